Background: an optimization exercise with open tools, aiming at small area. Do not read the settings as production practice. In this exercise RTL edits were held to simulation tests only and were not proved equivalent to the original. Runs are listed by start time; runs that overlapped did not see each other's results, and the first one shown may already differ from the original design. Some runs may be left out. An edit can pass the tests and still lose a function that they never use. Power and IR drop assume default switching activity.

`flow/run.sh`:
```
#!/bin/bash
# synth_recipe.tcl (not shown) runs the flow's synth.tcl, then flattens the netlist and writes it again
# the make line also repeats each setting of config.mk as NAME=value (left out here)
make -C /OpenROAD-flow-scripts/flow DESIGN_CONFIG=/design/flow/config.mk WORK_HOME=/design/flow/orfs CLKGATE_MAP_FILE= SYNTH_SCRIPT=/design/flow/synth_recipe.tcl finish
```
`flow/config.mk`:
```
export PLATFORM = sky130hd
export DESIGN_NAME = DE1_SoC
export DESIGN_NICKNAME = DE1_SoC
export VERILOG_FILES = /design/flow/design.v
export SDC_FILE = /design/flow/constraint.sdc
export NUM_CORES = 4
export LEC_CHECK = 0
export CAP_MARGIN = 20
export CORE_MARGIN = 2
export CORE_UTILIZATION = 40
export SLEW_MARGIN = 20
```
`flow/constraint.sdc`:
```
create_clock -name core_clock -period 6.0 [get_ports {CLOCK_50}]
set_input_delay 1.2000 -clock core_clock [delete_from_list [all_inputs] [get_ports {CLOCK_50}]]
set_output_delay 1.2000 -clock core_clock [all_outputs]
set_load 0.01 [all_outputs]
```
`flow/design.v`:
```
module bitCounter (
  input logic [7:0] data,
  output  logic [3:0] count
);
  always @(data) begin
    count <= count_ones(data);
  end
  function logic [3:0] count_ones (input logic [7:0] data);
    logic [3:0] county;
    county = 0;
    for (integer i = 0; i < 8; i++) begin
      if (data[i] == 1) begin
        county++;
      end
    end
    count_ones = county;
  endfunction
endmodule
module cCell(
  input logic clk, gameState,
  input logic [7:0]  neighbros,
  input logic userInput,
  input logic freeze,
  output logic status
);
logic nextStatus;
logic [3:0] count;
bitCounter counter_inst (.data(neighbros), .count(count));
always_comb begin
  case(status)
   1'b0: begin
    if( count == 4'b0011 ) nextStatus = 1'b1;
    else nextStatus = 1'b0;
   end
   1'b1: begin
     if( (count == 4'b0011) | (count == 4'b0010)) nextStatus = 1'b1;
    else nextStatus = 1'b0;
   end
   default: begin
    nextStatus = 1'bx;
   end
  endcase
end
always_ff @(posedge clk) begin
		 if (freeze) status <= status | userInput;
     else if (!gameState) status <= userInput;
     else status <= nextStatus;
	  end
endmodule
module gameOfLife(
  input logic clk,
  input logic gameState,
  input logic freeze,
  input logic  [15:0] [15:0] userInput,
  output logic [15:0] [15:0] cellStatus
  );
parameter gridSize = 16;
cCell cell_inst0 (.clk(clk),
      .gameState(gameState),
      .freeze(freeze),
      .neighbros({
      cellStatus[gridSize-1][gridSize-1],
      cellStatus[gridSize-1][0],
      cellStatus[gridSize-1][1],
      cellStatus[0][gridSize-1],
      cellStatus[0][1],
      cellStatus[1][gridSize -1],
      cellStatus[1][0],
      cellStatus[1][1]}),
      .userInput(userInput[0][0]),
      .status(cellStatus[0][0]));
generate
  genvar k;
    for ( k = 1; k < gridSize; k++) begin : gen_block_in
    cCell cell_inst (
      .clk(clk),
      .gameState(gameState),
      .freeze(freeze),
      .neighbros({
      cellStatus[(gridSize-1)][((k-1)%gridSize)],
      cellStatus[(gridSize-1)][(k)%gridSize],
      cellStatus[(gridSize-1)][(k+1)%gridSize],
      cellStatus[0][(k-1)%gridSize],
      cellStatus[0][(k+1)%gridSize],
      cellStatus[1][(k-1)%gridSize],
      cellStatus[1][(k)%gridSize],
      cellStatus[1][(k+1)%gridSize] }),
      .userInput(userInput[0][k]),
      .status(cellStatus[0][k])
    );
    end
  endgenerate
  generate
  genvar i;
  for ( i = 1; i < gridSize; i++) begin  : gen_block_out
    cCell cell_inst (
      .clk(clk),
      .gameState(gameState),
      .freeze(freeze),
      .neighbros({
      cellStatus[((i-1)%gridSize)][(gridSize)-1],
      cellStatus[(i-1)%gridSize][0],
      cellStatus[(i-1)%gridSize][1],
      cellStatus[(i)%gridSize][gridSize-1],
      cellStatus[(i)%gridSize][1],
      cellStatus[(i+1)%gridSize][(gridSize)-1],
      cellStatus[(i+1)%gridSize][0],
      cellStatus[(i+1)%gridSize][1] }),
      .userInput(userInput[i][0]),
      .status(cellStatus[i][0])
    );
  end
  endgenerate
 generate
  genvar x;
  genvar y;
  for ( x = 1; x < gridSize; x++) begin  : gen_block_out_2
    for ( y = 1; y < gridSize; y++) begin : gen_block_in_2
    cCell cell_inst (
      .clk(clk),
      .gameState(gameState),
      .freeze(freeze),
      .neighbros({
      cellStatus[((x-1)%gridSize)][((y-1)%gridSize)],
      cellStatus[(x-1)%gridSize][(y)%gridSize],
      cellStatus[(x-1)%gridSize][(y+1)%gridSize],
      cellStatus[(x)%gridSize][(y-1)%gridSize],
      cellStatus[(x)%gridSize][(y+1)%gridSize],
      cellStatus[(x+1)%gridSize][(y-1)%gridSize],
      cellStatus[(x+1)%gridSize][(y)%gridSize],
      cellStatus[(x+1)%gridSize][(y+1)%gridSize] }),
      .userInput(userInput[x][y]),
      .status(cellStatus[x][y])
    );
    end
  end
  endgenerate
endmodule
module cellSelector(
  input clk,
  input logic [3:0] counterValue1,
  input logic [3:0] counterValue2,
  input logic reset,
  input logic KEY,
  input logic [15:0][15:0] prevGame,
  output logic [15:0][15:0] userInput
);
integer decimalValue1;
integer decimalValue2;
logic debug;
always_comb begin
  decimalValue1 = $unsigned(counterValue1);
  decimalValue2 = $unsigned(counterValue2);
  if (KEY) debug= ~(userInput[decimalValue1][decimalValue2]);
  else debug = userInput[decimalValue1][decimalValue2];
end
always_ff @(posedge clk) begin
    if (reset) begin
      userInput <= prevGame;
		end
    else if (!reset)
      userInput[decimalValue1][decimalValue2] <= debug;
  end
endmodule
module bigSync(
  input logic clk,
  input logic [15:0][15:0] KEY,
  output logic [15:0][15:0] sync_KEY_out
);
	logic [15:0][15:0] sync_KEY;
  always_ff @(posedge clk) begin
   sync_KEY <= KEY;
	sync_KEY_out <= sync_KEY;
  end
endmodule  
module four_bit_counter (
  input logic clk,
  input logic count,
  input logic deCount,
  input logic reset,
  output logic [3:0] out
);
 logic [3:0] fOut;
  always_comb begin
    if (count) begin
	   if (out == 4'b1111) fOut = 4'b0000;
	   else fOut = out + 1'b1;
	  end
	 else if(deCount) begin
     if (out == 4'b0000) fOut = 4'b1111;
	   else fOut = out - 1'b1;
   end
   else
    fOut = out;
  end
  always_ff @(posedge clk) begin
    if (reset)
      out <= 1'b0;
    else if (count | deCount)
      out <= fOut;
  end
endmodule
module doubleCounterDisplay(
  input logic clk,
  input logic reset,
  input logic count,
  input logic deCount,
  output logic [6:0] out1,
  output logic [6:0] out2,
  output logic [3:0] counterValue
);
 four_bit_counter counter(.clk(clk), .reset(reset), .count(count), .deCount(deCount), .out(counterValue));
 logic [6:0] fOut1;
 logic [6:0] fOut2;
always_comb begin
  case(counterValue)
   4'b0000: begin
    fOut1 =  ~7'b0111111;
    fOut2 =  ~7'b0111111;
   end
   4'b0001: begin
    fOut1 = ~7'b0111111;
    fOut2 =  ~7'b0000110;
   end
   4'b0010: begin
    fOut1 =  ~7'b0111111;
    fOut2 =  ~7'b1011011;
   end
   4'b0011: begin
    fOut1 = ~7'b0111111;
    fOut2 =  ~7'b1001111;
   end
   4'b0100: begin
    fOut1 =  ~7'b0111111;
    fOut2 =  ~7'b1100110;
   end
   4'b0101: begin
    fOut1 = ~7'b0111111;
    fOut2 =  ~7'b1101101;
   end
   4'b0110: begin
    fOut1 =  ~7'b0111111;
    fOut2 =  ~7'b1111101;
   end
   4'b0111: begin
    fOut1 = ~7'b0111111;
    fOut2 =  ~7'b0000111;
   end
   4'b1000: begin
    fOut1 = ~7'b0111111;
    fOut2 =  ~7'b1111111;
   end
   4'b1001: begin
    fOut1 = ~7'b0111111;
    fOut2 =  ~7'b1101111;
   end
   4'b1010: begin
    fOut1 = ~7'b0000110;
    fOut2 =  ~7'b0111111;
   end
   4'b1011: begin
    fOut1 = ~7'b0000110;
    fOut2 =  ~7'b0000110;
   end
   4'b1100: begin
    fOut1 = ~7'b0000110;
    fOut2 =  ~7'b1011011;
   end
   4'b1101: begin
    fOut1 = ~7'b0000110;
    fOut2 =  ~7'b1001111;
   end
   4'b1110: begin
    fOut1 = ~7'b0000110;
    fOut2 =  ~7'b1100110;
   end
   4'b1111: begin
    fOut1 = ~7'b0000110;
    fOut2 =  ~7'b1101101;
   end
  endcase
end
always_ff @(posedge clk) begin
		 if(reset) begin
      out1 <= ~7'b0111111;
      out2 <= ~7'b0111111;
     end
     else begin
      out1 <= fOut1;
      out2 <= fOut2;
     end
	  end
endmodule  
module Mux8to1 (
  input logic [15:0][15:0] data0,
  input logic [15:0][15:0] data1,
  input logic [15:0][15:0] data2,
  input logic [15:0][15:0] data3,
  input logic [15:0][15:0] data4,
  input logic [15:0][15:0] data5,
  input logic [15:0][15:0] data6,
  input logic [15:0][15:0] data7,
  input logic [2:0] select,
  input logic reset,
  output logic [15:0][15:0] outputU
);
  always @* begin
    if (reset)
      outputU <= 0;
    else begin
    case (select)
      3'b000: outputU <= data0;
      3'b001: outputU <= data1;
      3'b010: outputU <= data2;
      3'b011: outputU <= data3;
      3'b100: outputU <= data4;
      3'b101: outputU <= data5;
      3'b110: outputU <= data6;
      3'b111: outputU <= data7;
    endcase
    end
  end
endmodule
module LEDDriver #(parameter FREQDIV = 0) (GPIO_1, RedPixels, GrnPixels, EnableCount, CLK, RST);
    output logic [35:0] GPIO_1;
    input logic [15:0][15:0] RedPixels ;
    input logic [15:0][15:0] GrnPixels ;
    input logic EnableCount, CLK, RST;
    reg [(FREQDIV + 3):0] Counter;
    logic [3:0] RowSelect;
    assign RowSelect = Counter[(FREQDIV + 3):FREQDIV];
    always_ff @(posedge CLK)
    begin
        if(RST) Counter <= 'b0;
        else if(EnableCount) Counter <= Counter + 1'b1;
    end
    assign GPIO_1[35:32] = RowSelect;
    assign GPIO_1[31:16] = { GrnPixels[RowSelect][0], GrnPixels[RowSelect][1], GrnPixels[RowSelect][2], GrnPixels[RowSelect][3], GrnPixels[RowSelect][4], GrnPixels[RowSelect][5], GrnPixels[RowSelect][6], GrnPixels[RowSelect][7], GrnPixels[RowSelect][8], GrnPixels[RowSelect][9], GrnPixels[RowSelect][10], GrnPixels[RowSelect][11], GrnPixels[RowSelect][12], GrnPixels[RowSelect][13], GrnPixels[RowSelect][14], GrnPixels[RowSelect][15] };
    assign GPIO_1[15:0] = { RedPixels[RowSelect][0], RedPixels[RowSelect][1], RedPixels[RowSelect][2], RedPixels[RowSelect][3], RedPixels[RowSelect][4], RedPixels[RowSelect][5], RedPixels[RowSelect][6], RedPixels[RowSelect][7], RedPixels[RowSelect][8], RedPixels[RowSelect][9], RedPixels[RowSelect][10], RedPixels[RowSelect][11], RedPixels[RowSelect][12], RedPixels[RowSelect][13], RedPixels[RowSelect][14], RedPixels[RowSelect][15] };
endmodule
module synchronizer(
  input logic clk,
  input logic KEY,
  output logic sync_KEY_out
);
  logic sync_KEY;
  always_ff @(posedge clk) begin
    sync_KEY <= KEY;
    sync_KEY_out <= sync_KEY;
  end
endmodule
module edgeDetector(
  input logic clk,
  input logic reset,
  input logic KEY,
  output logic KEY_O
);
  logic prev;
  always_ff @(posedge clk) begin
    if (reset) prev <= 1'b0;
    else prev <= KEY;
  end
  assign KEY_O = KEY & ~prev;
endmodule
module DE1_SoC
   ( output logic [6:0]  HEX0, HEX1, HEX2, HEX3, HEX4, HEX5,
	 output logic [9:0]  LEDR,
    input  logic [3:0]  KEY,
    input  logic [9:0]  SW,
    output logic [35:0] GPIO_1,
    input logic CLOCK_50);
   logic [15:0] [15:0] preset0;
   always_comb begin
   preset0 = 256'b0;
   preset0[0][0] = 1;
preset0[0][1] = 1;
preset0[0][2] = 1;
preset0[1][2] = 1;
preset0[2][1] = 1;
   end
   logic [15:0] [15:0] preset1;
   always_comb begin
   preset1 = 256'b0;
preset1[8][1] = 1;
preset1[8][2] = 1;
preset1[9][3] = 1;
preset1[10][3] = 1;
preset1[11][3] = 1;
preset1[12][3] = 1;
preset1[13][2] = 1;
preset1[13][1] = 1;
preset1[14][0] = 1;
preset1[1][0] = 1;
preset1[2][0] = 1;
preset1[3][0] = 1;
preset1[5][0] = 1;
preset1[6][0] = 1;
preset1[7][1] = 1;
preset1[7][3] = 1;
preset1[6][4] = 1;
preset1[7][5] = 1;
preset1[8][5] = 1;
preset1[9][5] = 1;
preset1[10][4] = 1;
preset1[12][2] = 1;
preset1[12][1] = 1;
preset1[13][0] = 1;
preset1[0][0] = 1;
   end
   logic [15:0] [15:0] preset2;
   always_comb begin
   preset2 = 256'b0;
preset2[3][2] = 1;
preset2[4][2] = 1;
preset2[6][2] = 1;
preset2[2][3] = 1;
preset2[4][3] = 1;
preset2[6][3] = 1;
preset2[7][3] = 1;
preset2[8][3] = 1;
preset2[9][3] = 1;
preset2[10][3] = 1;
preset2[11][3] = 1;
preset2[12][3] = 1;
preset2[1][4] = 1;
preset2[6][4] = 1;
preset2[11][4] = 1;
preset2[0][5] = 1;
preset2[5][5] = 1;
preset2[10][5] = 1;
preset2[12][5] = 1;
   end
   logic [15:0] [15:0] preset3;
   always_comb begin
   preset3 = 256'b0;
   preset3[3][2] = 1;
preset3[4][2] = 1;
preset3[5][2] = 1;
preset3[6][2] = 1;
preset3[3][3] = 1;
preset3[4][3] = 1;
preset3[5][3] = 1;
preset3[6][3] = 1;
preset3[7][3] = 1;
preset3[8][3] = 1;
preset3[9][3] = 1;
preset3[2][4] = 1;
preset3[3][4] = 1;
preset3[4][4] = 1;
preset3[5][4] = 1;
preset3[6][4] = 1;
preset3[7][4] = 1;
preset3[8][4] = 1;
preset3[9][4] = 1;
preset3[10][4] = 1;
preset3[3][5] = 1;
preset3[4][5] = 1;
preset3[5][5] = 1;
preset3[6][5] = 1;
preset3[7][5] = 1;
preset3[8][5] = 1;
preset3[9][5] = 1;
preset3[3][6] = 1;
preset3[4][6] = 1;
preset3[5][6] = 1;
preset3[6][6] = 1;
   end
   logic [15:0] [15:0] preset4;
   always_comb begin
   preset4 = 256'b0;
   preset4[5][2] = 1;
preset4[6][3] = 1;
preset4[7][4] = 1;
preset4[4][5] = 1;
preset4[5][5] = 1;
preset4[6][5] = 1;
preset4[7][5] = 1;
preset4[4][6] = 1;
preset4[5][7] = 1;
   end
   logic [15:0] [15:0] preset5;
   always_comb begin
   preset5 = 256'b0;
   preset5[0][0] = 0;
preset5[1][0] = 0;
preset5[2][0] = 0;
preset5[0][1] = 0;
preset5[1][1] = 0;
preset5[2][1] = 0;
preset5[0][2] = 1;
preset5[1][2] = 1;
preset5[2][2] = 1;
preset5[0][3] = 1;
preset5[1][3] = 0;
preset5[2][3] = 1;
preset5[0][4] = 1;
preset5[1][4] = 0;
preset5[2][4] = 1;
   end
   logic [15:0] [15:0] preset6;
   always_comb begin
   preset6 = 256'b0;
   end
	 logic SYSTEM_CLOCK;
	 logic GAME_CLOCK;
	 assign SYSTEM_CLOCK = CLOCK_50;
	 assign GAME_CLOCK = CLOCK_50;
	 assign HEX2 = 7'b0;
	 assign HEX5 = 7'b0;
	 assign LEDR = 10'b0;
	 logic [15:0][15:0]RedPixels;  
    logic [15:0][15:0]GrnPixels;  
	 logic RST;                    
	 assign RST = SW[9];
	 LEDDriver Driver (.CLK(SYSTEM_CLOCK), .RST, .EnableCount(1'b1), .RedPixels, .GrnPixels, .GPIO_1);
   logic [3:0] counterValue1;
   logic [3:0] counterValue2;
   logic [15:0][15:0] userInput;
      logic [15:0][15:0] userInput2;
	logic syncKEY0;
   synchronizer synchronizerKEY0 (.clk(GAME_CLOCK), .KEY(~KEY[0]), .sync_KEY_out(syncKEY0));
   logic syncKEY2;
   synchronizer synchronizerKEY2 (.clk(GAME_CLOCK), .KEY(~KEY[2]), .sync_KEY_out(syncKEY2));
   logic syncKEY3;
   synchronizer synchronizerKEY3 (.clk(GAME_CLOCK), .KEY(~KEY[3]), .sync_KEY_out(syncKEY3));
   logic syncKEY1;
   synchronizer synchronizerKEY1 (.clk(GAME_CLOCK), .KEY(~KEY[1]), .sync_KEY_out(syncKEY1));
   logic clockedKEY1;
   edgeDetector edgeDetectorKEY1(.clk(GAME_CLOCK), .reset(SW[8]& ~(SW[4])), .KEY(syncKEY1), .KEY_O(clockedKEY1));
   logic clockedKEY0;
   edgeDetector edgeDetectorKEY0(.clk(GAME_CLOCK), .reset(SW[8] & ~(SW[4])), .KEY(syncKEY0), .KEY_O(clockedKEY0));
   logic clockedKEY2;
   edgeDetector edgeDetectorKEY2(.clk(GAME_CLOCK), .reset(SW[8]& ~(SW[4])), .KEY(syncKEY2), .KEY_O(clockedKEY2));
   logic clockedKEY3;
   edgeDetector edgeDetectorKEY3(.clk(GAME_CLOCK), .reset(SW[8]& ~(SW[4])), .KEY(syncKEY3), .KEY_O(clockedKEY3));
   doubleCounterDisplay counter1(.clk(GAME_CLOCK), .reset(SW[8]& ~(SW[4])), .count(clockedKEY3), .deCount(clockedKEY1) ,.out1(HEX4), .out2(HEX3), .counterValue(counterValue1));
   doubleCounterDisplay counter2(.clk(GAME_CLOCK), .reset(SW[8]& ~(SW[4])), .count(clockedKEY2), .deCount(clockedKEY1) ,.out1(HEX1), .out2(HEX0), .counterValue(counterValue2));
   cellSelector selector(.clk(GAME_CLOCK),.counterValue1(counterValue1), .counterValue2(counterValue2), .reset(SW[8] & ~(SW[4])), .KEY(clockedKEY0), .prevGame(userInput2) ,.userInput(userInput));
   Mux8to1 mux(.reset(SW[8] & ~(SW[4])), .data0(userInput), .data1(preset0), .data2(preset1), .data3(preset2), .data4(preset3), .data5(preset4), .data6(preset5), .data7(preset6), .select(SW[7:5]), .outputU(userInput2));
   gameOfLife game(.clk(GAME_CLOCK), .gameState(SW[8]), .freeze(SW[4]), .cellStatus(RedPixels), .userInput(userInput2));
   bigSync synchronizerLED(.clk(GAME_CLOCK), .KEY(RedPixels), .sync_KEY_out(GrnPixels));
endmodule
```
==> results.txt, run 1 <==
number of DRC markers in iteration 0=12000; Yosys reg bits=1064; max-cap violations=0; initial antenna violation count=32; placed inst area=152000 um^2; post-route non-filler standard cell count=22100; CP delay by family, top=adder cells; prevailing post-synth register cell=dfxtp_1; Max-slew headroom=19.9%; CP Class=flip-flop to flip-flop; CP bufs+invs=3; Area growth, synth to finish=7.78%; vias in the first global route=118000; clk slew on worst S/H paths=0.07 ns; Setup Viol. Count Final=0; ANT nets after route=0; Worst R2R Path Depth=21; GR Util All Layers=25.6%; post-route clock period utilization=90.9%; Nets=19000; HP Class=flip-flop to flip-flop; Final min period=5.45 ns; worst-path fanout max=14; die span in y=607 um; status=complete, no violations; first-pass detailed-route iteration total=8; Final Cell Area=157000 um^2; Worst Setup Start Kind=flip-flop; wire length per cell=22.1 um; DRC Markers=0; synth unique cells=91; EDFF count, synth=0; Most Frequent Cell on Critical Path=ha_1; post-DR vias/cell=5.87; CP max stage delay=0.95 ns; Netlist Area Pre-Place=145000 um^2; final WL=489000 um; most frequent cells in the layout=xnor2_1, nand2_1, ha_1, dfxtp_1, nor2_1; CP required=6.72 ns; CP max-delay cell=dfxtp_1; Post-CTS Setup Bufs=0; total gr overflow=0; Port Buffers=68; H-tree level count=4; Max Fclk=183 MHz; YS warnings=11; RSZ-0062 raised after global routing=no; Final HPWL DP=366000 um; crit end category=flip-flop; Mapped Cells=17600; Final Hold Fails=0; cts repair resizes=0; measured slew at the worst slew-check pin=1.19 ns; Syn Area/Cell=8.28 um^2; worst clock skew=0.0715 ns; worst hold path depth=0; largest net degree at the start of global routing=152; number of top-level pins=103; row cnt=221; ratio of cells with drive above 1 in the final layout=9.60%; Synth async-reset ratio=0%; dpl ws=0.717 ns; register area share after synthesis=14.7%; Arr. time, crit path=6.17 ns; fin worst setup slack=0.547 ns; CTS tree=done; Clk Latency, worst-skew pair=0.87 ns; sequence of cells on the critical path=inv_2 > ha_1 > xor2_1 > ha_1 > nor2b_1 > a31oi_1 > ha_1 > nand2_1 > inv_1 > or2_2 > ha_1 > nand2b_1 > o31ai_1 > inv_1 > ha_1 > nand2_1 > xor2_1 > nand2_1 > and3_1 > a2111oi_0 > a211oi_1; Max Root-Sink Buffers=4; die width=607 um; Initial Util=40.2%; Cells after DPL=21800; CTS buffer count=144; CP Depth=21; first-pass GRT wire length=732000 um; via count=130000; clock sinks=1064; Root Driver=clkbuf_16; r2r setup slk=0.55 ns; setup TNS=0 ns; fin. max-slew vios=0; # hold bufs at CTS=0; Die ar.=368000 um^2; GP Congestion=0.924; most common cell after layout, fill and taps aside=xnor2_1; Core ar.=362000 um^2
## logic make-up after synthesis
family                     after synthesis  synth area share [%]
DFF                                   1064                  14.7
AOI/OAI and AO/OA                     3356                  16.4
buffers and inverters                 1899                  5.07
xor gates and xnor gates              3437                  24.0
other                                    2               0.00517
muxes                                  798                  7.62
and+or+nand+nor                       5188                  16.7
adders and majority gates             1809                  15.6
## worst register-to-register path, delay by kind of cell (launching register included)
kind	cells	cell delay, ns
adders and majority gates	5	1.58
and+or+nand+nor	7	1.03
DFF	1	0.95
AOI/OAI and AO/OA	4	0.69
buffers and inverters	3	0.65
xor gates and xnor gates	2	0.45
## sequential cells by signal (all words and copies together), names as in the netlist, 4 cells and up
| name | count |
|---|---|
| Driver.Counter | 4 |
| synchronizerLED.sync_KEY | 256 |
| game.gen_block_in.cell_inst.status | 15 |
| counter1.counter.out | 4 |
| game.gen_block_out_2.gen_block_in_2.cell_inst.status | 225 |
| counter2.counter.out | 4 |
| synchronizerLED.sync_KEY_out | 256 |
| game.gen_block_out.cell_inst.status | 15 |
| selector.userInput | 256 |
| counter1.out2 | 7 |
| counter2.out2 | 7 |
## per-layer routing
| layer | global-route usage [%] | part of all wire, % |
|---|---|---|
| met1 | 35.2 | 45 |
| met2 | 40.6 | 44 |
| met3 | 2.85 | 7.0 |
| met4 | 10.7 | 4.6 |
| met5 | 0 | 0.016 |
## worst min-delay path by stage
stage,slack [ns],startpoint,endpoint
2_1_floorplan,0.31,synchronizerKEY0.sync_KEY$_DFF_P_,synchronizerKEY0.sync_KEY_out$_DFF_P_
3_3_place_gp,0.31,synchronizerLED.sync_KEY[17]$_DFF_P_,synchronizerLED.sync_KEY_out[17]$_DFF_P_
3_5_place_dp,0.31,synchronizerLED.sync_KEY[115]$_DFF_P_,synchronizerLED.sync_KEY_out[115]$_DFF_P_
4_1_cts,0.30,synchronizerLED.sync_KEY[68]$_DFF_P_,synchronizerLED.sync_KEY_out[68]$_DFF_P_
5_1_grt,0.31,synchronizerLED.sync_KEY[65]$_DFF_P_,synchronizerLED.sync_KEY_out[65]$_DFF_P_
6_report,0.29,synchronizerLED.sync_KEY[68]$_DFF_P_,synchronizerLED.sync_KEY_out[68]$_DFF_P_
## per-stage QoR
step           hold WS (ns)  util [%]
6_report              0.292      43.3
5_1_grt               0.313      43.3
4_1_cts               0.298      43.3
3_5_place_dp          0.312      41.9
3_3_place_gp          0.310      41.9
2_1_floorplan         0.310         -
## cells in the mapped netlist, drive strengths merged, types with 172 or more instances
cell	instances	share of area, %
xor2	1019	6.1
clkbuf	843	2.2
nor3	222	0.76
nand3	651	2.2
o21ai	449	1.5
nand4	184	0.79
a21oi	637	2.2
nand2b	198	0.85
xnor2	2083	13
xnor3	228	3.5
inv	660	1.7
nor2	1053	2.7
dfxtp	1064	15
mux2	422	3.3
and2	304	1.3
a22oi	197	1.0
and3	172	0.74
buf	315	0.98
mux4	205	3.2
a311oi	297	1.8
a31oi	205	0.88
ha	1809	16
nand2	1936	5.0
o31ai	333	1.7
## area by class of cell
type / count / area [um^2]
Inverter: 741 / 2780
Clock buffer: 180 / 3990
Clock inverter: 65 / 815
Fill cell: 35800 / 205000
Sequential cell: 1064 / 21300
Timing Repair Buffer: 583 / 4840
Multi-Input combinational cell: 14600 / 117000
Antenna cell: 22 / 55.1
Tap cell: 4794 / 6000
Power of run 1 is not shown: the default activity estimate is doubtful for this run.
==> run 2: changes to the inputs <==
==> flow/design.v (replaced) <==
module DE1_SoC
   ( output logic [6:0]  HEX0, HEX1, HEX2, HEX3, HEX4, HEX5,
	 output logic [9:0]  LEDR,
    input  logic [3:0]  KEY,
    input  logic [9:0]  SW,
    output logic [35:0] GPIO_1,
    input logic CLOCK_50);
   logic [15:0] [15:0] preset0;
   always_comb begin
   preset0 = 256'b0;
   preset0[0][0] = 1;
preset0[0][1] = 1;
preset0[0][2] = 1;
preset0[1][2] = 1;
preset0[2][1] = 1;
   end
   logic [15:0] [15:0] preset1;
   always_comb begin
   preset1 = 256'b0;
preset1[8][1] = 1;
preset1[8][2] = 1;
preset1[9][3] = 1;
preset1[10][3] = 1;
preset1[11][3] = 1;
preset1[12][3] = 1;
preset1[13][2] = 1;
preset1[13][1] = 1;
preset1[14][0] = 1;
preset1[1][0] = 1;
preset1[2][0] = 1;
preset1[3][0] = 1;
preset1[5][0] = 1;
preset1[6][0] = 1;
preset1[7][1] = 1;
preset1[7][3] = 1;
preset1[6][4] = 1;
preset1[7][5] = 1;
preset1[8][5] = 1;
preset1[9][5] = 1;
preset1[10][4] = 1;
preset1[12][2] = 1;
preset1[12][1] = 1;
preset1[13][0] = 1;
preset1[0][0] = 1;
   end
   logic [15:0] [15:0] preset2;
   always_comb begin
   preset2 = 256'b0;
preset2[3][2] = 1;
preset2[4][2] = 1;
preset2[6][2] = 1;
preset2[2][3] = 1;
preset2[4][3] = 1;
preset2[6][3] = 1;
preset2[7][3] = 1;
preset2[8][3] = 1;
preset2[9][3] = 1;
preset2[10][3] = 1;
preset2[11][3] = 1;
preset2[12][3] = 1;
preset2[1][4] = 1;
preset2[6][4] = 1;
preset2[11][4] = 1;
preset2[0][5] = 1;
preset2[5][5] = 1;
preset2[10][5] = 1;
preset2[12][5] = 1;
   end
   logic [15:0] [15:0] preset3;
   always_comb begin
   preset3 = 256'b0;
   preset3[3][2] = 1;
preset3[4][2] = 1;
preset3[5][2] = 1;
preset3[6][2] = 1;
preset3[3][3] = 1;
preset3[4][3] = 1;
preset3[5][3] = 1;
preset3[6][3] = 1;
preset3[7][3] = 1;
preset3[8][3] = 1;
preset3[9][3] = 1;
preset3[2][4] = 1;
preset3[3][4] = 1;
preset3[4][4] = 1;
preset3[5][4] = 1;
preset3[6][4] = 1;
preset3[7][4] = 1;
preset3[8][4] = 1;
preset3[9][4] = 1;
preset3[10][4] = 1;
preset3[3][5] = 1;
preset3[4][5] = 1;
preset3[5][5] = 1;
preset3[6][5] = 1;
preset3[7][5] = 1;
preset3[8][5] = 1;
preset3[9][5] = 1;
preset3[3][6] = 1;
preset3[4][6] = 1;
preset3[5][6] = 1;
preset3[6][6] = 1;
   end
   logic [15:0] [15:0] preset4;
   always_comb begin
   preset4 = 256'b0;
   preset4[5][2] = 1;
preset4[6][3] = 1;
preset4[7][4] = 1;
preset4[4][5] = 1;
preset4[5][5] = 1;
preset4[6][5] = 1;
preset4[7][5] = 1;
preset4[4][6] = 1;
preset4[5][7] = 1;
   end
   logic [15:0] [15:0] preset5;
   always_comb begin
   preset5 = 256'b0;
   preset5[0][0] = 0;
preset5[1][0] = 0;
preset5[2][0] = 0;
preset5[0][1] = 0;
preset5[1][1] = 0;
preset5[2][1] = 0;
preset5[0][2] = 1;
preset5[1][2] = 1;
preset5[2][2] = 1;
preset5[0][3] = 1;
preset5[1][3] = 0;
preset5[2][3] = 1;
preset5[0][4] = 1;
preset5[1][4] = 0;
preset5[2][4] = 1;
   end
   logic [15:0] [15:0] preset6;
   always_comb begin
   preset6 = 256'b0;
   end
   wire       rst = SW[8] & ~SW[4];
   wire [2:0] sel = SW[7:5];
   assign HEX2 = 7'b0;
   assign HEX5 = 7'b0;
   assign LEDR = 10'b0;
   logic [3:0] ks1, ks2, kprev;
   always_ff @(posedge CLOCK_50) begin
      ks1   <= ~KEY;
      ks2   <= ks1;
      kprev <= rst ? 4'b0 : ks2;
   end
   wire [3:0] press = ks2 & ~kprev;
   logic [3:0] dr, dc;
   logic [3:1] kq;
   wire [3:0] cr = kq[3] ? dr + 4'd1 : kq[1] ? dr - 4'd1 : dr;
   wire [3:0] cc = kq[2] ? dc + 4'd1 : kq[1] ? dc - 4'd1 : dc;
   always_ff @(posedge CLOCK_50) begin
      dr <= rst ? 4'd0 : cr;
      dc <= rst ? 4'd0 : cc;
      kq <= rst ? 3'd0 : press[3:1];
   end
   function automatic logic [6:0] seg(input logic [3:0] v);
      case (v)
        4'd0: seg = 7'h40;
        4'd1: seg = 7'h79;
        4'd2: seg = 7'h24;
        4'd3: seg = 7'h30;
        4'd4: seg = 7'h19;
        4'd5: seg = 7'h12;
        4'd6: seg = 7'h02;
        4'd7: seg = 7'h78;
        4'd8: seg = 7'h00;
        4'd9: seg = 7'h10;
        default: seg = 7'bx;
      endcase
   endfunction
   wire rten = dr > 4'd9;
   wire cten = dc > 4'd9;
   assign HEX4 = rten ? 7'h79 : 7'h40;
   assign HEX3 = seg(rten ? dr - 4'd10 : dr);
   assign HEX1 = cten ? 7'h79 : 7'h40;
   assign HEX0 = seg(cten ? dc - 4'd10 : dc);
   logic [255:0] user, board, mux, life, vs, vc;
   logic [15:0] rowhit, colhit;
   genvar gi, gj;
   generate
      for (gi = 0; gi < 16; gi++) begin : g_hit
         assign rowhit[gi] = press[0] & (cr == gi);
         assign colhit[gi] = (cc == gi);
      end
   endgenerate
   always_comb begin
      if (rst) mux = '0;
      else case (sel)
        3'd0: mux = user;
        3'd1: mux = preset0;
        3'd2: mux = preset1;
        3'd3: mux = preset2;
        3'd4: mux = preset3;
        3'd5: mux = preset4;
        3'd6: mux = preset5;
        default: mux = preset6;
      endcase
   end
   generate
      for (gi = 0; gi < 16; gi++) begin : g_row
         for (gj = 0; gj < 16; gj++) begin : g_col
            localparam int C  = 16*gi + gj;
            localparam int U  = 16*((gi+15)%16) + gj;
            localparam int D  = 16*((gi+1)%16) + gj;
            localparam int L  = 16*gi + (gj+15)%16;
            localparam int R  = 16*gi + (gj+1)%16;
            assign vs[C] = board[U] ^ board[C] ^ board[D];
            assign vc[C] = (board[U] & board[C]) | (board[U] & board[D]) | (board[C] & board[D]);
            wire [3:0] t = {2'b0, vc[L], vs[L]} + {2'b0, vc[C], vs[C]} + {2'b0, vc[R], vs[R]};
            assign life[C] = (t == 4'd3) | ((t == 4'd4) & board[C]);
            always_ff @(posedge CLOCK_50) begin
               user[C] <= ~rst & (user[C] ^ (rowhit[gi] & colhit[gj]));
               if (SW[4])       board[C] <= board[C] | mux[C];
               else if (!SW[8]) board[C] <= mux[C];
               else             board[C] <= life[C];
            end
         end
      end
   endgenerate
   logic [3:0]  row;
   logic [15:0] gz, gn, grn;
   wire  [3:0]  ahead = SW[9] ? 4'd1 : row + 4'd2;
   always_ff @(posedge CLOCK_50) begin
      row <= SW[9] ? 4'd0 : row + 4'd1;
      gz  <= board[15:0];
      gn  <= board[16*ahead +: 16];
      grn <= SW[9] ? gz : gn;
   end
   wire [15:0] red = board[16*row +: 16];
   generate
      for (gj = 0; gj < 16; gj++) begin : g_out
         assign GPIO_1[15-gj] = red[gj];
         assign GPIO_1[31-gj] = grn[gj];
      end
   endgenerate
   assign GPIO_1[35:32] = row;
endmodule
--- a/flow/config.mk
+++ b/flow/config.mk
@@ -5,6 +5,7 @@
 export SDC_FILE = /design/flow/constraint.sdc
 export NUM_CORES = 4
 export LEC_CHECK = 0
+export ABC_AREA = 1
 export CAP_MARGIN = 20
 export CORE_MARGIN = 2
 export CORE_UTILIZATION = 40
==> run 2 against run 1 <==
Against the previous run: count of clock-buffer cells in the layout is 77 lower; synthesized cell count is 51% lower; utilization rose by 0.17 points; cell count is 52% lower; setup slack got worse by 0.061 ns; register-to-register slack improved by 1.6 ns; sequential cell count fell by 477; routed wire length decreased by 54%.
==> results.txt, run 2 <==
largest area contributor in the netlist=dfxtp_1; Max Root-Sink Buffers=3; Arr. time, crit path=4.31 ns; die width=394 um; Netlist Area Pre-Place=60900 um^2; fin worst setup slack=0.486 ns; Clk Latency, worst-skew pair=0.74 ns; Nets=9486; # hold bufs at CTS=0; GP Congestion=0.946; commonest cells in the netlist=nand2_1, inv_1, nand3_1, a21oi_1, dfxtp_1; initial antenna violation count=13; clk slew on worst S/H paths=0.06 ns; post-route non-filler standard cell count=10500; most common cell after layout, fill and taps aside=nand2_1; HP Class=flip-flop to flip-flop; status=complete, no violations; largest net degree at the start of global routing=169; fill cell count=15500; clock sinks=587; final WL=225000 um; Mapped Cells=8542; final hold slack=0.326 ns; Max-slew headroom=23.3%; Final min period=5.51 ns; Worst R2R Path Depth=7; worst clock skew=0.0505 ns; Root Driver=clkbuf_16; prevailing post-synth register cell=dfxtp_1; top post-synthesis cells by area=dfxtp_1, fa_1, ha_1, nand2_1, inv_1; Die ar.=155000 um^2; ANT nets after route=0; via count=57900; worst r2r src=row[0]$_SDFF_PP0_; Yosys reg bits=587; first-pass GRT wire length=337000 um; Final Hold Fails=0; number of DRC markers in iteration 0=5394; post-synth top area share=19.3%; Area growth, synth to finish=8.12%; Setup Viol. Count Final=0; Critical Path Sink=GPIO_1[7]; ratio of cells with drive above 1 in the final layout=3.46%; Post-CTS Setup Bufs=0; synth unique cells=48; Core ar.=152000 um^2; post-route clock period utilization=91.9%; Syn Area/Cell=7.13 um^2; HP Start=ks1[3]$_DFF_P_; H-tree level count=3; max-cap violations=0; Critical path origin=row[0]$_SDFF_PP0_; dpl ws=1.61 ns; YS warnings=1; EDFF count, synth=0; die span in y=394 um; CTS tree=done; number of top-level pins=103; measured slew at the worst slew-check pin=1.14 ns; DRC Markers=0; leading registers by flop count=board: 256 flops, user: 256 flops; CP required=4.80 ns; post-DR vias/cell=5.52; Max Fclk=181 MHz; Cells after DPL=10400; row cnt=143; reg2reg end=gn[11]$_DFF_P_; Worst Setup Start Kind=flip-flop; most frequent cell after synthesis=nand2_1; wire length per cell=21.4 um; Final HPWL DP=167000 um; Synth async-reset ratio=0%; first-pass detailed-route iteration total=6; crit end category=output pin; worst-path fanout max=127; Initial Util=40.2%; r2r setup slk=2.18 ns; register area share after synthesis=19.3%; most frequent cells in the layout=nand2_1, inv_1, nand3_1, a21oi_1, dfxtp_1; setup TNS=0 ns; GR Util All Layers=28.4%; CP Class=flip-flop to output pin; RSZ-0062 raised after global routing=no; total gr overflow=0; CTS buffer count=75; cts repair resizes=0; Port Buffers=68; vias in the first global route=54100; fin. max-slew vios=0
[run 2: area by class of cell]
cell class                      instances  area, um^2  area share [%]
Tap cell                             2030        2540            3.86
Antenna cell                            1        2.50         0.00380
Timing Repair Buffer                  147        1420            2.15
Clock inverter                         32         443           0.673
Inverter                             1491        5610            8.52
Sequential cell                       587       11800            17.9
Clock buffer                          103        2140            3.25
Multi-Input combinational cell       6101       41900            63.7
[run 2: cell families (layout without fill, tap and decap cells)]
kind of cell	count (synthesis)	in the layout	synth area share, %
AOI/OAI and AO/OA	1513	1513	14.4
xor gates and xnor gates	218	218	3.14
adders and majority gates	1068	1068	28.1
buffers and inverters	1882	1773	12.2
DFF	587	587	19.3
muxes	1	1	0.0164
other	2	31	0.0123
and+or+nand+nor	3271	3271	22.9
[run 2: worst max-delay path: stages (launching register included)]
cell	delay, ns
dfxtp_4	0.66
buf_12	0.52
o21ai_0	0.18
o22ai_1	0.44
o21ai_0	0.13
o21ai_0	0.83
clkdlybuf4s50_1	0.70
[run 2: worst min-delay path by stage]
stage,to,slack (ns),cells after the start
global route,ks2[3]$_DFF_P_,0.33,0
global placement,ks2[1]$_DFF_P_,0.31,0
CTS,ks2[3]$_DFF_P_,0.33,0
finish,ks2[3]$_DFF_P_,0.33,0
floorplan,ks2[0]$_DFF_P_,0.31,0
detailed placement,ks2[3]$_DFF_P_,0.32,0
[run 2: metal layers]
metal  track usage [%]  vias up  part of all wire [%]
met2              44.5     2426                    44
li1                  -    27400                     -
met4              12.8       10                   4.8
met3              5.37      497                   9.3
met1              37.9    27600                    42
met5                 0        -                 0.041
[run 2: per-stage QoR]
stage | area (um^2) | utilization [%]
floorplan | 61000 | -
global placement | 63200 | 41.7
detailed placement | 63300 | 41.7
CTS | 65800 | 43.4
global route | 65800 | 43.4
finish | 65800 | 43.4
Power of run 2 is left out: the tool's default activity adds up to more than one toggle a clock period on the data nets, which glitch-free logic cannot reach.
==> run 3: changes to the inputs <==
--- a/flow/design.v
+++ b/flow/design.v
@@ -137,8 +137,9 @@
    always_comb begin
    preset6 = 256'b0;
    end
-   wire       rst = SW[8] & ~SW[4];
-   wire [2:0] sel = SW[7:5];
+   wire       rst  = SW[8] & ~SW[4];    
+   wire [2:0] sel  = SW[7:5];
+   wire       selz = (sel == 3'd0) & ~rst;   
    assign HEX2 = 7'b0;
    assign HEX5 = 7'b0;
    assign LEDR = 10'b0;
@@ -179,59 +180,78 @@
    assign HEX3 = seg(rten ? dr - 4'd10 : dr);
    assign HEX1 = cten ? 7'h79 : 7'h40;
    assign HEX0 = seg(cten ? dc - 4'd10 : dc);
-   logic [255:0] user, board, mux, life, vs, vc;
+   logic [255:0] user, board, life, vs, vc, bnext, unext;
+   localparam logic [255:0] PMASK = 256'h000000010007002e001800380038003e003a007d00fd007c007d001f0015003f;  
    logic [15:0] rowhit, colhit;
+   logic [7:1]  psel;
    genvar gi, gj;
    generate
       for (gi = 0; gi < 16; gi++) begin : g_hit
          assign rowhit[gi] = press[0] & (cr == gi);
          assign colhit[gi] = (cc == gi);
       end
+      for (gi = 1; gi < 8; gi++) begin : g_psel
+         assign psel[gi] = (sel == gi) & ~rst;
+      end
    endgenerate
-   always_comb begin
-      if (rst) mux = '0;
-      else case (sel)
-        3'd0: mux = user;
-        3'd1: mux = preset0;
-        3'd2: mux = preset1;
-        3'd3: mux = preset2;
-        3'd4: mux = preset3;
-        3'd5: mux = preset4;
-        3'd6: mux = preset5;
-        default: mux = preset6;
-      endcase
-   end
    generate
       for (gi = 0; gi < 16; gi++) begin : g_row
          for (gj = 0; gj < 16; gj++) begin : g_col
-            localparam int C  = 16*gi + gj;
-            localparam int U  = 16*((gi+15)%16) + gj;
-            localparam int D  = 16*((gi+1)%16) + gj;
-            localparam int L  = 16*gi + (gj+15)%16;
-            localparam int R  = 16*gi + (gj+1)%16;
-            assign vs[C] = board[U] ^ board[C] ^ board[D];
-            assign vc[C] = (board[U] & board[C]) | (board[U] & board[D]) | (board[C] & board[D]);
-            wire [3:0] t = {2'b0, vc[L], vs[L]} + {2'b0, vc[C], vs[C]} + {2'b0, vc[R], vs[R]};
-            assign life[C] = (t == 4'd3) | ((t == 4'd4) & board[C]);
-            always_ff @(posedge CLOCK_50) begin
-               user[C] <= ~rst & (user[C] ^ (rowhit[gi] & colhit[gj]));
-               if (SW[4])       board[C] <= board[C] | mux[C];
-               else if (!SW[8]) board[C] <= mux[C];
-               else             board[C] <= life[C];
+            localparam int C = 16*gi + gj;
+            localparam int U = 16*((gi+15)%16) + gj;
+            localparam int D = 16*((gi+1)%16) + gj;
+            localparam int L = 16*gi + (gj+15)%16;
+            localparam int R = 16*gi + (gj+1)%16;
+            c_fa vsum (.a(board[U]), .b(board[C]), .c(board[D]), .s(vs[C]), .co(vc[C]));
+            life_rule rule (.cL(vc[L]), .sL(vs[L]), .cC(vc[C]), .sC(vs[C]),
+                            .cR(vc[R]), .sR(vs[R]), .self(board[C]), .y(life[C]));
+            wire ld;
+            if (PMASK[C]) begin : g_p
+               wire pc = |(psel & {preset6[gi][gj], preset5[gi][gj], preset4[gi][gj],
+                                    preset3[gi][gj], preset2[gi][gj], preset1[gi][gj],
+                                    preset0[gi][gj]});
+               c_a221o ldg (.A1(user[C]), .A2(selz), .B1(board[C]), .B2(SW[4]), .C1(pc), .X(ld));
+            end else begin : g_n
+               c_a22o  ldg (.A1(user[C]), .A2(selz), .B1(board[C]), .B2(SW[4]), .X(ld));
             end
+            c_a21o bmux (.A1(rst), .A2(life[C]), .B1(ld), .X(bnext[C]));
+            wire tn, xn;
+            c_nand2 ut (.A(rowhit[gi]), .B(colhit[gj]), .Y(tn));
+            c_xor2  ux (.A(user[C]), .B(tn), .X(xn));
+            c_nor2  ur (.A(xn), .B(rst), .Y(unext[C]));
          end
       end
    endgenerate
+   always_ff @(posedge CLOCK_50) begin
+      board <= bnext;
+      user  <= unext;
+   end
    logic [3:0]  row;
-   logic [15:0] gz, gn, grn;
-   wire  [3:0]  ahead = SW[9] ? 4'd1 : row + 4'd2;
+   logic [15:0] gz, gn, grn, rs, as, red, ahead;
+   generate
+      for (gi = 0; gi < 16; gi++) begin : g_rs
+         assign rs[gi] = (row == gi);
+         if (gi == 1) begin : g_a1
+            assign as[gi] = SW[9] | rs[15];
+         end else begin : g_an
+            assign as[gi] = ~SW[9] & rs[(gi+14)%16];
+         end
+      end
+      for (gj = 0; gj < 16; gj++) begin : g_sel
+         wire [15:0] colv;
+         for (gi = 0; gi < 16; gi++) begin : g_cv
+            assign colv[gi] = board[16*gi + gj];
+         end
+         sel16 sr (.s(rs), .d(colv), .y(red[gj]));
+         sel16 sa (.s(as), .d(colv), .y(ahead[gj]));
+      end
+   endgenerate
    always_ff @(posedge CLOCK_50) begin
       row <= SW[9] ? 4'd0 : row + 4'd1;
       gz  <= board[15:0];
-      gn  <= board[16*ahead +: 16];
+      gn  <= ahead;
       grn <= SW[9] ? gz : gn;
    end
-   wire [15:0] red = board[16*row +: 16];
    generate
       for (gj = 0; gj < 16; gj++) begin : g_out
          assign GPIO_1[15-gj] = red[gj];
@@ -240,3 +260,46 @@
    endgenerate
    assign GPIO_1[35:32] = row;
 endmodule
+module c_fa(input a, b, c, output s, co); assign s = a ^ b ^ c; assign co = (a & b) | (a & c) | (b & c); endmodule
+module c_a21o(input A1, A2, B1, output X); assign X = (A1 & A2) | B1; endmodule
+module c_a221o(input A1, A2, B1, B2, C1, output X); assign X = (A1 & A2) | (B1 & B2) | C1; endmodule
+module c_a222oi(input A1, A2, B1, B2, C1, C2, output Y); assign Y = ~((A1 & A2) | (B1 & B2) | (C1 & C2)); endmodule
+module c_a22o(input A1, A2, B1, B2, output X); assign X = (A1 & A2) | (B1 & B2); endmodule
+module c_a31o(input A1, A2, A3, B1, output X); assign X = (A1 & A2 & A3) | B1; endmodule
+module c_and4(input A, B, C, D, output X); assign X = A & B & C & D; endmodule
+module c_inv(input A, output Y); assign Y = ~A; endmodule
+module c_nand2(input A, B, output Y); assign Y = ~(A & B); endmodule
+module c_nand3(input A, B, C, output Y); assign Y = ~(A & B & C); endmodule
+module c_nand4(input A, B, C, D, output Y); assign Y = ~(A & B & C & D); endmodule
+module c_nor2(input A, B, output Y); assign Y = ~(A | B); endmodule
+module c_o21ai(input A1, A2, B1, output Y); assign Y = ~((A1 | A2) & B1); endmodule
+module c_o22ai(input A1, A2, B1, B2, output Y); assign Y = ~((A1 | A2) & (B1 | B2)); endmodule
+module c_or2(input A, B, output X); assign X = A | B; endmodule
+module c_or3(input A, B, C, output X); assign X = A | B | C; endmodule
+module c_xor2(input A, B, output X); assign X = A ^ B; endmodule
+module life_rule(input cL, sL, cC, sC, cR, sR, self, output y);
+  wire n00, n01, n02, n03, n04, n05, n06, n07, n08, n09, n10;
+  c_or3 g0 (.A(sL), .B(sR), .C(sC), .X(n10));
+  c_a22o g1 (.A1(cL), .A2(cR), .B1(cC), .B2(n10), .X(n00));
+  c_inv g2 (.A(n00), .Y(n01));
+  c_o22ai g3 (.A1(cL), .A2(cR), .B1(cC), .B2(n10), .Y(n02));
+  c_nand2 g4 (.A(n01), .B(n02), .Y(n03));
+  c_nand3 g5 (.A(sL), .B(sR), .C(sC), .Y(n04));
+  c_nand2 g6 (.A(sL), .B(sR), .Y(n05));
+  c_o21ai g7 (.A1(sL), .A2(sR), .B1(sC), .Y(n06));
+  c_a31o g8 (.A1(n10), .A2(n05), .A3(n06), .B1(self), .X(n07));
+  c_or2 g9 (.A(n01), .B(n02), .X(n08));
+  c_nand4 g10 (.A(n04), .B(n07), .C(n03), .D(n08), .Y(n09));
+  c_o21ai g11 (.A1(n03), .A2(n04), .B1(n09), .Y(y));
+endmodule
+module sel16(input [15:0] s, input [15:0] d, output y);
+  wire t0, t1, t2, t3, t4, t5, a;
+  c_a222oi m0 (.A1(s[0]),  .A2(d[0]),  .B1(s[1]),  .B2(d[1]),  .C1(s[2]),  .C2(d[2]),  .Y(t0));
+  c_a222oi m1 (.A1(s[3]),  .A2(d[3]),  .B1(s[4]),  .B2(d[4]),  .C1(s[5]),  .C2(d[5]),  .Y(t1));
+  c_a222oi m2 (.A1(s[6]),  .A2(d[6]),  .B1(s[7]),  .B2(d[7]),  .C1(s[8]),  .C2(d[8]),  .Y(t2));
+  c_a222oi m3 (.A1(s[9]),  .A2(d[9]),  .B1(s[10]), .B2(d[10]), .C1(s[11]), .C2(d[11]), .Y(t3));
+  c_a222oi m4 (.A1(s[12]), .A2(d[12]), .B1(s[13]), .B2(d[13]), .C1(s[14]), .C2(d[14]), .Y(t4));
+  c_nand2  m5 (.A(s[15]), .B(d[15]), .Y(t5));
+  c_and4   m6 (.A(t0), .B(t1), .C(t2), .D(t3), .X(a));
+  c_nand3  m7 (.A(a), .B(t4), .C(t5), .Y(y));
+endmodule
--- a/flow/config.mk
+++ b/flow/config.mk
@@ -5,8 +5,8 @@
 export SDC_FILE = /design/flow/constraint.sdc
 export NUM_CORES = 4
 export LEC_CHECK = 0
-export ABC_AREA = 1
 export CAP_MARGIN = 20
 export CORE_MARGIN = 2
-export CORE_UTILIZATION = 40
+export CORE_UTILIZATION = 55
 export SLEW_MARGIN = 20
+export SYNTH_HIERARCHICAL = 1
==> run 3 against run 2 <==
Against the previous run: die area is 43% lower; global-route usage increased by 11 points; register-to-register slack got worse by 0.10 ns; count of clock-buffer cells in the layout decreased by 12; setup slack better by 0.044 ns; sequential share of layout area rose by 4.4 points; worst hold slack got worse by 0.00071 ns.
==> results.txt, run 3 <==
top post-synthesis cells by area=dfxtp_1, fa_1, a22o_1, nand2_1, o21ai_1; first-pass detailed-route iteration total=13; Netlist Area Pre-Place=47400 um^2; clock sinks=587; via count=50000; prevailing post-synth register cell=dfxtp_1; vias in the first global route=43700; crit end category=output pin; final WL=182000 um; fin util=62.0%; Nets=6361; GP Congestion=1.02; Final HPWL DP=128000 um; Arr. time, crit path=4.27 ns; Final Cell Area=52900 um^2; Core ar.=85300 um^2; Final Hold Fails=0; most common cell after layout, fill and taps aside=nand2_1; synth unique cells=64; HP Class=flip-flop to flip-flop; most frequent cell after synthesis=nand2_1; EDFF count, synth=0; GR Util All Layers=39.7%; measured slew at the worst slew-check pin=1.16 ns; Worst VDD drop=0.335 mV; Max Fclk=183 MHz; Final min period=5.47 ns; largest net degree at the start of global routing=179; status=complete, no violations; wire length per cell=25.0 um; PwrDens=388 nW/um^2; Max-slew headroom=22.7%; dpl ws=1.55 ns; CTS buffer count=71; ratio of cells with drive above 1 in the final layout=5.44%; number of DRC markers in iteration 0=6702; max-cap violations=0; RSZ-0062 raised after global routing=no; Clk Latency, worst-skew pair=0.63 ns; YS warnings=7; final hold slack=0.326 ns; Root Driver=clkbuf_16; Setup Viol. Count Final=0; leading registers by flop count=board: 256 flops, user: 256 flops; Cells after DPL=7145; die span in y=298 um; initial antenna violation count=4; largest area contributor in the netlist=dfxtp_1; first-pass GRT wire length=272000 um; die width=298 um; fin worst setup slack=0.529 ns; Post-CTS Setup Bufs=0; Area growth, synth to finish=11.5%; worst-path fanout max=16; post-DR vias/cell=6.88; row cnt=107; Synth async-reset ratio=0%; leakage=21.9 nW; ANT nets after route=0; total gr overflow=0; post-route clock period utilization=91.2%; placed inst area=50600 um^2; Initial Util=55.6%; PnR Total Power=20.5 mW; H-tree level count=3; Max Root-Sink Buffers=3; Port Buffers=68; register area share after synthesis=24.8%; CP Class=flip-flop to output pin; commonest cells in the netlist=nand2_1, dfxtp_1, o21ai_1, a22o_1, nor2_1; most frequent cells in the layout=nand2_1, dfxtp_1, o21ai_1, a22o_1, nand3_1; clk slew on worst S/H paths=0.05 ns; Worst Setup Start Kind=flip-flop; Yosys reg bits=587; Syn Area/Cell=8.15 um^2; CP required=4.80 ns; CTS tree=done; post-synth top area share=24.8%; # hold bufs at CTS=0; Die ar.=88600 um^2; DRC Markers=0; number of top-level pins=103; Mapped Cells=5816; cts repair resizes=0; post-route non-filler standard cell count=7266; fin. max-slew vios=0; setup TNS=0 ns; worst clock skew=0.0198 ns
[run 3: cell count changes in the layout (fill, tap and decap cells not counted), moves of 243 or more]
cell,before,now
a22o_1,0,449
nand3_1,793,293
inv_1,1471,267
or2_1,0,256
o21ai_1,2,512
a31o_1,0,256
o21ai_0,468,11
a21o_1,5,256
ha_1,572,16
nand2_1,1753,817
o22ai_1,18,261
a21oi_1,607,14
or3_1,0,258
[run 3: logic make-up (layout without fill, tap and decap cells)]
logic type	count (synthesis)	count (layout)	synth area share, %
and+or+nand+nor	2325	2325	24.1
AOI/OAI and AO/OA	2016	2016	31.5
DFF	587	587	24.8
buffers and inverters	328	604	2.94
adders and majority gates	272	272	11.2
xor gates and xnor gates	269	269	5.02
muxes	17	17	0.404
other	2	32	0.0158
[run 3: report_power, final]
group	switching [mW]	leakage, nW	internal [mW]
registers	0.961	4.76	4.26
logic	6.43	16.0	4.58
clock network	1.81	1.12	2.47
[run 3: per-module statistics from Yosys, one instance, submodules excluded, excerpt]
module    area, um^2  copies in the design  flip-flops and latches
c_a221o         10.0                    63                       0
c_nor2          3.75                   256                       0
c_a222oi        10.0                   160                       0
c_o21ai         5.00                   512                       0
c_fa            20.0                   256                       0
c_nand4         6.26                   256                       0
c_nand3         5.00                   288                       0
c_a31o          8.76                   256                       0
c_inv           3.75                   256                       0
c_a21o          7.51                   256                       0
c_a22o          8.76                   449                       0
c_o22ai         6.26                   256                       0
DE1_SoC        14100                     1                     587
c_or2           6.26                   256                       0
c_nand2         3.75                   800                       0
[run 3: metal layers]
layer  vias to the layer above  global-route usage [%]  routed length (um)
met2                      2547                    60.1               77900
li1                      22800                       -                   -
met1                     24000                    52.6               71600
met4                         4                    22.5               12300
met5                         -                       0                  20
met3                       592                    8.49               19800
[run 3: final cells by class]
| class | instances | area (um^2) |
|---|---|---|
| multi-input combinational | 4929 | 34600 |
| fill | 7579 | 32400 |
| sequential | 587 | 11800 |
| clock buffer | 91 | 2000 |
| timing repair buffer | 216 | 1830 |
| tap | 1144 | 1430 |
| inverter | 269 | 1020 |
| clock inverter | 28 | 230 |
| antenna | 2 | 5.00 |
[run 3: critical path: stages (launching register included)]
cell and delay, ns:
dfxtp_1 0.83, nor2b_1 0.18, and2_1 0.48, a222oi_1 0.98, and4_1 0.39, nand3_1 0.21, clkdlybuf4s50_1 0.57
[run 3: final timing paths]
check / startpoint / to / depth (start not counted) / slack (ns)
setup reg to reg: dc[0]$_SDFF_PP0_ / user[219]$_DFF_P_ / 10 / 2.08
hold reg to reg: ks1[2]$_DFF_P_ / ks2[2]$_DFF_P_ / 0 / 0.33
hold / removal: ks1[2]$_DFF_P_ / ks2[2]$_DFF_P_ / 0 / 0.33
setup / recovery: row[3]$_SDFF_PP0_ / GPIO_1[4] / 6 / 0.53
==> run 4: changes to the inputs <==
--- a/flow/design.v
+++ b/flow/design.v
@@ -206,15 +206,16 @@
             life_rule rule (.cL(vc[L]), .sL(vs[L]), .cC(vc[C]), .sC(vs[C]),
                             .cR(vc[R]), .sR(vs[R]), .self(board[C]), .y(life[C]));
             wire ld;
+            wire bn;
+            c_a222oi ldg (.A1(rst), .A2(life[C]), .B1(user[C]), .B2(selz), .C1(board[C]), .C2(SW[4]), .Y(bn));
             if (PMASK[C]) begin : g_p
-               wire pc = |(psel & {preset6[gi][gj], preset5[gi][gj], preset4[gi][gj],
-                                    preset3[gi][gj], preset2[gi][gj], preset1[gi][gj],
-                                    preset0[gi][gj]});
-               c_a221o ldg (.A1(user[C]), .A2(selz), .B1(board[C]), .B2(SW[4]), .C1(pc), .X(ld));
+               wire pcn = ~|(psel & {preset6[gi][gj], preset5[gi][gj], preset4[gi][gj],
+                                     preset3[gi][gj], preset2[gi][gj], preset1[gi][gj],
+                                     preset0[gi][gj]});
+               c_nand2 bor (.A(bn), .B(pcn), .Y(bnext[C]));
             end else begin : g_n
-               c_a22o  ldg (.A1(user[C]), .A2(selz), .B1(board[C]), .B2(SW[4]), .X(ld));
+               c_inv   binv (.A(bn), .Y(bnext[C]));
             end
-            c_a21o bmux (.A1(rst), .A2(life[C]), .B1(ld), .X(bnext[C]));
             wire tn, xn;
             c_nand2 ut (.A(rowhit[gi]), .B(colhit[gj]), .Y(tn));
             c_xor2  ux (.A(user[C]), .B(tn), .X(xn));
@@ -261,36 +262,33 @@
    assign GPIO_1[35:32] = row;
 endmodule
 module c_fa(input a, b, c, output s, co); assign s = a ^ b ^ c; assign co = (a & b) | (a & c) | (b & c); endmodule
-module c_a21o(input A1, A2, B1, output X); assign X = (A1 & A2) | B1; endmodule
-module c_a221o(input A1, A2, B1, B2, C1, output X); assign X = (A1 & A2) | (B1 & B2) | C1; endmodule
 module c_a222oi(input A1, A2, B1, B2, C1, C2, output Y); assign Y = ~((A1 & A2) | (B1 & B2) | (C1 & C2)); endmodule
 module c_a22o(input A1, A2, B1, B2, output X); assign X = (A1 & A2) | (B1 & B2); endmodule
-module c_a31o(input A1, A2, A3, B1, output X); assign X = (A1 & A2 & A3) | B1; endmodule
+module c_a31oi(input A1, A2, A3, B1, output Y); assign Y = ~((A1 & A2 & A3) | B1); endmodule
+module c_and3(input A, B, C, output X); assign X = A & B & C; endmodule
 module c_and4(input A, B, C, D, output X); assign X = A & B & C & D; endmodule
 module c_inv(input A, output Y); assign Y = ~A; endmodule
 module c_nand2(input A, B, output Y); assign Y = ~(A & B); endmodule
 module c_nand3(input A, B, C, output Y); assign Y = ~(A & B & C); endmodule
-module c_nand4(input A, B, C, D, output Y); assign Y = ~(A & B & C & D); endmodule
 module c_nor2(input A, B, output Y); assign Y = ~(A | B); endmodule
 module c_o21ai(input A1, A2, B1, output Y); assign Y = ~((A1 | A2) & B1); endmodule
+module c_o221a(input A1, A2, B1, B2, C1, output X); assign X = (A1&B1&C1) | (A2&B1&C1) | (A1&B2&C1) | (A2&B2&C1); endmodule
 module c_o22ai(input A1, A2, B1, B2, output Y); assign Y = ~((A1 | A2) & (B1 | B2)); endmodule
-module c_or2(input A, B, output X); assign X = A | B; endmodule
 module c_or3(input A, B, C, output X); assign X = A | B | C; endmodule
 module c_xor2(input A, B, output X); assign X = A ^ B; endmodule
 module life_rule(input cL, sL, cC, sC, cR, sR, self, output y);
-  wire n00, n01, n02, n03, n04, n05, n06, n07, n08, n09, n10;
-  c_or3 g0 (.A(sL), .B(sR), .C(sC), .X(n10));
-  c_a22o g1 (.A1(cL), .A2(cR), .B1(cC), .B2(n10), .X(n00));
+  wire n00, n01, n02, n03, n04, n05, n06, n07, n08, n09;
+  c_or3 g0 (.A(sL), .B(sR), .C(sC), .X(n09));
+  c_a22o g1 (.A1(cL), .A2(cR), .B1(cC), .B2(n09), .X(n00));
   c_inv g2 (.A(n00), .Y(n01));
-  c_o22ai g3 (.A1(cL), .A2(cR), .B1(cC), .B2(n10), .Y(n02));
+  c_o22ai g3 (.A1(cL), .A2(cR), .B1(cC), .B2(n09), .Y(n02));
   c_nand2 g4 (.A(n01), .B(n02), .Y(n03));
-  c_nand3 g5 (.A(sL), .B(sR), .C(sC), .Y(n04));
+  c_and3 g5 (.A(sL), .B(sR), .C(sC), .X(n04));
   c_nand2 g6 (.A(sL), .B(sR), .Y(n05));
   c_o21ai g7 (.A1(sL), .A2(sR), .B1(sC), .Y(n06));
-  c_a31o g8 (.A1(n10), .A2(n05), .A3(n06), .B1(self), .X(n07));
-  c_or2 g9 (.A(n01), .B(n02), .X(n08));
-  c_nand4 g10 (.A(n04), .B(n07), .C(n03), .D(n08), .Y(n09));
-  c_o21ai g11 (.A1(n03), .A2(n04), .B1(n09), .Y(y));
+  c_a31oi g8 (.A1(n09), .A2(n05), .A3(n06), .B1(self), .Y(n07));
+  c_o21ai g9 (.A1(n04), .A2(n07), .B1(n03), .Y(n08));
+  c_o221a g10 (.A1(n01), .A2(n02), .B1(n03), .B2(n04), .C1(n08), .X(y));
 endmodule
 module sel16(input [15:0] s, input [15:0] d, output y);
   wire t0, t1, t2, t3, t4, t5, a;
--- a/flow/config.mk
+++ b/flow/config.mk
@@ -7,6 +7,8 @@
 export LEC_CHECK = 0
 export CAP_MARGIN = 20
 export CORE_MARGIN = 2
-export CORE_UTILIZATION = 55
+export CORE_UTILIZATION = 50
+export CTS_CLUSTER_DIAMETER = 80
+export CTS_CLUSTER_SIZE = 25
 export SLEW_MARGIN = 20
 export SYNTH_HIERARCHICAL = 1
==> run 4 against run 3 <==
Against the previous run: still clean; first-iteration DRC count is 15% higher; critical path depth stayed put; sequential power is 5.0% higher; clock skew is 0.020 ns higher; area after synthesis is 2.6% lower; register-to-register slack better by 0.19 ns; cell count is 3.7% lower; critical path type unchanged.
==> results.txt, run 4 <==
status=complete, no violations; cts repair resizes=0; CP required=4.80 ns; fin. max-slew vios=0; Root Driver=clkbuf_16; Max Fclk=195 MHz; commonest cells in the netlist=nand2_1, dfxtp_1, o21ai_1, inv_1, a222oi_1; Synth async-reset ratio=0%; Max-slew headroom=15.3%; fill cell count=8518; Port Buffers=68; Clk Latency, worst-skew pair=0.66 ns; Final Hold Fails=0; register area share after synthesis=25.5%; largest area contributor in the netlist=dfxtp_1; most common cell after layout, fill and taps aside=nand2_1; Multi-input gate area=32600 um^2; Final Cell Area=50800 um^2; vias in the first global route=41700; final WL=180000 um; RSZ-0062 raised after global routing=no; PwrDens=448 nW/um^2; HP Class=flip-flop to flip-flop; Final HPWL DP=127000 um; EDFF count, synth=0; measured slew at the worst slew-check pin=1.26 ns; initial antenna violation count=3; number of DRC markers in iteration 0=7720; Initial Util=50.4%; Post-CTS Setup Bufs=0; ratio of cells with drive above 1 in the final layout=4.70%; Yosys reg bits=587; max-cap violations=0; worst-path fanout max=17; leading registers by flop count=board: 256 flops, user: 256 flops; Syn Area/Cell=8.29 um^2; CTS tree=done; number of top-level pins=103; leakage=21.3 nW; clk slew on worst S/H paths=0.09 ns; DRC Markers=0; most frequent cells in the layout=nand2_1, dfxtp_1, o21ai_1, inv_1, a222oi_1; register area=11800 um^2; YS warnings=7; post-route clock period utilization=85.6%; Max Root-Sink Buffers=3; Core ar.=91500 um^2; Arr. time, crit path=3.94 ns; final hold slack=0.329 ns; post-DR vias/cell=6.94; CTS buffer count=45; post-synth top area share=25.5%; via count=48500; largest net degree at the start of global routing=188; PnR Total Power=22.8 mW; clock sinks=587; Netlist Area Pre-Place=46200 um^2; Worst VDD drop=0.446 mV; placed inst area=49200 um^2; die width=308 um; row cnt=111; prevailing post-synth register cell=dfxtp_1; Mapped Cells=5570; die span in y=308 um; ANT nets after route=0; wire length per cell=25.8 um; first-pass detailed-route iteration total=11; H-tree level count=2; CP Class=flip-flop to output pin; synth unique cells=67; GR Util All Layers=36.8%; Area growth, synth to finish=10.1%; # hold bufs at CTS=0; worst clock skew=0.0396 ns; most frequent cell after synthesis=nand2_1; GP Congestion=1.00; first-pass GRT wire length=265000 um; fin util=55.5%; setup TNS=0 ns; Die ar.=94800 um^2; total gr overflow=0; Final min period=5.14 ns; Setup Viol. Count Final=0; top post-synthesis cells by area=dfxtp_1, fa_1, a222oi_1, nand2_1, o221a_1; crit end category=output pin; Nets=6059; Worst Setup Start Kind=flip-flop
==> run 4: final timing paths <==
path,startpoint,slack [ns],depth (start not counted),to
setup / recovery,row[2]$_SDFF_PP0_,0.86,6,GPIO_1[9]
hold / removal,ks1[2]$_DFF_P_,0.33,0,ks2[2]$_DFF_P_
setup reg to reg,dc[0]$_SDFF_PP0_,2.27,9,user[79]$_DFF_P_
hold reg to reg,ks1[2]$_DFF_P_,0.33,0,ks2[2]$_DFF_P_
==> run 4: metrics by stage <==
| step | setup slack, ns | instances |
|---|---|---|
| 3_3_place_gp | 1.86 | 6910 |
| 5_1_grt | 0.847 | 6993 |
| 3_5_place_dp | 1.86 | 6910 |
| 4_1_cts | 1.16 | 6992 |
| 2_1_floorplan | -2.50 | 5598 |
| 6_report | 0.864 | 6995 |
==> run 4: area by class of cell <==
type,instances,area share [%]
diodes,2,0.00985
clock buffers,50,2.36
clock inverters,32,0.763
inverters,465,3.47
multi-input cells,4486,64.1
flip-flops and latches,587,23.1
well taps,1186,2.92
repair buffers,187,3.23
==> run 4: cells by family after synthesis <==
| group | after synthesis | share of synthesized area (%) |
|---|---|---|
| xor+xnor | 269 | 5.12 |
| buf+inv | 525 | 4.67 |
| flops | 587 | 25.5 |
| compound gates | 2017 | 33.6 |
| simple gates | 1881 | 19.2 |
| mux | 17 | 0.415 |
| other cells | 2 | 0.0163 |
| fa+ha+maj | 272 | 11.5 |
==> run 4: where the power goes <==
| part | total, mW | internal, mW | switching, mW |
|---|---|---|---|
| logic | 13.8 | 5.84 | 8.01 |
| clock network | 3.42 | 1.62 | 1.80 |
| registers | 5.48 | 4.35 | 1.13 |
| total | 22.8 | 11.8 | 10.9 |
==> run 4: per-module statistics from Yosys (local to each module, per instance), a selection <==
module / flip-flops and latches / cell area, um^2 / times used
DE1_SoC: 587 / 14200 / 1
c_a222oi: 0 / 10.0 / 416
c_a22o: 0 / 8.76 / 256
c_a31oi: 0 / 6.26 / 256
c_and3: 0 / 6.26 / 256
c_and4: 0 / 8.76 / 32
c_fa: 0 / 20.0 / 256
c_inv: 0 / 3.75 / 449
c_nand2: 0 / 3.75 / 863
c_nand3: 0 / 5.00 / 32
c_nor2: 0 / 3.75 / 256
c_o21ai: 0 / 5.00 / 512
c_o221a: 0 / 11.3 / 256
c_o22ai: 0 / 6.26 / 256
c_or3: 0 / 6.26 / 256
c_xor2: 0 / 8.76 / 256
==> run 4: per-layer routing <==
metal | track usage [%] | wire length (um)
met5 | 0 | 33
met4 | 19.4 | 10900
met3 | 7.21 | 19000
met2 | 55.8 | 77500
met1 | 49.6 | 73000
==> run 4: worst max-delay path: stages, from the launching register on <==
cell and delay (ns):
dfxtp_1 0.70, nor2_1 0.17, and2_1 0.43, a222oi_1 0.76, and4_1 0.47, nand3_1 0.22, clkdlybuf4s50_1 0.54
==> run 5: changes to the inputs <==
--- a/flow/config.mk
+++ b/flow/config.mk
@@ -8,7 +8,7 @@
 export CAP_MARGIN = 20
 export CORE_MARGIN = 2
 export CORE_UTILIZATION = 50
-export CTS_CLUSTER_DIAMETER = 80
-export CTS_CLUSTER_SIZE = 25
+export CTS_CLUSTER_DIAMETER = 150
+export CTS_CLUSTER_SIZE = 20
 export SLEW_MARGIN = 20
 export SYNTH_HIERARCHICAL = 1
==> run 5 against run 4 <==
Against the previous run: area after synthesis stayed put; sequential power hardly changed; first-iteration DRC count is 5.0% higher; cell area is 1.3% lower; clock skew is 0.0046 ns lower; sequential share of layout area is 0.30 points higher; routed wire length is 0.31% lower; fmax is 2.0% higher; count of clock-buffer cells in the layout is 13 lower; die area stayed put; combinational power hardly changed; critical endpoint unchanged; largest cell class unchanged; highest routed layer unchanged.
==> results.txt, run 5 <==
Mapped Cells=5570; Worst VDD drop=0.443 mV; Max Root-Sink Buffers=3; Initial Util=50.4%; prevailing post-synth register cell=dfxtp_1; first-pass GRT wire length=264000 um; ANT nets after route=0; register area=11800 um^2; DRC Markers=0; switching share of power=48.4%; vias in the first global route=41500; CP delay by family, top=simple AND/OR/NAND/NOR gates; CP bufs+invs=1; YS warnings=7; CP Class=flip-flop to output pin; Netlist Area Pre-Place=46200 um^2; CTS tree=done; CTS buffer count=35; Clock power frac=11.7%; worst-path fanout max=17; number of top-level pins=103; row cnt=111; largest area contributor in the netlist=dfxtp_1; Final Cell Area=50200 um^2; crit end category=output pin; # hold bufs at CTS=0; fin. max-slew vios=0; wire length per cell=25.9 um; Core ar.=91500 um^2; Nets=6049; post-route clock period utilization=83.9%; Area growth, synth to finish=8.66%; placed inst area=49200 um^2; initial antenna violation count=3; Synth async-reset ratio=0%; Multi-input gate area=32600 um^2; via count=48300; clk slew on worst S/H paths=0.09 ns; Worst Setup Start Kind=flip-flop; Final HPWL DP=127000 um; Die ar.=94800 um^2; GR Util All Layers=36.7%; fill cell count=8564; cts repair resizes=0; GP Congestion=1.00; HP Class=flip-flop to flip-flop; most frequent cell after synthesis=nand2_1; top post-synthesis cells by area=dfxtp_1, fa_1, a222oi_1, nand2_1, o221a_1; number of DRC markers in iteration 0=8109; Max-slew headroom=15.9%; commonest cells in the netlist=nand2_1, dfxtp_1, o21ai_1, inv_1, a222oi_1; internal power=11.3 mW; measured slew at the worst slew-check pin=1.25 ns; die span in y=308 um; leakage=21.0 nW; die width=308 um; largest net degree at the start of global routing=188; Final Hold Fails=0; synth unique cells=67; post-synth top area share=25.5%; sequential share of power=25.0%; leading registers by flop count=board: 256 flops, user: 256 flops; status=complete, no violations; ratio of cells with drive above 1 in the final layout=4.01%; Yosys reg bits=587; most frequent cells in the layout=nand2_1, dfxtp_1, o21ai_1, inv_1, a222oi_1; total gr overflow=0; setup TNS=0 ns; sequence of cells on the critical path=nor2_1 > and2_1 > a222oi_1 > and4_1 > nand3_1 > clkdlybuf4s50_1; RSZ-0062 raised after global routing=no; Comb pwr share=63.2%; Final min period=5.03 ns; final WL=180000 um; Post-CTS Setup Bufs=0; Arr. time, crit path=3.83 ns; CP max-delay cell=a222oi_1; clock sinks=587; PwrDens=436 nW/um^2; register area share after synthesis=25.5%; Setup Viol. Count Final=0; Max Fclk=199 MHz; Clk Latency, worst-skew pair=0.62 ns; max-cap violations=0; CP max stage delay=0.74 ns; Root Driver=clkbuf_16; Syn Area/Cell=8.29 um^2; H-tree level count=2; most common cell after layout, fill and taps aside=nand2_1; CP required=4.80 ns; Port Buffers=68; worst clock skew=0.0350 ns; post-DR vias/cell=6.95; first-pass detailed-route iteration total=14; switching power total=10.6 mW; EDFF count, synth=0
==> run 5: changes by cell type in the layout (fill, tap and decap cells not counted), moves of 2 or more <==
cell / previous run / this run
bufinv_16: 2 / 0
clkbuf_1: 2 / 0
clkbuf_16: 47 / 37
clkinv_2: 4 / 0
clkinv_4: 2 / 0
clkinv_8: 6 / 1
inv_6: 8 / 0
inv_8: 7 / 0
==> run 5: cell type report <==
type / instances / area share (%)
antenna: 1 / 0.00499
clock buffer: 37 / 1.85
clock inverter: 1 / 0.0324
inverter: 465 / 3.51
multi-input combinational: 4486 / 65.0
sequential: 587 / 23.4
tap: 1186 / 2.96
timing repair buffer: 187 / 3.27
==> run 5: power groups by stage <==
stage                     clock, mW  sequential, mW  combinational, mW
after global placement            0            5.54               13.1
after CTS                      2.63            5.45               13.5
after detailed placement          0            5.55               13.4
after global routing           2.75            5.53               15.1
final                          2.57            5.48               13.8
after floorplan                   0            5.12               10.3
==> run 5: cells by family (layout without fill, tap and decap cells) <==
logic type | count (synthesis) | count (layout) | share of synthesized area (%)
multiplexers | 17 | 17 | 0.415
other | 2 | 31 | 0.0163
AO/OA/AOI/OAI | 2017 | 2017 | 33.6
adder cells (fa/ha/maj) | 272 | 272 | 11.5
buffers and inverters | 525 | 690 | 4.67
AND/OR/NAND/NOR | 1881 | 1881 | 19.2
XOR/XNOR | 269 | 269 | 5.12
flip-flops | 587 | 587 | 25.5
==> run 5: layer usage <==
metal / part of all wire [%] / wire length (um) / global-route usage, % / vias up
li1: - / - / - / 22200
met1: 41 / 73200 / 49.5 / 23300
met2: 43 / 77200 / 55.6 / 2331
met3: 10 / 18600 / 7.17 / 465
met4: 6.0 / 10900 / 19.1 / 4
met5: 0.011 / 20 / 0 / -
==> run 5: through the flow <==
stage / util [%] / std cells / setup WS [ns] / power, mW / hold WS, ns
finish: 54.8 / 6950 / 0.967 / 21.9 / 0.332
global route: 54.8 / 6949 / 0.898 / 23.4 / 0.339
CTS: 54.8 / 6948 / 1.20 / 21.6 / 0.335
detailed placement: 53.8 / 6910 / 1.86 / 19.0 / 0.315
global placement: 53.8 / 6910 / 1.86 / 18.7 / 0.310
floorplan: - / 5598 / -2.50 / 15.4 / 0.310
==> run 5: path summary, 6_finish.rpt <==
check / from / end / slack (ns) / depth (start not counted)
min reg2reg: ks1[3]$_DFF_P_ / ks2[3]$_DFF_P_ / 0.33 / 0
max reg2reg: dc[0]$_SDFF_PP0_ / user[15]$_DFF_P_ / 2.27 / 9
max: row[2]$_SDFF_PP0_ / GPIO_1[9] / 0.97 / 6
min: ks1[3]$_DFF_P_ / ks2[3]$_DFF_P_ / 0.33 / 0
==> run 5: Yosys stat by module (local to each module, per instance), excerpt <==
module	cells inside	flip-flops and latches	cell area [um^2]
DE1_SoC	962	587	14200
c_a222oi	1	0	10.0
c_a22o	1	0	8.76
c_a31oi	1	0	6.26
c_and3	1	0	6.26
c_and4	1	0	8.76
c_fa	1	0	20.0
c_inv	1	0	3.75
c_nand2	1	0	3.75
c_nand3	1	0	5.00
c_nor2	1	0	3.75
c_o21ai	1	0	5.00
c_o221a	1	0	11.3
c_o22ai	1	0	6.26
c_or3	1	0	6.26
c_xor2	1	0	8.76

[afterwards: timing with drivers on the ports]
The flow's constraints put no driver on any port. The routed layouts listed below were extracted and timed again, unchanged, in two steps. Step 1: set_driving_cell puts a clkbuf_16 on CLOCK_50 and a buf_2 on each other input, an assumption about the parent block. Step 2, shift: input delay + t, output delay - t, t = (earliest + latest rising clock arrival at the registers) / 2. This alone moves slack from input paths to output paths. a / b / c = no drivers / after step 1 / after step 2; a / b = the first two.
| run | shift t [ns] | slack for setup (ns) | worst setup path at the end | worst slew at a driven data input, ns | pins driven straight from the clock port |
|---|---|---|---|---|---|
| run 1 | 0.960 | 0.547 / 0.547 / 0.547 | register to register | 0.08 | 1 |
| run 2 | 0.786 | 0.486 / 0.409 / 1.196 | register to output | 0.10 | 1 |
| run 3 | 0.697 | 0.529 / 0.455 / 1.152 | register to output | 0.12 | 1 |
| run 4 | 0.714 | 0.864 / 0.786 / 1.500 | register to output | 0.05 | 1 |
| run 5 | 0.678 | 0.967 / 0.890 / 1.568 | register to output | 0.05 | 1 |
After both steps setup and hold are still met in every run listed.
